This design comes from an exercise in tuning for small area on the open sky130 flow, not from production work. Only simulation tests tie the RTL to the original design; equivalence was not proved. The runs stand in the order in which they began. Some may have run side by side, so a run need not build on the results above it, and the first need not be the original design. Not every run is shown, and edits may drop behaviour that the tests do not exercise. Power figures rest on the tool's default switching activity, not on a simulated workload.

[flow/config.mk]
export PLATFORM = sky130hd
export DESIGN_NAME = CC_HIT_DATA_FIFO
export DESIGN_NICKNAME = CC_HIT_DATA_FIFO
export VERILOG_FILES = /design/flow/design.v
export SDC_FILE = /design/flow/constraint.sdc
export NUM_CORES = 4
export LEC_CHECK = 0
export CAP_MARGIN = 20
export CORE_MARGIN = 2
export CORE_UTILIZATION = 35
export SLEW_MARGIN = 20
export SYNTH_MEMORY_MAX_BITS = 16384
[flow/constraint.sdc]
create_clock -name core_clock -period 5.0 [get_ports {clk}]
set_input_delay 1.0000 -clock core_clock [delete_from_list [all_inputs] [get_ports {clk}]]
set_output_delay 1.0000 -clock core_clock [all_outputs]
set_load 0.01 [all_outputs]
[flow/design.v]
module CC_FIFO #(
    parameter       FIFO_DEPTH          = 16,
    parameter       DATA_WIDTH          = 32,
    parameter       AFULL_THRESHOLD     = 16,
    parameter       AEMPTY_THRESHOLD    = 0
)
(
    input   wire                        clk,
    input   wire                        rst_n,
    output  wire                        full_o,
    output  wire                        afull_o,
    input   wire                        wren_i,
    input   wire    [DATA_WIDTH-1:0]    wdata_i,
    output  wire                        empty_o,
    output  wire                        aempty_o,
    input   wire                        rden_i,
    output  wire    [DATA_WIDTH-1:0]    rdata_o
);
    localparam  DEPTH_LG2               = $clog2(FIFO_DEPTH);
    reg     [DATA_WIDTH-1:0]            data[FIFO_DEPTH];
    reg     [DEPTH_LG2-1:0]             wrptr;
    reg     [FIFO_DEPTH-1:0]            rdsel;       
    reg     [DEPTH_LG2:0]               counter;
    wire                                full    = (counter == FIFO_DEPTH);
    wire                                empty   = (counter == 0);
    wire                                push    = wren_i & ~full;
    wire                                pop     = rden_i & ~empty;
    always_ff @(posedge clk)
        if (!rst_n) begin
            wrptr                       <= {DEPTH_LG2{1'b0}};
            rdsel                       <= {{(FIFO_DEPTH-1){1'b0}}, 1'b1};
            counter                     <= {(DEPTH_LG2+1){1'b0}};
        end
        else begin
            if (push)
                wrptr                   <= wrptr + 'd1;
            if (pop)
                rdsel                   <= {rdsel[FIFO_DEPTH-2:0], rdsel[FIFO_DEPTH-1]};
            counter                     <= counter + push - pop;
        end
    always_ff @(posedge clk)
        for (int i=0; i<FIFO_DEPTH; i++)
            if (push & (wrptr == i))
                data[i]                 <= wdata_i;
    reg     [DATA_WIDTH-1:0]            rdata;
    always_comb begin
        rdata                           = {DATA_WIDTH{1'b0}};
        for (int i=0; i<FIFO_DEPTH; i++)
            rdata                       = rdata | (data[i] & {DATA_WIDTH{rdsel[i]}});
    end
    assign  full_o                      = full;
    assign  afull_o                     = (counter >= AFULL_THRESHOLD);
    assign  empty_o                     = empty;
    assign  aempty_o                    = (counter <= AEMPTY_THRESHOLD);
    assign  rdata_o                     = rdata;
endmodule
module CC_HIT_DATA_FIFO
(
    input   wire                clk,
    input   wire                rst_n,
    output  wire                full_o,
    output  wire                afull_o,
    input   wire                wren_i,
    input   wire    [517:0]     wdata_i,
    output  wire                empty_o,
    output  wire                aempty_o,
    input   wire                rden_i,
    output  wire    [517:0]     rdata_o
);
    CC_FIFO #(
        .FIFO_DEPTH         (8),
        .DATA_WIDTH         (518),
        .AFULL_THRESHOLD    (6),
        .AEMPTY_THRESHOLD   (0)
    ) u_hit_data_fifo (
        .clk                (clk),
        .rst_n              (rst_n),
        .full_o             (full_o),
        .afull_o            (afull_o),
        .wren_i             (wren_i),
        .wdata_i            (wdata_i),
        .empty_o            (empty_o),
        .aempty_o           (aempty_o),
        .rden_i             (rden_i),
        .rdata_o            (rdata_o)
    );
endmodule
[flow/run.sh]
#!/bin/bash
# synth_recipe.tcl (not shown) runs the flow's synth.tcl, then flattens the netlist and writes it again
# the make line also repeats each setting of config.mk as NAME=value (left out here)
make -C /OpenROAD-flow-scripts/flow DESIGN_CONFIG=/design/flow/config.mk WORK_HOME=/design/flow/orfs CLKGATE_MAP_FILE= SYNTH_SCRIPT=/design/flow/synth_recipe.tcl finish
==> results of run 1 <==
power groups by stage:
stage | registers (mW) | logic, mW | clock network, mW
floorplan | 42.4 | 5.33 | 0
detailed placement | 42.2 | 14.2 | 0
CTS | 41.5 | 14.2 | 31.5
finish | 41.5 | 14.1 | 31.0
global placement | 42.1 | 14.1 | 0
global route | 41.6 | 14.7 | 32.9
state kept, by name (all words and copies together) (netlist names):
signal / count
u_hit_data_fifo.counter: 4
u_hit_data_fifo.wrptr: 3
u_hit_data_fifo.data: 4144
u_hit_data_fifo.rdsel: 8
cell usage after synthesis, drive strengths merged:
master / instances / share of area, %
o211ai: 1 / 0.0051
mux2i: 10 / 0.069
nor2b: 1 / 0.0043
xnor2: 1 / 0.0060
and2: 3 / 0.015
nand4: 518 / 2.2
buf: 194 / 0.63
edfxtp: 4144 / 85
inv: 14 / 0.036
nand3: 1 / 0.0034
o21ai: 1 / 0.0034
a21oi: 1 / 0.0034
fa: 1 / 0.014
or3b: 1 / 0.0077
and3: 8 / 0.034
ha: 13 / 0.11
a22oi: 2072 / 11
a21o: 1 / 0.0051
clkbuf: 274 / 0.70
nand2b: 2 / 0.0086
nand2: 15 / 0.039
o211a: 1 / 0.0069
dfxtp: 15 / 0.21
nor3b: 1 / 0.0051
placed cells by master, fill, tap and decap left out, types with 72 or more instances in the layout:
master / count
a22oi_1: 2072
buf_12: 126
buf_4: 184
clkbuf_1: 72
clkbuf_16: 418
clkdlybuf4s50_1: 1043
clkinv_1: 108
diode_2: 72
edfxtp_1: 4144
nand4_1: 518
worst max-delay path: cells and delay by family (launching register included):
| family | cells | cell delay [ns] |
|---|---|---|
| buf+inv | 2 | 1.39 |
| flops | 1 | 0.69 |
| simple gates | 1 | 0.27 |
| compound gates | 1 | 0.20 |
how the worst max path moves through the flow:
stage / startpoint / endpoint / slack, ns
detailed placement: wren_i / u_hit_data_fifo.data[4][183] / 1.30
finish: u_hit_data_fifo.rdsel[2] / rdata_o[39] / 0.39
floorplan: wren_i / u_hit_data_fifo.data[4][0] / -0.37
global route: u_hit_data_fifo.rdsel[2] / rdata_o[39] / 0.23
CTS: u_hit_data_fifo.rdsel[2] / rdata_o[39] / 0.29
global placement: wren_i / u_hit_data_fifo.data[4][177] / 1.31
cells by family (layout without fill, tap and decap cells):
family | after synthesis | count (layout) | share of synthesized area [%]
xor gates and xnor gates | 1 | 1 | 0.005999
other | 0 | 72 | 0
buffers and inverters | 482 | 2132 | 1.371
adders and majority gates | 14 | 14 | 0.1251
muxes | 10 | 10 | 0.06855
DFF | 4159 | 4159 | 85.42
AOI/OAI and AO/OA | 2077 | 2077 | 10.68
and+or+nand+nor | 550 | 550 | 2.336
final cells by class:
class	count	area [sq um]	share of cell area (%)
clock buffers	490	10730	5.988
clock inverters	275	2920	1.630
repair buffers	1353	14340	8.004
diodes	72	180.2	0.1005
inverters	14	52.55	0.02932
multi-input cells	2652	19330	10.79
well taps	5497	6878	3.838
flip-flops and latches	4159	124800	69.62
metal layers:
metal / wire [um] / global-route usage (%) / vias to the layer above
li1: - / - / 34060
met1: 173500 / 26.16 / 43000
met2: 209500 / 31.85 / 3919
met3: 33430 / 3.555 / 744
met4: 18010 / 7.808 / 42
met5: 258 / 0 / -
stage by stage:
stage | hold slack (ns) | instance area [sq um] | power, mW | TNS [ns] | util (%)
final | 0.5115 | 179200 | 86.64 | 0 | 43.07
after global routing | 0.5530 | 179100 | 89.16 | 0 | 43.05
after CTS | 0.5094 | 179000 | 87.28 | 0 | 43.03
after detailed placement | 0.5035 | 165400 | 56.40 | 0 | 39.75
after global placement | 0.4812 | 165400 | 56.26 | 0 | 39.75
after floorplan | 0.4677 | 146100 | 47.69 | -1259.36 | -
==> out/results.tsv, run 1 <==
metric	value	unit
status	complete, no violations	
dr.first_iter.drc_count	9692	
wirelength	434.7	mm
slowest_stage	buf_4	
cp-start-kind	flip-flop	
crit_required	4.00	ns
instances_no_fill	14510	
start_util	35.10	%
dp_worst_setup_slack	1.302	ns
r2r_slack	2.06	ns
powerDensity	483.5	nW/um^2
hold-path-cell-count	2	
fillCellCount	35530	
path_max_fanout	58	
arrival	3.61	ns
slew_headroom	33.50	%
internal-power	64.24	mW
clock-root-buffer	clkbuf_16	
drv_cap	0	
drt.antenna.violating_nets	0	
power_frac_seq	47.9	%
fin_crit_sh	92.15	%
ctsHtreeMaxLevel	5	
grt_first_pass_wirelength	606.4	mm
die_area	422400	sq um
cpPeakStageDelay	0.77	ns
ir_drop	0.3902	mV
rows	237	
insertion_delay	0.99	ns
drc	0	
dpl.hpwl	252.3	mm
clock_power_share	35.8	%
drv_slew	0	
p_leak	54.45	nW
fin_ws	0.3926	ns
fmax	217.0	MHz
clock-sinks	4159	
netlist_instances	7293	
layout_min_cycle_time	4.607	ns
hold_start	u_hit_data_fifo.wrptr[0]	
syn_area_per_cell	20.02	sq um
gp_congestion	0.8080	
rr_worst_depth	6	
place_inst	13680	
cts_hold_buffers	0	
rsz0062_at_grt	false	
ys_types	29	
critPathCaptureType	primary output	
sw_frac_of_total	25.85	%
critPathKind	flip-flop to primary output	
antenna_found_initial	125	
hp-class	flip-flop to flip-flop	
grt_usage	19.62	%
num_vias	81760	
cts_setup_buffers	0	
pwr-share-comb	16.3	%
portBuffers	1043	
drive_gt1_share	10.22	%
switchingPower	22.40	mW
area_delta_synth_final	22.72	%
cts_made_buffers	416	
dr.pass1.iters	8	
reg2reg_from	u_hit_data_fifo.counter[2]	
synth_seq_area_share	85.42	%
wl_per_cell	29.96	um
ctsResizeCount	0	
globalRoute.totalOverflow	0	
worstMarginPinSlew	0.9974	ns
skew	0.05745	ns
cts_tree	done	
grt_pass1_vias	79510	
ys_ff_latch	4159	
setup_viol	0	
min_to	u_hit_data_fifo.wrptr[0]	
finalHoldViolations	0	
num-nets-final	9132	
design.core.area	416000	sq um
ys_warn_count	2	
die_h	649.9	um
io_pins	1044	
fp.dieW	649.9	um
r2r-end	u_hit_data_fifo.data[4][183]	
syn_nets	7829	
grt_max_degree	94	
cts_buffer_depth	4	
vias_per_cell	5.634	
clkTransAtPathRegs	0.06	ns
synth_area	146000	sq um
crit_chain	buf_4, a22oi_1, nand4_1, clkdlybuf4s50_1	
==> run 2: changes to the inputs <==
--- a/flow/design.v
+++ b/flow/design.v
@@ -17,8 +17,9 @@
     output  wire    [DATA_WIDTH-1:0]    rdata_o
 );
     localparam  DEPTH_LG2               = $clog2(FIFO_DEPTH);
-    reg     [DATA_WIDTH-1:0]            data[FIFO_DEPTH];
-    reg     [DEPTH_LG2-1:0]             wrptr;
+    reg     [FIFO_DEPTH-1:0][DATA_WIDTH-1:0] data;
+    reg     [FIFO_DEPTH-1:0]            wrsel;       
+    reg     [FIFO_DEPTH-1:0]            wrsel_n;     
     reg     [FIFO_DEPTH-1:0]            rdsel;       
     reg     [DEPTH_LG2:0]               counter;
     wire                                full    = (counter == FIFO_DEPTH);
@@ -27,21 +28,26 @@
     wire                                pop     = rden_i & ~empty;
     always_ff @(posedge clk)
         if (!rst_n) begin
-            wrptr                       <= {DEPTH_LG2{1'b0}};
+            wrsel                       <= {{(FIFO_DEPTH-1){1'b0}}, 1'b1};
+            wrsel_n                     <= {{(FIFO_DEPTH-1){1'b1}}, 1'b0};
             rdsel                       <= {{(FIFO_DEPTH-1){1'b0}}, 1'b1};
             counter                     <= {(DEPTH_LG2+1){1'b0}};
         end
         else begin
-            if (push)
-                wrptr                   <= wrptr + 'd1;
+            if (push) begin
+                wrsel                   <= {wrsel[FIFO_DEPTH-2:0], wrsel[FIFO_DEPTH-1]};
+                wrsel_n                 <= {wrsel_n[FIFO_DEPTH-2:0], wrsel_n[FIFO_DEPTH-1]};
+            end
             if (pop)
                 rdsel                   <= {rdsel[FIFO_DEPTH-2:0], rdsel[FIFO_DEPTH-1]};
             counter                     <= counter + push - pop;
         end
+    wire    [FIFO_DEPTH-1:0]            load    = {FIFO_DEPTH{push}} & wrsel;
+    wire    [FIFO_DEPTH-1:0]            hold    = {FIFO_DEPTH{~push}} | wrsel_n;
     always_ff @(posedge clk)
         for (int i=0; i<FIFO_DEPTH; i++)
-            if (push & (wrptr == i))
-                data[i]                 <= wdata_i;
+            data[i]                     <= (data[i] & {DATA_WIDTH{hold[i]}})
+                                         | (wdata_i & {DATA_WIDTH{load[i]}});
     reg     [DATA_WIDTH-1:0]            rdata;
     always_comb begin
         rdata                           = {DATA_WIDTH{1'b0}};
==> flow/flow/run.sh (new file) <==
#!/bin/bash
# The standard layout, with the port buffers made of the smallest buffer
# (sky130_fd_sc_hd__buf_1) instead of the one buffer_ports picks by default.
set -euo pipefail
bash standard.sh BUFFER_PORTS_ARGS="-buffer_cell sky130_fd_sc_hd__buf_1" finish > standard_flow.log 2>&1
==> flow/standard.sh (new file) <==
#!/bin/bash
# synth_recipe.tcl (not shown) runs the flow's synth.tcl, then flattens the netlist and writes it again
# the make line also repeats each setting of config.mk as NAME=value (left out here)
make -C /OpenROAD-flow-scripts/flow DESIGN_CONFIG=/design/flow/config.mk WORK_HOME=/design/flow/orfs CLKGATE_MAP_FILE= SYNTH_SCRIPT=/design/flow/synth_recipe.tcl "${@:-finish}"
removed: flow/run.sh
==> out/results.tsv, run 2 <==
metric	value	unit
dr.pass1.iters	6	
place_area	155000	sq um
wl_per_cell	30.65	um
largest_reg_flops	4144	
grt_pass1_vias	116400	
ys_top_cells_by_area	dfxtp_1 57%, a22o_1 25%, a22oi_1 11%	
gp_congestion	0.8093	
syn_area_per_cell	11.40	sq um
switchingPower	31.37	mW
fp.dieW	653.0	um
async_flop_share	0	%
critPathCaptureType	primary output	
rsz0062_at_grt	false	
area_delta_synth_final	15.61	%
clock-root-buffer	clkbuf_16	
syn_nets	13460	
cts_made_buffers	427	
status	complete, no violations	
ctsHtreeMaxLevel	5	
cts_setup_buffers	0	
skew	0.05214	ns
antenna_found_initial	178	
die_area	426500	sq um
netlist_instances	12930	
drv_cap	0	
finalHoldViolations	0	
path_max_fanout	86	
crit_required	4.00	ns
cp-start-kind	flip-flop	
grt_usage	25.46	%
drv_slew	0	
layout_min_cycle_time	4.396	ns
slowest_stage	dfxtp_4	
synth_seq_area_share	56.65	%
p_leak	63.11	nW
synth_area	147400	sq um
fin_setup_tns	0	ns
clkTransAtPathRegs	0.06	ns
yosys_most_used_dff	dfxtp_1	
ctsResizeCount	0	
regMostFlops	u_hit_data_fifo.data	
die_h	653.0	um
insertion_delay	0.99	ns
cts_buffer_depth	4	
start_util	35.11	%
synth_edf_count	0	
place_inst	17940	
ir_drop	0.4718	mV
setup_viol	0	
cpPeakStageDelay	0.92	ns
wirelength	577.6	mm
worstMarginPinSlew	1.082	ns
slew_headroom	27.83	%
drt.antenna.violating_nets	0	
crit_chain	buf_12, a22oi_1, nand4_1, buf_1	
drc	0	
final_cell_mix	4164 x dfxtp_1, 4144 x a22o_1, 2072 x a22oi_1	
num-nets-final	13370	
clock-sinks	4172	
cts_tree	done	
rows	238	
design.core.area	419900	sq um
internal-power	69.27	mW
ys_warn_count	1	
hp-class	input pin to flip-flop	
dpl.hpwl	312.2	mm
instances_no_fill	18850	
pwr-share-comb	21.9	%
grt_first_pass_wirelength	832.9	mm
fillCellCount	39820	
dr.first_iter.drc_count	14650	
num_vias	121600	
ys_types	31	
portBuffers	1043	
critPathKind	flip-flop to primary output	
final_cell_area	170500	sq um
drive_gt1_share	8.324	%
yosys-top-cells-count	4172 x dfxtp_1, 4144 x a22o_1, 2072 x a22oi_1	
arrival	3.40	ns
sw_frac_of_total	31.17	%
fmax	227.5	MHz
final_common_cell	dfxtp_1	
cts_hold_buffers	0	
power_frac_seq	44.2	%
io_pins	1044	
vias_per_cell	6.449	
yosys.area.top_type_share	56.65	%
fin_crit_sh	87.93	%
powerDensity	590.4	nW/um^2
synth.most_common_cell	dfxtp_1	
ys_ff_latch	4172	
globalRoute.totalOverflow	0	
synth_top_area_cell	dfxtp_1	
grt_max_degree	122	
clock_power_share	33.9	%
-- run 2: critical path: cells and delay by family (launching register included) --
family	cells	cell delay, ns
AOI/OAI and AO/OA	1	0.22
buffers and inverters	2	0.88
and+or+nand+nor	1	0.15
DFF	1	0.92
-- run 2: stage by stage --
stage | total power [mW] | setup WS [ns] | utilization [%] | hold slack [ns]
after floorplan | 57.37 | 2.336 | - | 0.4374
after global placement | 66.20 | 1.150 | 36.92 | 0.4479
after detailed placement | 66.47 | 1.098 | 36.92 | 0.4540
after CTS | 100.4 | 0.5155 | 40.52 | 0.2687
after global routing | 104.0 | 0.5101 | 40.57 | 0.3682
final | 100.6 | 0.6036 | 40.60 | 0.3813
-- run 2: cell families (layout without fill, tap and decap cells) --
family	count (synthesis)	in the layout	share of synthesized area [%]
other cells	0	124	0
fa+ha+maj	8	8	0.07298
compound gates	6235	6235	35.25
xor+xnor	1	1	0.005941
mux	9	9	0.06110
simple gates	576	576	2.400
buf+inv	1932	2202	5.558
flops	4172	4172	56.65
-- run 2: power by group through the flow --
stage / clock, mW / sequential [mW] / combinational (mW)
floorplan: 0 / 43.8 / 13.6
global placement: 0 / 44.8 / 21.4
detailed placement: 0 / 44.8 / 21.7
CTS: 34.4 / 44.3 / 21.7
global route: 35.8 / 45.2 / 23.1
finish: 34.1 / 44.5 / 22.0
-- run 2: path summary, 6_finish.rpt --
| kind | end | slack [ns] | from | depth (start not counted) |
|---|---|---|---|---|
| hold reg to reg | u_hit_data_fifo.wrsel[3] | 0.46 | u_hit_data_fifo.wrsel[3] | 2 |
| setup reg to reg | u_hit_data_fifo.data[702] | 1.57 | u_hit_data_fifo.counter[2] | 7 |
| setup / recovery | rdata_o[514] | 0.60 | u_hit_data_fifo.rdsel[1] | 4 |
| hold / removal | u_hit_data_fifo.rdsel[0] | 0.38 | rden_i | 4 |
-- run 2: layout make-up --
class                   count  area [sq um]  share of cell area [%]
diodes                    124         310.3                  0.1820
clock buffers             610         12500                   7.332
clock inverters           178          2623                   1.539
inverters                  13         48.80                 0.02863
multi-input cells        6829         55810                   32.74
flip-flops and latches   4172         83550                   49.02
well taps                5520          6907                   4.052
repair buffers           1401          8705                   5.107
-- run 2: metal layers --
layer / global-route usage (%) / share of wire [%] / wire, um / vias to the layer above
met5: 0 / 0.098 / 566 / -
met4: 12.41 / 4.8 / 27740 / 90
met3: 5.661 / 8.9 / 51640 / 1227
met2: 38.77 / 44 / 254100 / 6314
met1: 33.97 / 42 / 243500 / 62790
li1: - / - / - / 51130
==> run 3: changes to the inputs <==
==> flow/flow/run.sh (replaced) <==
#!/bin/bash
# The standard layout, with
# - the read multiplexer of the standard synthesis remapped to a222oi cells
#   (flow/patch_mux.py; registers and everything else untouched);
# - the port buffers made of the smallest buffer (sky130_fd_sc_hd__buf_1)
#   instead of the one buffer_ports picks by default;
# - clock tree synthesis without dummy loads, with clkbuf_8 sink clusters.
set -euo pipefail
R=orfs/results/sky130hd/CC_HIT_DATA_FIFO/base
CTS="-sink_clustering_enable -repair_clock_nets -dont_use_dummy_load"
CTS="$CTS -sink_clustering_size 16 -sink_clustering_max_diameter 60"
CTS="$CTS -buf_list {sky130_fd_sc_hd__clkbuf_8}"
KNOBS=(BUFFER_PORTS_ARGS="-buffer_cell sky130_fd_sc_hd__buf_1" CTS_ARGS="$CTS")

bash standard.sh "${KNOBS[@]}" synth > flow_synth.log 2>&1
cp $R/1_2_yosys.v $R/1_2_yosys_standard.v
python3 flow/patch_mux.py $R/1_2_yosys_standard.v $R/1_2_yosys.v > flow_patch.log 2>&1
rm -f $R/1_synth.odb $R/1_synth.sdc
bash standard.sh "${KNOBS[@]}" finish > flow_finish.log 2>&1
==> flow/flow/patch_mux.py (new file) <==
#!/usr/bin/env python3
"""Remap the read multiplexer of the synthesized netlist.

ABC maps each 8-input AND-OR of the read side to four a22oi_1 and a nand4_1
(36.3 um2). Its mapper never uses the 6-input a222oi_1, so this script
rewrites every such group as two a222oi_1, one a22oi_1 and a nand3_1
(32.5 um2), the same function. Usage: patch_mux.py IN.v OUT.v
"""
import re
import sys
from collections import defaultdict

src = open(sys.argv[1]).read()

inst_re = re.compile(r"^  (sky130_fd_sc_hd__\w+) (\S+) \((.*?)\n  \);\n", re.S | re.M)
pin_re = re.compile(r"\.(\w+)\(([^()]*)\)")

insts = []
for m in inst_re.finditer(src):
    pins = dict((p, n) for p, n in pin_re.findall(m.group(3)))
    insts.append((m.start(), m.end(), m.group(1), m.group(2), pins))

OUT = {"Y", "X", "Q", "Q_N", "HI", "LO", "COUT", "SUM"}
driver = {}
loads = defaultdict(int)
for i, (_, _, cell, name, pins) in enumerate(insts):
    for p, n in pins.items():
        if p in OUT:
            driver[n.strip()] = i
        else:
            loads[n.strip()] += 1
# nets used by assign statements or ports count as loads too
for n in re.findall(r"assign\s+[^=]+=\s*([^;]+);", src):
    loads[n.strip()] += 1

replace = {}  # index -> new text ('' to drop)
dead_nets = set()
count = 0
for i, (_, _, cell, name, pins) in enumerate(insts):
    if cell != "sky130_fd_sc_hd__nand4_1":
        continue
    ins = [pins[p] for p in "ABCD"]
    srcs = [driver.get(n.strip()) for n in ins]
    if any(s is None for s in srcs) or len(set(srcs)) != 4:
        continue
    if any(insts[s][2] != "sky130_fd_sc_hd__a22oi_1" for s in srcs):
        continue
    if any(loads[n.strip()] != 1 for n in ins) or any(s in replace for s in srcs):
        continue
    pairs = []
    for s in srcs:
        p = insts[s][4]
        pairs += [(p["A1"], p["A2"]), (p["B1"], p["B2"])]
    n1, n2, n3, n4 = ins
    t = "  sky130_fd_sc_hd__a222oi_1 %s (\n" % insts[srcs[0]][3]
    t += "    .A1(%s),\n    .A2(%s),\n    .B1(%s),\n    .B2(%s),\n    .C1(%s),\n    .C2(%s),\n    .Y(%s)\n  );\n" % (
        pairs[0] + pairs[1] + pairs[2] + (n1,))
    replace[srcs[0]] = t
    t = "  sky130_fd_sc_hd__a222oi_1 %s (\n" % insts[srcs[1]][3]
    t += "    .A1(%s),\n    .A2(%s),\n    .B1(%s),\n    .B2(%s),\n    .C1(%s),\n    .C2(%s),\n    .Y(%s)\n  );\n" % (
        pairs[3] + pairs[4] + pairs[5] + (n2,))
    replace[srcs[1]] = t
    t = "  sky130_fd_sc_hd__a22oi_1 %s (\n" % insts[srcs[2]][3]
    t += "    .A1(%s),\n    .A2(%s),\n    .B1(%s),\n    .B2(%s),\n    .Y(%s)\n  );\n" % (pairs[6] + pairs[7] + (n3,))
    replace[srcs[2]] = t
    replace[srcs[3]] = ""
    t = "  sky130_fd_sc_hd__nand3_1 %s (\n" % name
    t += "    .A(%s),\n    .B(%s),\n    .C(%s),\n    .Y(%s)\n  );\n" % (n1, n2, n3, pins["Y"])
    replace[i] = t
    dead_nets.add(n4.strip())
    count += 1

out = []
pos = 0
for i, (s, e, _, _, _) in enumerate(insts):
    if i in replace:
        out.append(src[pos:s])
        out.append(replace[i])
        pos = e
out.append(src[pos:])
text = "".join(out)
for n in dead_nets:
    text = re.sub(r"^  wire %s;\n" % re.escape(n), "", text, count=1, flags=re.M)
open(sys.argv[2], "w").write(text)
print("patch_mux: remapped %d read multiplexer groups" % count)
--- a/flow/config.mk
+++ b/flow/config.mk
@@ -5,8 +5,12 @@
 export SDC_FILE = /design/flow/constraint.sdc
 export NUM_CORES = 4
 export LEC_CHECK = 0
-export CAP_MARGIN = 20
+export CAP_MARGIN = 10
 export CORE_MARGIN = 2
-export CORE_UTILIZATION = 35
-export SLEW_MARGIN = 20
+export CORE_UTILIZATION = 70
+export CTS_BUF_LIST = sky130_fd_sc_hd__clkbuf_8
+export CTS_CLUSTER_DIAMETER = 60
+export CTS_CLUSTER_SIZE = 16
+export PLACE_DENSITY = 0.8
+export SLEW_MARGIN = 10
 export SYNTH_MEMORY_MAX_BITS = 16384
==> out/results.tsv, run 3 <==
metric	value	unit
die_area	211500	sq um
dp_worst_setup_slack	1.322	ns
status	complete, no violations	
dr.first_iter.drc_count	24500	
gr-usage-met2	67.29	%
globalRoute.totalOverflow	0	
power_frac_seq	54.3	%
fp.dieW	459.9	um
crit_required	4.00	ns
finalCoreUtilization	73.98	%
use_met3	16.05	%
critPathCaptureType	primary output	
rows	167	
hp-class	input pin to flip-flop	
regMostFlops	u_hit_data_fifo.data	
largest_reg_flops	4144	
start_util	70.33	%
fin_setup_tns	0	ns
ctsResizeCount	0	
die_h	459.9	um
powerDensity	537.7	nW/um^2
cts_hold_buffers	0	
ir_drop	0.3366	mV
dpl.hpwl	274.6	mm
final_common_cell	dfxtp_1	
cts_setup_buffers	0	
total_power	82.29	mW
finalHoldViolations	0	
skew	0.07257	ns
antenna_found_initial	223	
grt_max_degree	140	
wirelength	513.4	mm
cts_buffer_depth	4	
syn_nets	12950	
cts_made_buffers	312	
cp-start-kind	flip-flop	
dr.pass1.iters	10	
clock-sinks	4172	
insertion_delay	1.13	ns
layout_min_cycle_time	4.780	ns
place_area	148300	sq um
sw_frac_of_total	33.37	%
fmax	209.2	MHz
wl_per_cell	34.29	um
vias_per_cell	8.189	
p_leak	57.52	nW
instances_no_fill	14970	
ctsHtreeMaxLevel	5	
fin_crit_sh	95.59	%
slew_headroom	7.882	%
clock-root-buffer	clkbuf_8	
ys_warn_count	1	
grt_usage	45.91	%
final_cell_mix	4164 x dfxtp_1, 4144 x a22o_1, 1043 x buf_1	
drc	0	
io_pins	1044	
fin_ws	0.2203	ns
num_vias	122600	
grt_first_pass_wirelength	756.7	mm
r2r_slack	1.19	ns
synth_area	145500	sq um
drive_gt1_share	4.867	%
critPathKind	flip-flop to primary output	
rsz0062_at_grt	false	
grt.busiest_layer	met2	
met1_usage	57.46	%
gp_congestion	0.8852	
netlist_instances	12420	
arrival	3.78	ns
place_inst	14490	
portBuffers	1043	
final_cell_area	153000	sq um
hold_ws	0.2471	ns
internal-power	54.83	mW
switchingPower	27.46	mW
design.core.area	206900	sq um
num-nets-final	12630	
cts_tree	done	
worstMarginPinSlew	1.382	ns
pwr-share-comb	26.2	%
area_delta_synth_final	5.181	%
grt_pass1_vias	119200	
path_max_fanout	65	
clock_power_share	19.5	%
drt.antenna.violating_nets	0	
drv_slew	0	
clkTransAtPathRegs	0.10	ns
setup_viol	0	
syn_area_per_cell	11.72	sq um
fillCellCount	14140	
drv_cap	0	
-- run 3: worst paths after layout --
kind                            depth (start not counted)                        from                          to
worst max-delay path                                    4    u_hit_data_fifo.rdsel[5]                rdata_o[236]
worst min-delay path                                    4                      rden_i    u_hit_data_fifo.rdsel[0]
worst max register to register                          7  u_hit_data_fifo.counter[2]  u_hit_data_fifo.data[3511]
worst min register to register                          2    u_hit_data_fifo.wrsel[7]    u_hit_data_fifo.wrsel[7]
-- run 3: worst max-delay path: stages (launching register included) --
cell and delay (ns):
dfxtp_4 1.22, buf_4 0.50, a22oi_1 0.17, nand3_1 0.13, buf_1 0.67
-- run 3: area by class of cell --
cell class / instances / area (sq um) / area share (%)
Antenna cell: 168 / 420.4 / 0.2747
Clock buffer: 312 / 4294 / 2.806
Inverter: 13 / 48.80 / 0.03189
Multi-Input combinational cell: 6311 / 53870 / 35.20
Sequential cell: 4172 / 83550 / 54.60
Tap cell: 2704 / 3383 / 2.211
Timing Repair Buffer: 1293 / 7468 / 4.880
-- run 3: power by group through the flow --
stage	Combinational, mW	Clock, mW	Sequential, mW
finish	21.5	16.1	44.7
floorplan	13.6	0	43.8
global placement	20.1	0	44.6
CTS	20.7	15.9	44.4
detailed placement	20.6	0	45.0
global route	22.3	17.1	45.2
-- run 3: routing by layer --
metal | part of all wire, % | up-vias
li1 | - | 49230
met1 | 36 | 60940
met2 | 43 | 10380
met3 | 15 | 1910
met4 | 6.8 | 164
met5 | 0.20 | -
==> run 4: changes to the inputs <==
--- a/flow/config.mk
+++ b/flow/config.mk
@@ -5,12 +5,12 @@
 export SDC_FILE = /design/flow/constraint.sdc
 export NUM_CORES = 4
 export LEC_CHECK = 0
-export CAP_MARGIN = 10
+export CAP_MARGIN = 20
 export CORE_MARGIN = 2
 export CORE_UTILIZATION = 70
 export CTS_BUF_LIST = sky130_fd_sc_hd__clkbuf_8
 export CTS_CLUSTER_DIAMETER = 60
 export CTS_CLUSTER_SIZE = 16
 export PLACE_DENSITY = 0.8
-export SLEW_MARGIN = 10
+export SLEW_MARGIN = 20
 export SYNTH_MEMORY_MAX_BITS = 16384
==> out/results.tsv, run 4 <==
metric	value	unit
grt_max_degree	140	
syn_area_per_cell	11.72	sq um
clock-root-buffer	clkbuf_8	
drive_gt1_share	4.883	%
final_common_cell	dfxtp_1	
wirelength	514.9	mm
status	complete, no violations	
clkTransAtPathRegs	0.10	ns
die_area	211500	sq um
cts_buffer_depth	4	
ys_warn_count	1	
slew_headroom	18.29	%
start_util	70.33	%
fp.dieW	459.9	um
fmax	216.5	MHz
rsz0062_at_grt	false	
fin_setup_tns	0	ns
netlist_instances	12420	
layout_min_cycle_time	4.620	ns
portBuffers	1043	
cts_setup_buffers	0	
die_h	459.9	um
design.core.area	206900	sq um
powerDensity	537.6	nW/um^2
drc	0	
rows	167	
dp_worst_setup_slack	1.322	ns
fin_crit_sh	92.40	%
dr.first_iter.drc_count	25440	
drv_cap	0	
io_pins	1044	
wl_per_cell	34.42	um
gp_congestion	0.8852	
dr.pass1.iters	13	
final_cell_mix	4164 x dfxtp_1, 4144 x a22o_1, 1043 x buf_1	
setup_viol	0	
cp-start-kind	flip-flop	
cts_made_buffers	312	
place_area	148300	sq um
final_cell_area	153000	sq um
dpl.hpwl	275.1	mm
cts_tree	done	
num-nets-final	12640	
synth_area	145500	sq um
hp-class	input pin to flip-flop	
skew	0.06720	ns
worstMarginPinSlew	1.226	ns
critPathKind	flip-flop to primary output	
r2r_slack	1.24	ns
finalHoldViolations	0	
crit_required	4.00	ns
path_max_fanout	92	
grt_usage	46.01	%
vias_per_cell	8.188	
ir_drop	0.3735	mV
arrival	3.62	ns
num_vias	122500	
clock-sinks	4172	
insertion_delay	1.13	ns
drt.antenna.violating_nets	0	
syn_nets	12950	
cts_hold_buffers	0	
drv_slew	0	
regMostFlops	u_hit_data_fifo.data	
fin_ws	0.3801	ns
area_delta_synth_final	5.191	%
critPathCaptureType	primary output	
globalRoute.totalOverflow	0	
p_leak	57.55	nW
grt_first_pass_wirelength	757.9	mm
ctsResizeCount	0	
ctsHtreeMaxLevel	5	
grt_pass1_vias	118800	
antenna_found_initial	223	
largest_reg_flops	4144	
-- run 4: cell types whose count changed in the layout (fill, tap and decap cells not counted), sizes merged --
cell	before	now
buf	1293	1295
diode	168	152
-- run 4: area by class of cell --
cell class / instances / area [sq um]
multi-input combinational: 6311 / 53870
clock buffer: 312 / 4294
inverter: 13 / 48.80
tap: 2704 / 3383
antenna: 152 / 380.4
timing repair buffer: 1295 / 7523
sequential: 4172 / 83550
fill: 14180 / 53810
-- run 4: per-stage QoR --
stage / hold slack [ns] / power (mW) / cells / utilization (%)
6_report: 0.2579 / 82.27 / 14960 / 73.99
3_5_place_dp: 0.4590 / 65.60 / 14490 / 71.71
3_3_place_gp: 0.4483 / 64.66 / 14490 / 71.70
2_1_floorplan: 0.4374 / 57.38 / 12420 / -
4_1_cts: 0.2002 / 80.93 / 14810 / 73.79
5_1_grt: 0.2839 / 84.63 / 14910 / 73.92
-- run 4: routing by layer --
layer / share of wire, % / GRT usage [%] / up-vias / wire length (um)
li1: - / - / 49170 / -
met1: 35 / 57.34 / 60870 / 182400
met2: 42 / 67.22 / 10370 / 218300
met3: 15 / 16.90 / 1894 / 78390
met4: 6.7 / 29.58 / 180 / 34640
met5: 0.22 / 0 / - / 1143
-- run 4: worst max-delay path: stages, from the launching register on --
cell	delay (ns)
dfxtp_4	0.91
buf_12	0.55
a222oi_1	0.19
nand3_1	0.67
buf_1	0.22
-- run 4: path summary, 6_finish.rpt --
| kind | to | startpoint | depth (start not counted) |
|---|---|---|---|
| setup / recovery | rdata_o[495] | u_hit_data_fifo.rdsel[2] | 4 |
| hold / removal | u_hit_data_fifo.rdsel[0] | rden_i | 4 |
| setup reg to reg | u_hit_data_fifo.data[1294] | u_hit_data_fifo.counter[2] | 7 |
| hold reg to reg | u_hit_data_fifo.wrsel[7] | u_hit_data_fifo.wrsel[7] | 2 |
-- run 4: power breakdown --
part           internal [mW]  switching [mW]  total [mW]
clock network           5.64            10.4        16.0
registers               40.4            4.22        44.6
logic                   8.79            12.8        21.6
==> run 5: changes to the inputs <==
--- a/flow/flow/run.sh
+++ b/flow/flow/run.sh
@@ -8,7 +8,7 @@
 set -euo pipefail
 R=orfs/results/sky130hd/CC_HIT_DATA_FIFO/base
 CTS="-sink_clustering_enable -repair_clock_nets -dont_use_dummy_load"
-CTS="$CTS -sink_clustering_size 16 -sink_clustering_max_diameter 60"
+CTS="$CTS -sink_clustering_size 18 -sink_clustering_max_diameter 60"
 CTS="$CTS -buf_list {sky130_fd_sc_hd__clkbuf_8}"
 KNOBS=(BUFFER_PORTS_ARGS="-buffer_cell sky130_fd_sc_hd__buf_1" CTS_ARGS="$CTS")
 
--- a/flow/config.mk
+++ b/flow/config.mk
@@ -5,12 +5,12 @@
 export SDC_FILE = /design/flow/constraint.sdc
 export NUM_CORES = 4
 export LEC_CHECK = 0
-export CAP_MARGIN = 20
+export CAP_MARGIN = 10
 export CORE_MARGIN = 2
 export CORE_UTILIZATION = 70
 export CTS_BUF_LIST = sky130_fd_sc_hd__clkbuf_8
 export CTS_CLUSTER_DIAMETER = 60
-export CTS_CLUSTER_SIZE = 16
+export CTS_CLUSTER_SIZE = 18
 export PLACE_DENSITY = 0.8
-export SLEW_MARGIN = 20
+export SLEW_MARGIN = 10
 export SYNTH_MEMORY_MAX_BITS = 16384
==> out/results.tsv, run 5 <==
metric	value	unit
status	complete, no violations	
rows	167	
num-nets-final	12610	
final_common_cell	dfxtp_1	
path_max_fanout	65	
grt_usage	45.95	%
layout_min_cycle_time	4.867	ns
wl_per_cell	34.37	um
rr_worst_depth	7	
slew_headroom	6.702	%
hp-class	input pin to flip-flop	
drv_cap	0	
vias_per_cell	8.207	
area_delta_synth_final	4.924	%
globalRoute.totalOverflow	0	
critPathCaptureType	primary output	
min_to	u_hit_data_fifo.rdsel[0]	
fillCellCount	14150	
worstMarginPinSlew	1.399	ns
gp_congestion	0.8852	
wirelength	513.6	mm
clkTransAtPathRegs	0.11	ns
grt_max_degree	140	
cts_buffer_depth	4	
crit_required	4.00	ns
drc	0	
fin_setup_tns	0	ns
netlist_instances	12420	
die_h	459.9	um
rsz0062_at_grt	false	
cp-start-kind	flip-flop	
hold_start	rden_i	
design.core.area	206900	sq um
place_inst	14490	
setup_viol	0	
skew	0.07490	ns
final_cell_mix	4164 x dfxtp_1, 4144 x a22o_1, 1043 x buf_1	
num_vias	122700	
ctsHtreeMaxLevel	5	
grt_first_pass_wirelength	757.4	mm
die_area	211500	sq um
dpl.hpwl	274.6	mm
ir_drop	0.3818	mV
fin_crit_sh	97.33	%
p_leak	57.33	nW
syn_area_per_cell	11.72	sq um
cts_tree	done	
clock-root-buffer	clkbuf_8	
insertion_delay	1.14	ns
r2r-end	u_hit_data_fifo.data[3491]	
hold-path-cell-count	4	
cts_setup_buffers	0	
dr.pass1.iters	14	
regMostFlops	u_hit_data_fifo.data	
portBuffers	1043	
clock-sinks	4172	
start_util	70.33	%
fp.dieW	459.9	um
largest_reg_flops	4144	
r2r_slack	1.17	ns
cts_hold_buffers	0	
io_pins	1044	
drv_slew	0	
synth_area	145500	sq um
ys_warn_count	1	
ctsResizeCount	0	
dr.first_iter.drc_count	25870	
reg2reg_from	u_hit_data_fifo.counter[2]	
finalHoldViolations	0	
critPathKind	flip-flop to primary output	
fmax	205.5	MHz
drt.antenna.violating_nets	0	
antenna_found_initial	224	
arrival	3.87	ns
cts_made_buffers	285	
grt_pass1_vias	118800	
instances_no_fill	14950	
powerDensity	535.2	nW/um^2
drive_gt1_share	4.655	%
syn_nets	12950	
[run 5: metal layers]
layer	wire (um)	vias up	global-route usage, %	share of wire, %
met5	1112	-	0.3444	0.22
met4	33960	176	28.28	6.6
met3	77090	1916	15.93	15
met2	218800	10300	67.82	43
met1	182700	61110	57.74	36
li1	-	49160	-	-
[run 5: final cells by class]
class	instances	area (sq um)	share of cell area (%)
repair buffers	1293	7468	4.892
well taps	2704	3383	2.216
inverters	13	48.80	0.03196
clock buffers	285	3923	2.569
multi-input cells	6311	53870	35.29
diodes	167	417.9	0.2737
flip-flops and latches	4172	83550	54.73
[run 5: power by group]
group | internal (mW) | total [mW] | leakage [nW] | switching (mW)
clock network | 5.17 | 15.4 | 2.05 | 10.2
logic | 8.78 | 21.6 | 21.2 | 12.8
registers | 40.4 | 44.7 | 34.1 | 4.27
total | 54.4 | 81.7 | 57.3 | 27.3
[run 5: critical path, stage by stage (launching register included)]
cell and delay (ns):
dfxtp_4 1.24, buf_4 0.51, a222oi_1 0.18, nand3_1 0.16, buf_1 0.68
[run 5: how the worst max path moves through the flow]
stage	depth (start not counted)	start	to	slack, ns
CTS	4	u_hit_data_fifo.rdsel[5]	rdata_o[401]	0.38
finish	4	u_hit_data_fifo.rdsel[5]	rdata_o[221]	0.13
detailed placement	6	wren_i	u_hit_data_fifo.data[1308]	1.32
global route	4	u_hit_data_fifo.rdsel[5]	rdata_o[221]	0.14
global placement	6	wren_i	u_hit_data_fifo.data[1361]	1.33
floorplan	8	wren_i	u_hit_data_fifo.counter[2]	2.34
[run 5: stage by stage]
stage                     hold WS [ns]  util, %  setup slack (ns)  area (sq um)  power (mW)
after detailed placement        0.4627    71.70             1.322        148300       65.61
final                           0.2561    73.80            0.1335        152700       81.70
after global placement          0.4483    71.70             1.334        148300       64.66
after floorplan                 0.4374        -             2.336        145500       57.38
after global routing            0.2857    73.72            0.1425        152500       84.05
after CTS                       0.2110    73.60            0.3788        152200       80.31
==> run 6: changes to the inputs <==
--- a/flow/flow/run.sh
+++ b/flow/flow/run.sh
@@ -8,7 +8,7 @@
 set -euo pipefail
 R=orfs/results/sky130hd/CC_HIT_DATA_FIFO/base
 CTS="-sink_clustering_enable -repair_clock_nets -dont_use_dummy_load"
-CTS="$CTS -sink_clustering_size 18 -sink_clustering_max_diameter 60"
+CTS="$CTS -sink_clustering_size 16 -sink_clustering_max_diameter 60"
 CTS="$CTS -buf_list {sky130_fd_sc_hd__clkbuf_8}"
 KNOBS=(BUFFER_PORTS_ARGS="-buffer_cell sky130_fd_sc_hd__buf_1" CTS_ARGS="$CTS")
 
--- a/flow/config.mk
+++ b/flow/config.mk
@@ -7,10 +7,10 @@
 export LEC_CHECK = 0
 export CAP_MARGIN = 10
 export CORE_MARGIN = 2
-export CORE_UTILIZATION = 70
+export CORE_UTILIZATION = 76
 export CTS_BUF_LIST = sky130_fd_sc_hd__clkbuf_8
 export CTS_CLUSTER_DIAMETER = 60
-export CTS_CLUSTER_SIZE = 18
-export PLACE_DENSITY = 0.8
+export CTS_CLUSTER_SIZE = 16
+export PLACE_DENSITY = 0.86
 export SLEW_MARGIN = 10
 export SYNTH_MEMORY_MAX_BITS = 16384
==> out/results.tsv, run 6 <==
metric	value	unit
p_leak	57.31	nW
reg2reg_from	u_hit_data_fifo.counter[2]	
netlist_instances	12420	
drive_gt1_share	4.607	%
dr.first_iter.drc_count	27410	
rows	160	
insertion_delay	1.15	ns
design.core.area	190200	sq um
fin_setup_tns	0	ns
hp-class	input pin to flip-flop	
grt_max_degree	161	
clock-sinks	4172	
finalCoreUtilization	80.12	%
wl_per_cell	34.47	um
crit_path_end	rdata_o[201]	
drt.antenna.violating_nets	0	
ctsResizeCount	0	
slew_headroom	16.03	%
wirelength	508.9	mm
fillCellCount	11640	
final_cell_mix	4164 x dfxtp_1, 4144 x a22o_1, 1043 x buf_1	
dr.pass1.iters	13	
gp_congestion	0.8952	
critPathCaptureType	primary output	
path_max_fanout	52	
layout_min_cycle_time	4.838	ns
place_inst	14270	
globalRoute.totalOverflow	0	
io_pins	1044	
cts_made_buffers	311	
clkTransAtPathRegs	0.10	ns
largest_reg_flops	4144	
critPathKind	flip-flop to primary output	
skew	0.06356	ns
drv_cap	0	
rsz0062_at_grt	false	
regMostFlops	u_hit_data_fifo.data	
drc	0	
fp.dieW	441.5	um
ir_drop	0.3716	mV
ys_warn_count	1	
grt_first_pass_wirelength	753.4	mm
fin_crit_sh	96.76	%
ctsHtreeMaxLevel	5	
clock-root-buffer	clkbuf_8	
r2r-end	u_hit_data_fifo.data[2801]	
final_common_cell	dfxtp_1	
portBuffers	1043	
multiInputGateArea	53870	sq um
crit_start	u_hit_data_fifo.rdsel[6]	
worstMarginPinSlew	1.260	ns
grt_pass1_vias	120700	
rr_worst_depth	7	
finalHoldViolations	0	
setup_viol	0	
syn_nets	12950	
cts_tree	done	
fmax	206.7	MHz
drv_slew	0	
num_vias	123600	
cts_buffer_depth	4	
dpl.hpwl	265.7	mm
arrival	3.84	ns
instances_no_fill	14770	
antenna_found_initial	215	
syn_area_per_cell	11.72	sq um
r2r_slack	1.27	ns
crit_required	4.00	ns
synth_area	145500	sq um
die_area	195000	sq um
powerDensity	540.2	nW/um^2
fin_ws	0.1621	ns
num-nets-final	12600	
area_delta_synth_final	4.728	%
dp_worst_setup_slack	1.338	ns
start_util	76.50	%
vias_per_cell	8.367	
status	complete, no violations	
cp-start-kind	flip-flop	
die_h	441.5	um
regArea	83550	sq um
grt_usage	49.69	%
[run 6: final cells by class]
class | count | area share, %
multi-input combinational | 6311 | 35.35
sequential | 4172 | 54.83
timing repair buffer | 1261 | 4.604
clock buffer | 311 | 2.809
antenna | 188 | 0.3087
inverter | 13 | 0.03202
tap | 2511 | 2.062
[run 6: how the worst min path moves through the flow]
stage                                         from                    endpoint  slack, ns  cells past startpoint
final                                 wdata_i[502]   u_hit_data_fifo.data[502]       0.28                      2
after global routing                  wdata_i[242]  u_hit_data_fifo.data[2832]       0.26                      2
after CTS                             wdata_i[167]   u_hit_data_fifo.data[167]       0.23                      2
after detailed placement  u_hit_data_fifo.wrsel[2]    u_hit_data_fifo.wrsel[2]       0.46                      2
after global placement    u_hit_data_fifo.wrsel[2]    u_hit_data_fifo.wrsel[2]       0.45                      2
after floorplan           u_hit_data_fifo.wrsel[1]    u_hit_data_fifo.wrsel[1]       0.44                      2
[run 6: layer usage]
layer / vias to the layer above / GRT usage (%) / wire, um
li1: 49160 / - / -
met1: 60620 / 60.29 / 173400
met2: 11310 / 72.03 / 213700
met3: 2352 / 17.41 / 76400
met4: 120 / 38.75 / 44440
met5: - / 1.051 / 997
[run 6: report_power, final]
group / switching (mW) / total [mW] / internal [mW]
registers: 4.31 / 44.7 / 40.4
logic: 12.9 / 21.6 / 8.74
clock network: 10.3 / 16.0 / 5.62
total: 27.6 / 82.3 / 54.8
[run 6: per-stage QoR]
step | area, sq um | hold slack [ns] | power, mW
final | 152400 | 0.2815 | 82.32
after CTS | 151900 | 0.2278 | 80.61
after global routing | 152200 | 0.2615 | 84.55
after detailed placement | 147600 | 0.4619 | 65.43
after global placement | 147600 | 0.4490 | 64.30
after floorplan | 145500 | 0.4374 | 57.38
[run 6: worst max-delay path, stage by stage, from the launching register on]
cell and delay [ns]:
dfxtp_4 0.88, buf_4 0.80, a222oi_1 0.27, nand3_1 0.14
buf_1 0.60
[run 6: what timing repair did]
item / 4_1_cts / 5_1_grt
buffers inserted: 0 / 1
hold buffers: 0 / 0
endpoints found under the setup margin: 0 / 1
==> run 7: changes to the inputs <==
--- a/flow/flow/run.sh
+++ b/flow/flow/run.sh
@@ -8,7 +8,7 @@
 set -euo pipefail
 R=orfs/results/sky130hd/CC_HIT_DATA_FIFO/base
 CTS="-sink_clustering_enable -repair_clock_nets -dont_use_dummy_load"
-CTS="$CTS -sink_clustering_size 16 -sink_clustering_max_diameter 60"
+CTS="$CTS -sink_clustering_size 18 -sink_clustering_max_diameter 60"
 CTS="$CTS -buf_list {sky130_fd_sc_hd__clkbuf_8}"
 KNOBS=(BUFFER_PORTS_ARGS="-buffer_cell sky130_fd_sc_hd__buf_1" CTS_ARGS="$CTS")
 
--- a/flow/config.mk
+++ b/flow/config.mk
@@ -10,7 +10,7 @@
 export CORE_UTILIZATION = 76
 export CTS_BUF_LIST = sky130_fd_sc_hd__clkbuf_8
 export CTS_CLUSTER_DIAMETER = 60
-export CTS_CLUSTER_SIZE = 16
+export CTS_CLUSTER_SIZE = 18
 export PLACE_DENSITY = 0.86
 export SLEW_MARGIN = 10
 export SYNTH_MEMORY_MAX_BITS = 16384
==> out/results.tsv, run 7 <==
metric	value	unit
cp-start-kind	flip-flop	
clkTransAtPathRegs	0.11	ns
insertion_delay	1.14	ns
grt_usage	49.71	%
clock-root-buffer	clkbuf_8	
die_area	195000	sq um
hp-class	input pin to flip-flop	
min_to	u_hit_data_fifo.data[1236]	
fillCellCount	11730	
die_h	441.5	um
final_cell_mix	4164 x dfxtp_1, 4144 x a22o_1, 1043 x buf_1	
fmax	202.6	MHz
r2r_slack	1.29	ns
final_common_cell	dfxtp_1	
syn_area_per_cell	11.72	sq um
design.core.area	190200	sq um
skew	0.06250	ns
start_util	76.50	%
rr_worst_depth	7	
cpPeakStageDelay	1.02	ns
area_delta_synth_final	4.461	%
antenna_found_initial	231	
slowest_stage	dfxtp_4	
gp_congestion	0.8952	
arrival	3.94	ns
powerDensity	538.2	nW/um^2
fin_crit_sh	98.73	%
drc	0	
layout_min_cycle_time	4.937	ns
setup_viol	0	
portBuffers	1043	
critPathCaptureType	primary output	
fin_setup_tns	0	ns
clock-sinks	4172	
reg2reg_from	u_hit_data_fifo.counter[2]	
io_pins	1044	
grt_pass1_vias	120100	
status	complete, no violations	
r2r-end	u_hit_data_fifo.data[2962]	
num_vias	123000	
finalHoldViolations	0	
cts_made_buffers	284	
cts_buffer_depth	4	
critPathKind	flip-flop to primary output	
grt_first_pass_wirelength	752.2	mm
rsz0062_at_grt	false	
netlist_instances	12420	
wirelength	509.0	mm
globalRoute.totalOverflow	0	
syn_nets	12950	
cts_tree	done	
hold_start	wdata_i[200]	
crit_required	4.00	ns
wl_per_cell	34.55	um
drive_gt1_share	4.402	%
p_leak	57.12	nW
path_max_fanout	47	
worstMarginPinSlew	1.250	ns
drv_cap	0	
dr.pass1.iters	14	
vias_per_cell	8.348	
dr.first_iter.drc_count	27610	
regMostFlops	u_hit_data_fifo.data	
crit_chain	buf_4, a222oi_1, nand3_1, buf_1	
slew_headroom	16.68	%
ys_warn_count	1	
grt_max_degree	161	
hold-path-cell-count	2	
synth_area	145500	sq um
fp.dieW	441.5	um
dpl.hpwl	265.7	mm
met1_usage	60.55	%
use_met3	17.43	%
regArea	83550	sq um
cts_hold_buffers	0	
hold_ws	0.2895	ns
drv_slew	0	
gr-usage-met2	72.06	%
largest_reg_flops	4144	
rows	160	
num-nets-final	12570	
drt.antenna.violating_nets	0	
multiInputGateArea	53870	sq um
grt.busiest_layer	met2	
ir_drop	0.4246	mV
ctsHtreeMaxLevel	5	
## run 7: through the flow
stage | power (mW) | utilization (%) | instance area, sq um | setup slack, ns | std cells
3_5_place_dp | 65.43 | 77.61 | 147600 | 1.338 | 14270
6_report | 81.80 | 79.92 | 152000 | 0.06349 | 14730
3_3_place_gp | 64.30 | 77.61 | 147600 | 1.364 | 14270
2_1_floorplan | 57.38 | - | 145500 | 2.336 | 12420
5_1_grt | 84.07 | 79.86 | 151900 | 0.1275 | 14690
4_1_cts | 79.97 | 79.67 | 151500 | 0.2294 | 14550
## run 7: worst max-delay path, delay by kind of cell, from the launching register on
kind,cells,cell delay [ns]
buffers and inverters,2,1.36
DFF,1,1.02
AOI/OAI and AO/OA,1,0.19
and+or+nand+nor,1,0.10
## run 7: layout make-up
type | count | area share [%]
Multi-Input combinational cell | 6311 | 35.45
Antenna cell | 179 | 0.2947
Sequential cell | 4172 | 54.97
Tap cell | 2511 | 2.067
Inverter | 13 | 0.03211
Timing Repair Buffer | 1261 | 4.616
Clock buffer | 284 | 2.572
## run 7: what timing repair did
| item | CTS | global route |
|---|---|---|
| endpoints found under the setup margin | 0 | 4 |
| setup buffers | 0 | 1 |
| gates resized for setup | 0 | 1 |
## run 7: power breakdown
group          internal [mW]  total [mW]  switching (mW)
clock                   5.16        15.3            10.2
combinational           8.74        21.8            13.0
sequential              40.4        44.7            4.32
## run 7: how the worst max path moves through the flow
stage	startpoint	to	slack (ns)	cells past startpoint
detailed placement	wren_i	u_hit_data_fifo.data[552]	1.34	5
finish	u_hit_data_fifo.rdsel[4]	rdata_o[470]	0.06	4
floorplan	wren_i	u_hit_data_fifo.counter[2]	2.34	8
global route	u_hit_data_fifo.rdsel[6]	rdata_o[201]	0.13	4
CTS	u_hit_data_fifo.rdsel[6]	rdata_o[231]	0.23	4
global placement	wren_i	u_hit_data_fifo.data[976]	1.36	5
## run 7: layer usage
metal	share of wire, %	routed length [um]
met1	34	173400
met3	15	76560
met2	42	214500
met5	0.19	979
met4	8.5	43500
==> run 8: changes to the inputs <==
--- a/flow/flow/run.sh
+++ b/flow/flow/run.sh
@@ -8,7 +8,7 @@
 set -euo pipefail
 R=orfs/results/sky130hd/CC_HIT_DATA_FIFO/base
 CTS="-sink_clustering_enable -repair_clock_nets -dont_use_dummy_load"
-CTS="$CTS -sink_clustering_size 18 -sink_clustering_max_diameter 60"
+CTS="$CTS -sink_clustering_size 16 -sink_clustering_max_diameter 60"
 CTS="$CTS -buf_list {sky130_fd_sc_hd__clkbuf_8}"
 KNOBS=(BUFFER_PORTS_ARGS="-buffer_cell sky130_fd_sc_hd__buf_1" CTS_ARGS="$CTS")
 
--- a/flow/config.mk
+++ b/flow/config.mk
@@ -7,10 +7,10 @@
 export LEC_CHECK = 0
 export CAP_MARGIN = 10
 export CORE_MARGIN = 2
-export CORE_UTILIZATION = 76
+export CORE_UTILIZATION = 82
 export CTS_BUF_LIST = sky130_fd_sc_hd__clkbuf_8
 export CTS_CLUSTER_DIAMETER = 60
-export CTS_CLUSTER_SIZE = 18
-export PLACE_DENSITY = 0.86
+export CTS_CLUSTER_SIZE = 16
+export PLACE_DENSITY = 0.9
 export SLEW_MARGIN = 10
 export SYNTH_MEMORY_MAX_BITS = 16384
==> out/results.tsv, run 8 <==
metric	value	unit
critPathCaptureType	primary output	
hp-class	input pin to flip-flop	
cts_hold_buffers	0	
skew	0.04026	ns
io_pins	1044	
slowest_stage	dfxtp_4	
dpl.hpwl	263.2	mm
rows	154	
wirelength	511.3	mm
die_h	425.2	um
globalRoute.totalOverflow	0	
portBuffers	1043	
regMostFlops	u_hit_data_fifo.data	
insertion_delay	1.14	ns
num-nets-final	12560	
drv_cap	0	
path_max_fanout	41	
vias_per_cell	8.644	
drc	0	
finalHoldViolations	0	
ys_warn_count	1	
worstMarginPinSlew	1.212	ns
num_vias	126000	
grt_pass1_vias	122900	
ir_drop	0.5791	mV
final_common_cell	dfxtp_1	
grt_first_pass_wirelength	763.5	mm
rr_worst_depth	7	
synth_area	145500	sq um
drive_gt1_share	4.306	%
arrival	3.74	ns
place_inst	14060	
crit_required	4.00	ns
fp.dieW	425.2	um
fin_setup_tns	0	ns
antenna_found_initial	234	
ctsResizeCount	0	
syn_area_per_cell	11.72	sq um
instances_no_fill	14580	
largest_reg_flops	4144	
drv_slew	0	
start_util	82.52	%
dr.pass1.iters	14	
die_area	180800	sq um
critPathKind	flip-flop to primary output	
setup_viol	0	
rsz0062_at_grt	false	
fillCellCount	9206	
wl_per_cell	35.08	um
crit_chain	buf_4, a222oi_1, nand3_1, buf_1	
dr.first_iter.drc_count	32350	
grt_usage	53.92	%
cp-start-kind	flip-flop	
area_delta_synth_final	4.315	%
fmax	211.1	MHz
ctsHtreeMaxLevel	5	
design.core.area	176300	sq um
reg2reg_from	u_hit_data_fifo.counter[2]	
crit_start	u_hit_data_fifo.rdsel[7]	
netlist_instances	12420	
status	complete, no violations	
clock-root-buffer	clkbuf_8	
layout_min_cycle_time	4.737	ns
cpPeakStageDelay	0.80	ns
powerDensity	543.3	nW/um^2
grt_max_degree	160	
cts_tree	done	
cts_buffer_depth	4	
crit_path_end	rdata_o[36]	
drt.antenna.violating_nets	0	
gp_congestion	0.8922	
clkTransAtPathRegs	0.11	ns
slew_headroom	19.20	%
hold_ws	0.2837	ns
r2r_slack	1.23	ns
cts_made_buffers	310	
fin_crit_sh	94.74	%
syn_nets	12950	
clock-sinks	4172	
r2r-end	u_hit_data_fifo.data[3046]	
cts_setup_buffers	0	
final_cell_mix	4164 x dfxtp_1, 4144 x a22o_1, 1043 x buf_1	
p_leak	57.09	nW
[run 8: worst min-delay path by stage]
| stage | startpoint | end | cells past startpoint |
|---|---|---|---|
| detailed placement | u_hit_data_fifo.wrsel[5] | u_hit_data_fifo.wrsel[5] | 2 |
| global route | wdata_i[334] | u_hit_data_fifo.data[3960] | 2 |
| floorplan | u_hit_data_fifo.wrsel[1] | u_hit_data_fifo.wrsel[1] | 2 |
| global placement | u_hit_data_fifo.wrsel[5] | u_hit_data_fifo.wrsel[5] | 2 |
| CTS | wdata_i[443] | u_hit_data_fifo.data[961] | 2 |
| finish | wdata_i[443] | u_hit_data_fifo.data[961] | 2 |
[run 8: final cells by class]
class	count	area (sq um)	area share [%]
clock buffer	310	4267	2.811
tap	2340	2928	1.929
timing repair buffer	1224	6600	4.349
antenna	205	513.0	0.3380
multi-input combinational	6311	53870	35.49
inverter	13	48.80	0.03215
sequential	4172	83550	55.05
[run 8: metrics by stage]
step	total power [mW]	worst slack, ns	instance area (sq um)	utilization, %
floorplan	57.38	2.336	145500	-
finish	82.46	0.2628	151800	86.08
CTS	80.38	0.6207	151300	85.79
global placement	64.06	1.362	147000	83.37
detailed placement	65.28	1.299	147000	83.37
global route	84.56	0.3692	151600	86.00
[run 8: power by group]
group	switching, mW	leakage, nW	total [mW]	internal (mW)
Sequential	4.38	34.1	44.8	40.4
Clock	10.3	2.23	15.9	5.60
Combinational	13.1	20.8	21.8	8.65
Total	27.8	57.1	82.5	54.7
[run 8: critical path, delay by kind of cell, from the launching register on]
kind | cells | cell delay, ns
AO/OA/AOI/OAI | 1 | 0.24
buffers and inverters | 2 | 1.41
flip-flops | 1 | 0.80
AND/OR/NAND/NOR | 1 | 0.14
[run 8: routing by layer]
| layer | vias up | part of all wire (%) | track usage (%) |
|---|---|---|---|
| met5 | - | 0.19 | 1.058 |
| met4 | 150 | 9.1 | 42.72 |
| met2 | 13060 | 41 | 76.93 |
| met3 | 2838 | 16 | 20.49 |
| li1 | 49120 | - | - |
| met1 | 60820 | 33 | 65.28 |
==> run 9: changes to the inputs <==
--- a/flow/flow/run.sh
+++ b/flow/flow/run.sh
@@ -8,7 +8,7 @@
 set -euo pipefail
 R=orfs/results/sky130hd/CC_HIT_DATA_FIFO/base
 CTS="-sink_clustering_enable -repair_clock_nets -dont_use_dummy_load"
-CTS="$CTS -sink_clustering_size 16 -sink_clustering_max_diameter 60"
+CTS="$CTS -sink_clustering_size 18 -sink_clustering_max_diameter 60"
 CTS="$CTS -buf_list {sky130_fd_sc_hd__clkbuf_8}"
 KNOBS=(BUFFER_PORTS_ARGS="-buffer_cell sky130_fd_sc_hd__buf_1" CTS_ARGS="$CTS")
 
--- a/flow/config.mk
+++ b/flow/config.mk
@@ -7,10 +7,10 @@
 export LEC_CHECK = 0
 export CAP_MARGIN = 10
 export CORE_MARGIN = 2
-export CORE_UTILIZATION = 82
+export CORE_UTILIZATION = 79
 export CTS_BUF_LIST = sky130_fd_sc_hd__clkbuf_8
 export CTS_CLUSTER_DIAMETER = 60
-export CTS_CLUSTER_SIZE = 16
-export PLACE_DENSITY = 0.9
+export CTS_CLUSTER_SIZE = 18
+export PLACE_DENSITY = 0.88
 export SLEW_MARGIN = 10
 export SYNTH_MEMORY_MAX_BITS = 16384
==> out/results.tsv, run 9 <==
metric	value	unit
antenna_found_initial	232	
clock-root-buffer	clkbuf_8	
final_cell_mix	4164 x dfxtp_1, 4144 x a22o_1, 1043 x buf_1	
skew	0.1093	ns
globalRoute.totalOverflow	0	
hp-class	input pin to flip-flop	
vias_per_cell	8.433	
dpl.hpwl	260.1	mm
design.core.area	183100	sq um
crit_chain	buf_4, a222oi_1, nand3_1, buf_1	
status	complete, no violations	
fmax	207.5	MHz
final_common_cell	dfxtp_1	
powerDensity	538.0	nW/um^2
io_pins	1044	
fp.dieW	433.2	um
finalHoldViolations	0	
grt_max_degree	169	
gp_congestion	0.8953	
ir_drop	0.4371	mV
num_vias	123700	
reg2reg_from	u_hit_data_fifo.counter[2]	
gr-usage-met2	73.39	%
wirelength	506.4	mm
critPathKind	flip-flop to primary output	
cts_made_buffers	283	
drc	0	
drv_slew	0	
path_max_fanout	52	
final_cell_area	151800	sq um
cpPeakStageDelay	0.76	ns
slew_headroom	9.324	%
fin_ws	0.1811	ns
use_met3	19.16	%
grt_pass1_vias	120900	
critPathCaptureType	primary output	
num-nets-final	12540	
ys_warn_count	1	
dr.first_iter.drc_count	28960	
clock-sinks	4172	
p_leak	56.96	nW
syn_nets	12950	
portBuffers	1043	
worstMarginPinSlew	1.360	ns
place_area	147400	sq um
crit_start	u_hit_data_fifo.rdsel[1]	
r2r_slack	1.13	ns
grt.busiest_layer	met2	
ctsResizeCount	0	
insertion_delay	1.15	ns
die_h	433.2	um
cp-start-kind	flip-flop	
cts_hold_buffers	0	
die_area	187600	sq um
crit_required	4.00	ns
setup_viol	0	
crit_path_end	rdata_o[510]	
syn_area_per_cell	11.72	sq um
fin_crit_sh	96.38	%
dr.pass1.iters	13	
synth_area	145500	sq um
rr_worst_depth	7	
largest_reg_flops	4144	
hold_start	wdata_i[49]	
regMostFlops	u_hit_data_fifo.data	
grt_first_pass_wirelength	752.4	mm
rsz0062_at_grt	false	
cts_tree	done	
area_delta_synth_final	4.330	%
drive_gt1_share	4.115	%
fillCellCount	10520	
clkTransAtPathRegs	0.11	ns
arrival	3.82	ns
drv_cap	0	
met1_usage	62.03	%
ctsHtreeMaxLevel	5	
rows	157	
netlist_instances	12420	
start_util	79.47	%
layout_min_cycle_time	4.819	ns
slowest_stage	dfxtp_4	
cts_setup_buffers	0	
wl_per_cell	34.52	um
drt.antenna.violating_nets	0	
grt_usage	51.45	%
cts_buffer_depth	4	
dp_worst_setup_slack	1.299	ns
fin_setup_tns	0	ns
r2r-end	u_hit_data_fifo.data[1454]	
-- run 9: layout make-up --
class                   instances  area, sq um  share of cell area, %
flip-flops and latches       4172        83550                  55.04
multi-input cells            6311        53870                  35.49
repair buffers               1226         6840                  4.506
clock buffers                 283         3895                  2.566
well taps                    2464         3083                  2.031
diodes                        202        505.5                 0.3330
inverters                      13        48.80                0.03215
-- run 9: through the flow --
stage	hold WS [ns]	total power [mW]	cells	util, %
floorplan	0.4374	57.38	12420	-
global placement	0.4482	64.11	14190	80.50
detailed placement	0.4612	65.28	14190	80.51
CTS	0.2162	79.84	14470	82.64
global route	0.2684	83.87	14610	82.83
finish	0.2755	81.66	14670	82.91
-- run 9: worst min path at each step --
stage	endpoint	cells after the start
2_1_floorplan	u_hit_data_fifo.wrsel[1]	2
3_3_place_gp	u_hit_data_fifo.wrsel_n[0]	2
3_5_place_dp	u_hit_data_fifo.wrsel[7]	2
4_1_cts	u_hit_data_fifo.data[1085]	2
5_1_grt	u_hit_data_fifo.data[3648]	2
6_report	u_hit_data_fifo.data[1085]	2
-- run 9: critical path, delay by kind of cell (launching register included) --
family          cells  cell delay, ns
flops               1            0.76
compound gates      1            0.24
buf+inv             2            0.97
simple gates        1            0.74
-- run 9: layer usage --
| layer | up-vias | wire length [um] |
|---|---|---|
| met5 | - | 1207 |
| met4 | 144 | 45150 |
| met3 | 2380 | 78450 |
| met2 | 11550 | 210600 |
| met1 | 60600 | 171000 |
| li1 | 49050 | - |
-- run 9: where the power goes --
part           internal [mW]  total, mW  leakage, nW  switching [mW]
Combinational           8.67       21.6         20.8            12.9
Sequential              40.4       44.8         34.1            4.35
Clock                   5.14       15.3         2.04            10.2
Total                   54.2       81.7         57.0            27.4
==> run 10: changes to the inputs <==
--- a/flow/config.mk
+++ b/flow/config.mk
@@ -7,10 +7,10 @@
 export LEC_CHECK = 0
 export CAP_MARGIN = 10
 export CORE_MARGIN = 2
-export CORE_UTILIZATION = 79
+export CORE_UTILIZATION = 82
 export CTS_BUF_LIST = sky130_fd_sc_hd__clkbuf_8
 export CTS_CLUSTER_DIAMETER = 60
 export CTS_CLUSTER_SIZE = 18
-export PLACE_DENSITY = 0.88
+export PLACE_DENSITY = 0.9
 export SLEW_MARGIN = 10
 export SYNTH_MEMORY_MAX_BITS = 16384
==> out/results.tsv, run 10 <==
metric	value	unit
status	complete, no violations	
largest_reg_flops	4144	
wirelength	510.4	mm
reg2reg_from	u_hit_data_fifo.counter[2]	
io_pins	1044	
ir_drop	0.5665	mV
cp-start-kind	flip-flop	
drv_slew	0	
skew	0.04402	ns
met2_wirelength	210.3	mm
synth_area	145500	sq um
syn_area_per_cell	11.72	sq um
rows	154	
final_cell_mix	4164 x dfxtp_1, 4144 x a22o_1, 1043 x buf_1	
clock-root-buffer	clkbuf_8	
cts_hold_buffers	0	
ys_warn_count	1	
grt_first_pass_wirelength	757.9	mm
fin_setup_tns	0	ns
finalHoldViolations	0	
top_layer	met5	
drv_cap	0	
cts_buffer_depth	4	
min_to	u_hit_data_fifo.data[276]	
regMostFlops	u_hit_data_fifo.data	
multiInputGateArea	53870	sq um
start_util	82.52	%
worstMarginPinSlew	1.221	ns
dr_wl_met3	83.43	mm
place_area	147000	sq um
vias_per_cell	8.638	
dpl.hpwl	263.2	mm
hold_start	wdata_i[276]	
gp_congestion	0.8922	
dp_worst_setup_slack	1.299	ns
fp.dieW	425.2	um
r2r-end	u_hit_data_fifo.data[3049]	
path_max_fanout	41	
slew_headroom	18.60	%
fmax	212.6	MHz
wl_met1	168.2	mm
num-nets-final	12530	
cts_made_buffers	282	
hold-path-cell-count	2	
netlist_instances	12420	
crit_required	4.00	ns
grt_usage	53.60	%
cts_setup_buffers	0	
portBuffers	1043	
powerDensity	540.9	nW/um^2
ctsHtreeMaxLevel	5	
critPathKind	flip-flop to primary output	
clkTransAtPathRegs	0.12	ns
final_cell_area	151400	sq um
grt_pass1_vias	122200	
p_leak	56.88	nW
final_common_cell	dfxtp_1	
regArea	83550	sq um
dr.pass1.iters	13	
ctsResizeCount	0	
cts_tree	done	
layout_min_cycle_time	4.704	ns
num_vias	125600	
rr_worst_depth	7	
syn_nets	12950	
drive_gt1_share	4.083	%
clock-sinks	4172	
drt.antenna.violating_nets	0	
finalCoreUtilization	85.85	%
area_delta_synth_final	4.035	%
instances_no_fill	14540	
fillCellCount	9302	
design.core.area	176300	sq um
critPathCaptureType	primary output	
antenna_found_initial	239	
wl_per_cell	35.11	um
globalRoute.totalOverflow	0	
insertion_delay	1.14	ns
die_h	425.2	um
hp-class	input pin to flip-flop	
arrival	3.70	ns
r2r_slack	1.30	ns
place_inst	14060	
setup_viol	0	
grt_max_degree	160	
drc	0	
dr.first_iter.drc_count	32410	
rsz0062_at_grt	false	
die_area	180800	sq um
fin_ws	0.2957	ns
fin_crit_sh	94.09	%
## run 10: how the worst max path moves through the flow
stage                             startpoint  slack (ns)                         end
global route        u_hit_data_fifo.rdsel[5]        0.38                rdata_o[294]
detailed placement                    wren_i        1.30  u_hit_data_fifo.data[3046]
finish              u_hit_data_fifo.rdsel[7]        0.30                 rdata_o[42]
floorplan                             wren_i        2.34  u_hit_data_fifo.counter[2]
global placement                      wren_i        1.36  u_hit_data_fifo.data[2640]
CTS                 u_hit_data_fifo.rdsel[6]        0.64                rdata_o[342]
## run 10: critical path, stage by stage, from the launching register on
cell	delay, ns
dfxtp_4	0.81
buf_4	0.65
a222oi_1	0.24
nand3_1	0.13
buf_1	0.73
## run 10: power breakdown
group	internal [mW]	leakage, nW	switching, mW
combinational	8.65	20.8	13.1
sequential	40.4	34.1	4.37
clock	5.12	2.03	10.2
## run 10: area by class of cell
| cell class | count | area share, % |
|---|---|---|
| Sequential cell | 4172 | 55.20 |
| Tap cell | 2340 | 1.934 |
| Multi-Input combinational cell | 6311 | 35.59 |
| Inverter | 13 | 0.03224 |
| Clock buffer | 282 | 2.564 |
| Antenna cell | 196 | 0.3240 |
| Timing Repair Buffer | 1224 | 4.360 |
## run 10: routing by layer
| layer | vias to the layer above | track usage, % |
|---|---|---|
| met4 | 142 | 43.32 |
| met1 | 60750 | 64.76 |
| met3 | 2792 | 20.42 |
| li1 | 49040 | - |
| met5 | - | 0.4497 |
| met2 | 12860 | 76.25 |
## run 10: metrics by stage
stage	power, mW	hold WS, ns
6_report	81.87	0.2837
5_1_grt	83.84	0.2943
4_1_cts	79.73	0.2399
3_5_place_dp	65.28	0.4557
3_3_place_gp	64.06	0.4489
2_1_floorplan	57.38	0.4374

-- port drivers added, routing unchanged --
The results above use ideal ports. As a check the final layouts listed here were re-extracted and re-timed, cells and wires unchanged.
Step 1: set_driving_cell puts a clkbuf_16 on clk and a buf_2 on each other input, an assumption about the parent block.
Step 2 times the ports against the registers' clock, not the clock port: input delays grow and output delays shrink by t, the midpoint of the rising clock arrivals with the driver on.
Slacks: ideal / step 1 / step 2; pairs: ideal / step 1.
| run | shift t [ns] | setup slack, ns | worst hold slack (ns) | worst setup path after step 2 | slew at the worst register clock pin (ns) |
|---|---|---|---|---|---|
| run 1 | 1.059 | 0.393 / 0.282 / 1.190 | 0.511 / 0.511 / 0.511 | input to register | 0.07 / 0.07 |
| run 2 | 1.055 | 0.604 / 0.497 / 1.021 | 0.381 / 0.364 / 0.461 | input to register | 0.07 / 0.07 |
| run 3 | 1.185 | 0.220 / 0.123 / 0.974 | 0.247 / 0.222 / 0.475 | input to register | 0.11 / 0.11 |
| run 4 | 1.185 | 0.380 / 0.285 / 1.011 | 0.258 / 0.232 / 0.471 | input to register | 0.11 / 0.11 |
| run 5 | 1.190 | 0.133 / 0.038 / 0.888 | 0.256 / 0.230 / 0.478 | input to register | 0.12 / 0.12 |
| run 6 | 1.210 | 0.162 / 0.067 / 0.801 | 0.282 / 0.218 / 0.474 | input to register | 0.11 / 0.11 |
| run 7 | 1.207 | 0.063 / -0.036 / 0.569 | 0.290 / 0.215 / 0.471 | input to register | 0.12 / 0.12 |
| run 8 | 1.214 | 0.263 / 0.164 / 0.834 | 0.284 / 0.222 / 0.465 | input to register | 0.11 / 0.11 |
| run 9 | 1.195 | 0.181 / 0.084 / 0.602 | 0.276 / 0.199 / 0.469 | input to register | 0.12 / 0.12 |
| run 10 | 1.210 | 0.296 / 0.197 / 0.937 | 0.284 / 0.216 / 0.466 | input to register | 0.12 / 0.12 |
After both steps every run listed still meets setup and hold.
